This is an optimization exercise on Yosys and OpenROAD, whose aim is small area, not a production implementation.
At most, simulation tests tie the RTL to the original design; equivalence was not proved.
Order is by start time. A run may have started before the one above it ended, and the first run may already hold edits.
The series may have gaps, and a smaller design here may also do less where the tests do not look.
For runs 1 to 6, only the layout was checked, not whether the RTL still works.
Power figures rest on the tool's default switching activity, not on a simulated workload.

--- flow/constraint.sdc ---
create_clock -name core_clock -period 10.0 [get_ports {clk}]
set_input_delay 2.0000 -clock core_clock [delete_from_list [all_inputs] [get_ports {clk}]]
set_output_delay 2.0000 -clock core_clock [all_outputs]
set_load 0.01 [all_outputs]
--- flow/run.sh ---
#!/bin/bash
# synth_recipe.tcl (not shown) runs the flow's synth.tcl, then flattens the netlist and writes it again
# the make line also repeats each setting of config.mk as NAME=value (left out here)
make -C /OpenROAD-flow-scripts/flow DESIGN_CONFIG=/design/flow/config.mk WORK_HOME=/design/flow/orfs CLKGATE_MAP_FILE= SYNTH_SCRIPT=/design/flow/synth_recipe.tcl finish
--- flow/config.mk ---
export PLATFORM = sky130hd
export DESIGN_NAME = labyrinth_car
export DESIGN_NICKNAME = labyrinth_car
export VERILOG_FILES = /design/flow/design.v
export SDC_FILE = /design/flow/constraint.sdc
export NUM_CORES = 4
export LEC_CHECK = 0
export CAP_MARGIN = 20
export CORE_MARGIN = 2
export CORE_UTILIZATION = 40
export SLEW_MARGIN = 20
--- flow/design.v ---
module UART_Tx
(
   input       i_Clock		,
   input       i_Reset		,	 
   input       i_TX_DV		,
   input [7:0] i_TX_Byte	,
   output reg  o_TX_Serial	,
   output      o_TX_Done
 );
  parameter CLKS_PER_BIT =       5;
  parameter IDLE         =  3'b000;
  parameter TX_START_BIT =  3'b001;
  parameter TX_DATA_BITS =  3'b010;
  parameter TX_STOP_BIT  =  3'b011;
  parameter CLEANUP      =  3'b100;
  reg [ 2:0] r_SM_Main     ;
  reg [12:0] r_Clock_Count ;
  reg [ 2:0] r_Bit_Index   ;
  reg [ 7:0] r_TX_Data     ;
  reg        r_TX_Done     ;
  reg        r_TX_Active   ;
  always @(posedge i_Clock)
  begin
    if (i_Reset)
    begin
      r_SM_Main     <= IDLE;
      r_Clock_Count <= 0;
      r_Bit_Index   <= 0;
      r_TX_Data     <= 0;
      r_TX_Done     <= 1'b0;
      r_TX_Active   <= 1'b0;
      o_TX_Serial   <= 1'b1;
    end
    else
    case (r_SM_Main)
      IDLE :
        begin
          o_TX_Serial   <= 1'b1;          
          r_TX_Done     <= 1'b0;
          r_Clock_Count <= 0;
          r_Bit_Index   <= 0;
          if (i_TX_DV)
          begin
            r_TX_Active <= 1'b1;
            r_TX_Data   <= i_TX_Byte;
            r_SM_Main   <= TX_START_BIT;
          end
          else
            r_SM_Main <= IDLE;
        end  
      TX_START_BIT :
        begin
          o_TX_Serial <= 1'b0;
          if (r_Clock_Count < CLKS_PER_BIT-1)
          begin
            r_Clock_Count <= r_Clock_Count + 1;
            r_SM_Main     <= TX_START_BIT;
          end
          else
          begin
            r_Clock_Count <= 0;
            r_SM_Main     <= TX_DATA_BITS;
          end
        end  
      TX_DATA_BITS :
        begin
          o_TX_Serial <= r_TX_Data[r_Bit_Index];
          if (r_Clock_Count < CLKS_PER_BIT-1)
          begin
            r_Clock_Count <= r_Clock_Count + 1;
            r_SM_Main     <= TX_DATA_BITS;
          end
          else
          begin
            r_Clock_Count <= 0;
            if (r_Bit_Index < 7)
            begin
              r_Bit_Index <= r_Bit_Index + 1;
              r_SM_Main   <= TX_DATA_BITS;
            end
            else
            begin
              r_Bit_Index <= 0;
              r_SM_Main   <= TX_STOP_BIT;
            end
          end
        end  
      TX_STOP_BIT :
        begin
          o_TX_Serial <= 1'b1;
          if (r_Clock_Count < CLKS_PER_BIT-1)
          begin
            r_Clock_Count <= r_Clock_Count + 1;
            r_SM_Main     <= TX_STOP_BIT;
          end
          else
          begin
            r_TX_Done     <= 1'b1;
            r_Clock_Count <= 0;
            r_SM_Main     <= CLEANUP;
            r_TX_Active   <= 1'b0;
          end
        end  
      CLEANUP :
        begin
          r_TX_Done <= 1'b1;
          r_SM_Main <= IDLE;
        end
      default :
        r_SM_Main <= IDLE;
    endcase
  end
  assign o_TX_Done   = r_TX_Done;
endmodule
module hcsr04
(
	input  					clk			,
	input  					rst			,	 
	input  					echoPin		,	 
	output reg 				trigPin		,	 
	output wire [11:0]	o_distance	, 	 
	output reg 				M_end				 
);
localparam [11:0] TRIG_LEN    = 12'd5;      
localparam [11:0] PERIOD      = 12'd3000;   
localparam [11:0] COUNTER_1CM = 12'd4;      
reg [11:0] 	counter			 ;  
reg [11:0]	echoHighCounter ;  
reg [11:0]  distance;
reg [11:0]  cnt_n;
reg [11:0]  dist_n;
reg         mend_n;
always@(posedge clk)
begin
	if (rst)
	begin
		counter         <= 0;
		echoHighCounter <= 0;
		distance        <= 0;
		M_end           <= 0;
		trigPin         <= 0;
	end
	else
	begin
		cnt_n  = counter + 1;
		dist_n = distance;
		mend_n = M_end;
		if(cnt_n <= TRIG_LEN)
			trigPin <= 1;
		else
			trigPin <= 0;
		if(echoPin)
			echoHighCounter <= echoHighCounter + 1;
		else
		begin
			if(echoHighCounter!=0)
			begin
				dist_n = echoHighCounter;
				echoHighCounter <= 0;
				if(dist_n >= 5*COUNTER_1CM && dist_n <= 180*COUNTER_1CM) mend_n = 1;
				else mend_n = 0;
			end
		end
		if(cnt_n == PERIOD)
		begin
			cnt_n  = 0;
			mend_n = 0;
		end
		counter  <= cnt_n;
		distance <= dist_n;
		M_end    <= mend_n;
	end
end
assign o_distance = distance;
endmodule
module PWM_generator
(
	input 					clk	,
	input 					rst	,	 
	input  		[27:0] 	duty	,	 
	output reg 	[ 3:0] 	IN			 
);
reg [12:0] counter;
reg [12:0] cnt_n;
always@(posedge clk)
begin
	if (rst)
	begin
		counter <= 0;
		IN      <= 4'b0000;
	end
	else
	begin
		cnt_n = counter + 1;
		if(cnt_n <= 62*duty[6:0])
			IN[0] <= 1;
		else
			IN[0] <= 0;
		if(cnt_n <= 62*duty[13:7])
			IN[1] <= 1;
		else
			IN[1] <= 0;
		if(cnt_n <= 62*duty[20:14])
			IN[2] <= 1;
		else
			IN[2] <= 0;
		if(cnt_n <= 62*duty[27:21])
			IN[3] <= 1;
		else
			IN[3] <= 0;
		if(cnt_n == 6200)
			counter <= 0;
		else
			counter <= cnt_n;
	end
end
endmodule
module algoritamKretanja
(
	input 				clk,
	input 				rst,		 
	input 		 [11:0] USR,		 
	input 		 [11:0]	USL,		 
	input 		 [11:0]	USM,		 
	input 				endR,		 
	input 				endL,		 
	input 				endM,		 
	output 	reg			TxEnable,	 
	output 	reg [ 7:0] 	TxData,		 
	output 	reg [27:0]	duty,		 
	output 	reg led,
	output 	reg buzzer
);
localparam [16:0] IDLE_WAIT     = 17'd50000;    
localparam [16:0] SENDINIT_WAIT = 17'd105;      
localparam [ 6:0] SENDINIT_MSG2 = 7'd100;       
localparam [ 6:0] SENDINIT_END  = 7'd101;
localparam [16:0] WAIT_LEFT     = 17'd3001;     
localparam [11:0] SEND_PERIOD   = 12'd3000;     
localparam [16:0] straight      = 17'd70500;    
localparam [16:0] turningTime   = 17'd55000;    
localparam [16:0] pause         = 17'd50000;    
localparam [16:0] turnTime      = 17'd80000;    
localparam [16:0] END_BLINK     = 17'd25000;    
localparam [ 5:0] numberOfMeasures = 6'd32;     
localparam        SHIFT         = 2;            
reg [16:0] 	statesCounter 	 ;	 
reg [11:0] 	counterSending 	 ;	 
reg [ 6:0] 	countSendingINIT ;	 
reg [16:0]  countSendingTurns;	 
reg [ 7:0] distanceL ;
reg [ 7:0] distanceD ;
reg [ 7:0] distanceS ;
reg [ 7:0]  initS	 ;		 
reg 		initEnd	 ;		 
reg [ 5:0]  NMeasures;		 
reg [13:0]	sum		 ;		 
reg [ 2:0] 	STATE;
parameter IDLE 				= 3'b000;
parameter INIT 				= 3'b001;
parameter sendingINIT 		= 3'b010;
parameter STRAIGHT 			= 3'b011;
parameter turningRIGHT 		= 3'b100;
parameter turningLEFT		= 3'b101;
parameter TURN 				= 3'b110;
parameter END 				= 3'b111;
parameter initialization 	= 3'd1;
parameter turnedRight 		= 3'd2;
parameter turnedLeft 		= 3'd3;
parameter turned 			= 3'd4;
reg [7:0] turns;	 
reg [7:0] turning;	 
reg [2:0] index;	 
wire rightBigger;
wire leftBigger;
wire centralSmaller9;
wire centralBigger43;
assign rightBigger = distanceD > 21;
assign leftBigger = distanceL > 21;
assign centralBigger43 = distanceS > 43;
assign centralSmaller9 = distanceS <= 9;
reg endR_q, endL_q, endM_q;
reg [ 5:0] nm_n;
reg [ 7:0] ds_n;
reg [13:0] sum_n;
always@(posedge clk)
begin
	if (rst)
	begin
		endR_q    <= 0;
		endL_q    <= 0;
		endM_q    <= 0;
		distanceD <= 0;
		distanceL <= 0;
		distanceS <= 0;
		NMeasures <= 0;
		sum       <= 0;
		initS     <= 0;
		initEnd   <= 0;
	end
	else
	begin
		endR_q <= endR;
		endL_q <= endL;
		endM_q <= endM;
		if (endR && !endR_q)
			distanceD <= USR >> SHIFT;
		if (endL && !endL_q)
			distanceL <= USL >> SHIFT;
		if (endM && !endM_q)
		begin
			if(STATE == INIT)
			begin
				nm_n  = NMeasures + 1;
				ds_n  = USM >> SHIFT;
				sum_n = sum + ds_n;
				NMeasures <= nm_n;
				distanceS <= ds_n;
				sum       <= sum_n;
				if(nm_n == numberOfMeasures)
				begin
					initS   <= sum_n >> 5;	 
					initEnd <= 1;
				end
			end
			else
			begin
				sum       <= 0;
				NMeasures <= 0;
				distanceS <= USM >> SHIFT;
				initEnd   <= 0;
			end
		end
	end
end
reg [16:0] sc_n;
reg [ 2:0] idx_n;
reg [ 7:0] turns_n;
reg [ 7:0] turning_n;
always@(posedge clk)
begin
	if (rst)
	begin
		STATE         <= IDLE;
		duty          <= 28'd0;
		statesCounter <= 0;
		index         <= 0;
		turns         <= 0;
		turning       <= 0;
		led           <= 0;
		buzzer        <= 0;
	end
	else
	begin
		sc_n      = statesCounter;
		idx_n     = index;
		turns_n   = turns;
		turning_n = turning;
		case(STATE)
			IDLE:
			begin
				sc_n = statesCounter + 1;
				duty <= {7'd0, 7'd0, 7'd0, 7'd0};
				if(sc_n == IDLE_WAIT)
				begin
					STATE <= INIT;
					sc_n  = 0;
				end
			end
			INIT:
			begin
				duty <= {7'd0, 7'd0, 7'd0, 7'd0};
				if(initEnd) STATE <= sendingINIT;
			end
			sendingINIT:
			begin
				duty <= {7'd0, 7'd0, 7'd0, 7'd0};
				sc_n = statesCounter + 1;
				if(statesCounter == SENDINIT_WAIT)
				begin
					STATE <= STRAIGHT;
					sc_n  = 0;
				end
			end
			STRAIGHT:
			begin
				if(turning[index]==0)
				begin
					if(!leftBigger && !rightBigger && !centralSmaller9) followLeft;
					else if(leftBigger && centralBigger43 && distanceD > 11 && !rightBigger) STATE <= END;
					else if(leftBigger || rightBigger)
					begin
						if(centralBigger43)		 
						begin
							idx_n = index + 1;
							turning_n[idx_n] = 0;
							turns_n[idx_n] = leftBigger ? 1'b0 : 1'b1;
						end
						STATE <= leftBigger ? turningLEFT : turningRIGHT;
					end
					else if(!leftBigger && !rightBigger && centralSmaller9)
						STATE <= TURN;
				end
				else	 
				begin
					case({rightBigger, leftBigger, centralBigger43})
						3'b110:
						begin
							idx_n = index - 1;
							if(turns[index] == 1)
								STATE <= turningRIGHT;
							else
								STATE <= turningLEFT;
						end
						3'b100: STATE <= turningRIGHT;
						3'b010:
						begin
							sc_n = statesCounter + 1;
							if(sc_n == WAIT_LEFT)
							begin
								STATE <= turningLEFT;
								sc_n  = 0;
							end
						end
						3'b000:
						begin
							if(centralSmaller9) STATE <= TURN;
						end
						3'b101, 3'b001: followLeft;
						3'b011: followRight;
						default: ;
					endcase
				end
			end
			turningLEFT:
			begin
				sc_n = statesCounter + 1;
				if(statesCounter <= straight)
					duty <= {7'd60, 7'd60, 7'd0, 7'd0};
				else if(statesCounter > straight && statesCounter < straight + turningTime)
					duty <= {7'd80, 7'd0, 7'd0, 7'd0};
				else if (statesCounter == straight + turningTime)
				begin
					sc_n  = 0;
					STATE <= IDLE;
					duty  <= {7'd0, 7'd0, 7'd0, 7'd0};
				end
			end
			turningRIGHT:
			begin
				sc_n = statesCounter + 1;
				if(statesCounter <= straight)
					duty <= {7'd60, 7'd60, 7'd0, 7'd0};
				else if(statesCounter > straight && statesCounter < straight + turningTime)
					duty <= {7'd0, 7'd80, 7'd0, 7'd0};
				else if (statesCounter == straight + turningTime)
				begin
					sc_n  = 0;
					STATE <= IDLE;
					duty  <= {7'd0, 7'd0, 7'd0, 7'd0};
				end
			end
			TURN:
			begin
				sc_n = statesCounter + 1;
				if(statesCounter <= pause)
					duty <= {7'd0, 7'd0, 7'd0, 7'd0};
				else if(statesCounter > pause && statesCounter < pause + turnTime)
					duty <= {7'd0, 7'd65, 7'd75, 7'd0};
				else if (statesCounter == pause + turnTime)
				begin
					sc_n  = 0;
					STATE <= IDLE;
					turning_n[index] = 1;
				end
			end
			END:
			begin
				duty <= {7'd0, 7'd0, 7'd0, 7'd0};
				sc_n = statesCounter + 1;
				if(statesCounter == END_BLINK)
				begin
					led    <= !led;
					buzzer <= !buzzer;
					sc_n   = 0;
				end
			end
			default:
				STATE <= IDLE;
		endcase
		statesCounter <= sc_n;
		index         <= idx_n;
		turns         <= turns_n;
		turning       <= turning_n;
	end
end
task followLeft;
	begin
		if(distanceL == 11)	  duty <= {7'd55, 7'd55, 7'd0, 7'd0};
		if(distanceL < 11) 	  duty <= {7'd55, 7'd65, 7'd0, 7'd0};
		else if(distanceL > 11) duty <= {7'd65, 7'd55, 7'd0, 7'd0};
	end
endtask
task followRight;
	begin
		if(distanceD == 11)	  duty <= {7'd55, 7'd55, 7'd0, 7'd0};
		if(distanceD < 11) 	  duty <= {7'd65, 7'd55, 7'd0, 7'd0};
		else if(distanceD > 11) duty <= {7'd55, 7'd65, 7'd0, 7'd0};
	end
endtask
reg [ 6:0] csi_n;
reg [16:0] cst_n;
always@(posedge clk)
begin
	if (rst)
	begin
		TxEnable          <= 0;
		TxData            <= 0;
		counterSending    <= 0;
		countSendingINIT  <= 0;
		countSendingTurns <= 0;
	end
	else
	case(STATE)
		sendingINIT:
		begin
			csi_n = countSendingINIT + 1;
			countSendingINIT <= csi_n;
			if(csi_n == 1)
			begin
				TxData 	<= initialization;
				TxEnable <= 1;
			end
			else if(csi_n == SENDINIT_MSG2)
			begin
				TxData 	<= initS;
				TxEnable <= 1;
			end
			else if(csi_n == SENDINIT_END)
			begin
				TxEnable 		 <= 0;
				counterSending	 <= 0;
			end
			else TxEnable <= 0;
		end
		STRAIGHT:
		begin
			countSendingTurns <= 0;
			if(counterSending == SEND_PERIOD)
			begin
				TxData 			 <= distanceS;
				TxEnable 		 <= 1;
				counterSending	 <= 0;
				countSendingINIT <= 0;
			end
			else
			begin
				counterSending <= counterSending + 1;
				TxEnable <= 0;
			end
		end
		turningLEFT, turningRIGHT:
		begin
			cst_n = countSendingTurns + 1;
			countSendingTurns <= cst_n;
			if(cst_n <= straight)	 
			begin
				if(counterSending == SEND_PERIOD)
				begin
					TxData 			<= distanceS;
					TxEnable 		<= 1;
					counterSending	<= 0;
				end
				else
				begin
					counterSending <= counterSending + 1;
					TxEnable <= 0;
				end
			end
			else
			begin
				if(TxData != ((STATE == turningLEFT) ? turnedLeft : turnedRight))	 
				begin
					TxData 	<= (STATE == turningLEFT) ? turnedLeft : turnedRight;
					TxEnable <= 1;
				end
				else TxEnable <= 0;
			end
		end
		TURN:
		begin
			if(TxData != turned)
			begin
				TxData 	<= turned;
				TxEnable <= 1;
			end
			else TxEnable <= 0;
		end
		default: ;
	endcase
end
endmodule
module labyrinth_car
(
	input  		 clk	,
	input  		 rst	,	 
	input  		 echoR,
	input  		 echoL,
	input  		 echoM,
	output 		 trigR,	 
	output 		 trigL,
	output 		 trigM,
	output 		 Tx	,
	output [3:0] motors_PWM,
	output 		 led,
	output 		 buzzer
);
wire [ 7:0] dataTransmit;
wire 			TxEnable 	;
wire [11:0] distanceR	;
wire [11:0] distanceL	;
wire [11:0] distanceM	;
wire 			endR 			;
wire 			endL			;
wire 			endM			;
wire [27:0]	duty			;
UART_Tx UART_Transmitter(
	.i_Clock(clk)        	,
	.i_Reset(rst)        	,
	.i_TX_DV(TxEnable)     	,
	.i_TX_Byte(dataTransmit),
	.o_TX_Serial(Tx) 		,
	.o_TX_Done()
);
algoritamKretanja AK
(
	.clk(clk)		,
	.rst(rst)		,
	.USR(distanceR),
	.USL(distanceL),
	.USM(distanceM),
	.endR(endR)		,
	.endL(endL)		,
	.endM(endM)		,
	.TxEnable(TxEnable)	,
	.TxData(dataTransmit),
	.duty(duty),
	.led(led),
	.buzzer(buzzer)
);
hcsr04 UltrasonicR
(
	.clk(clk)		,
	.rst(rst)		,
	.echoPin(echoR),
	.trigPin(trigR),
	.o_distance(distanceR),
	.M_end(endR)
);
hcsr04 UltrasonicL
(
	.clk(clk)		,
	.rst(rst)		,
	.echoPin(echoL),
	.trigPin(trigL),
	.o_distance(distanceL),
	.M_end(endL)
);
hcsr04 UltrasonicM
(
	.clk(clk)		,
	.rst(rst)		,
	.echoPin(echoM),
	.trigPin(trigM),
	.o_distance(distanceM),
	.M_end(endM)
);
PWM_generator PWM
(
	.clk(clk)	,
	.rst(rst)	,
	.duty(duty)	,
	.IN(motors_PWM)
);
endmodule
==> results of run 1 <==
layer usage:
layer | GRT usage, % | routed length (um)
met4 | 4.46 | 799
met3 | 2.65 | 1600
met2 | 29.2 | 21300
met1 | 22.9 | 21800
met5 | 0 | 0
cells in the final DEF, fill, tap and decap left out, types with 23 or more instances in the layout:
cell type / Yosys / final
nand2_1: 209 / 209
a31oi_1: 29 / 29
a21o_1: 28 / 28
xnor2_1: 74 / 74
ha_1: 168 / 168
nor3_1: 57 / 56
mux2i_1: 47 / 47
nand2b_1: 23 / 23
nor2b_1: 34 / 33
clkbuf_16: 0 / 39
fa_1: 57 / 57
nand3_1: 103 / 103
xor2_1: 60 / 60
a21oi_1: 191 / 191
and3_1: 50 / 50
inv_1: 164 / 163
o21a_1: 28 / 28
nor2_1: 276 / 276
or3_1: 27 / 27
o21ai_0: 107 / 104
nand4_1: 31 / 31
dfxtp_1: 316 / 316
cell families (layout without fill, tap and decap cells):
kind of cell | Yosys count | in the layout
AO/OA/AOI/OAI | 521 | 521
buffers and inverters | 284 | 258
flip-flops | 316 | 316
multiplexers | 64 | 64
adder cells (fa/ha/maj) | 225 | 225
XOR/XNOR | 134 | 134
AND/OR/NAND/NOR | 918 | 918
cell type report:
type	instances	area, um2	area share [%]
inverter	165	619	2.78
clock inverter	18	293	1.31
timing repair buffer	25	224	1.00
tap	672	841	3.77
clock buffer	50	1090	4.88
multi-input combinational	1862	12900	57.9
sequential	316	6330	28.4
power by group through the flow:
stage,logic (mW),clock network (mW),registers [mW]
floorplan,0.507,0,1.38
global placement,0.618,0,1.41
detailed placement,0.633,0,1.41
CTS,0.639,1.57,1.38
global route,0.729,1.62,1.39
finish,0.641,1.52,1.38
through the flow:
step                      std cells  area [um2]  setup slack (ns)  power, mW
final                          3108       22300              4.97       3.54
after global routing           3108       22300              4.66       3.74
after CTS                      3108       22300              4.96       3.59
after detailed placement       3040       20900              4.96       2.04
after global placement         3040       20900              5.14       2.03
after floorplan                2462       20300              5.35       1.88
critical path, cell delays in order (launching register included):
cell	delay [ns]
dfxtp_1	0.44
fa_1	0.51
fa_1	0.58
inv_1	0.08
fa_1	0.51
inv_1	0.04
ha_1	0.30
nor2b_1	0.14
o21ai_0	0.22
a21oi_1	0.11
o21ai_0	0.15
nand2b_1	0.11
a21o_1	0.18
a21oi_1	0.16
xor2_1	0.09
ha_1	0.30
and4_1	0.25
nand4_1	0.10
or3_1	0.33
nand2_1	0.08
a21oi_1	0.04
a211oi_1	0.21
final timing paths:
path                                       end
max                       PWM.IN[0]$_SDFF_PP0_
max reg2reg               PWM.IN[0]$_SDFF_PP0_
min          UltrasonicM.counter[0]$_SDFF_PP0_
min reg2reg  UltrasonicM.counter[0]$_SDFF_PP0_
registers in the layout (all words and copies together) (netlist names), 12 cells and up:
register	cells
AK.countSendingTurns	17
AK.counterSending	12
AK.duty	28
AK.statesCounter	17
AK.sum	13
PWM.counter	13
UART_Transmitter.r_Clock_Count	13
UltrasonicL.counter	12
UltrasonicL.echoHighCounter	12
UltrasonicM.counter	12
UltrasonicM.echoHighCounter	12
UltrasonicR.counter	12
UltrasonicR.echoHighCounter	12
==> impl_metrics.toml, run 1 <==
[outcome]
status = "complete, no violations"

[power]
p_sw_share_pct = 28.6
pwr-share-clk_pct = 42.8
power_frac_comb_pct = 18.1
p_per_area_mw_per_mm2 = 159
switchingPower_mw = 1.01
seq_power_share_pct = 39.1
peakVddDrop_mv = 0.100
p_leak_nw = 8.90
p_int_mw = 2.53

[synthesis]
synth_seq_cells = 316
avgSynthCellArea_um2 = 8.25
ys_types = 83
synth_adder_area_share_pct = 16.0
synth_top_family_by_area = "simple AND/OR/NAND/NOR gates"
syn_inst = 2462
synth_top_area_share_pct = 31.2
yosys.cell_count.top_type = "dfxtp_1"
synth_enable_flop_cells = 0
seq_area_frac_synth_pct = 31.2
synth_simple_gate_area_share_pct = 22.2
synth_compound_area_share_pct = 15.8
synth_area_leader_cell = "dfxtp_1"
synth_top_flop_cell = "dfxtp_1"
yosys_warnings = 4
synth_commonest_cells = "dfxtp_1, nor2_1, nand2_1"
async_reset_ff_share_pct = 0
syn_area_mm2 = 0.0203
muxShareOfSynthArea_pct = 3.65
syn-num-nets = 2692
synth_xor_area_share_pct = 5.78
synthTopCellsByArea = "dfxtp_1, ha_1, fa_1"

[floorplanning]
rows = 82
chipWidth_um = 229
start_util_pct = 40.5
die_h_um = 229
boundaryPins = 15
die_area_mm2 = 0.0526
coreArea_mm2 = 0.0502

[global_route]
grt_pass1_wl_um = 77600
grt_pass1_vias = 15900
overflow = 0
track_usage_pct = 17.3
grt_max_degree = 82
antenna_found_initial = 0

[worst_setup_path]
worstPathArrival_ns = 5.49
cp_max_fo = 5
cp-startpoint = "AK.duty[2]$_SDFFE_PP0P_"
r2r-start = "AK.duty[2]$_SDFFE_PP0P_"
critPathKind = "flop to flop"
required_ns = 10.46
end_kind = "flop"
critPathLaunchType = "flop"
r2r_setup_slack_ns = 4.97
reg2reg_depth = 21

[timing]
timing.setup.tns_ns = 0
tightest_slew_ns = 1.08
skew_ns = 0.0121
holdWs_ns = 0.456
slew_viol_final = 0
final_hold_viol_count = 0
timing.fmax_mhz = 199
finalSetupViolCount = 0
max_slew_margin_pct = 28.1
finalCritPeriodShare_pct = 50.3
rsz0062_at_grt = "no"
fin_crit_ns = 5.03

[finish]
area_growth_syn_to_layout_pct = 9.82
drive_above_1_share_pct = 4.64
final_nets = 2639
fill_cells = 4905
diodes = 0
finalCoreUtilization_pct = 44.4

[place]
finalWeightedCongestion = 0.833
hpwl_um = 32100
portBuffers = 14

[clock_network]
post_cts_resized = 0
cts_root_buf = "clkbuf_16"
clk_pin_slew_ns = 0.06
cts_sinks = 316
cts_setup_buffers = 0
ctsHoldBuffers = 0
htree_levels = 2
cts_tree = "done"
clk_latency_ns = 0.55
cts_buffers = 39
cts_max_path_buffers = 3

[detailed_routing]
post_drt_wl_per_cell_um = 14.6
via_per_inst = 5.37
drc_errors = 0
drtIter0Drc = 1159
drtPass1Iterations = 6
antenna_left = 0
routed_wl_um = 45500
num_vias = 16700

[hold_path]
hp-start = "UltrasonicM.counter[0]$_SDFF_PP0_"
whs_path_depth = 1
worst_hold_path_type = "flop to flop"

[flow_run]
maxCapViolations = 0
==> inputs of run 2 (changes only) <==
==> flow/design.v (replaced) <==
module UART_Tx
(
   input       i_Clock		,
   input       i_Reset		,	 
   input       i_TX_DV		,
   input [7:0] i_TX_Byte	,
   output reg  o_TX_Serial
 );
  reg [3:0] ph;
  reg [2:0] cc;
  reg [7:0] data;
  wire idle    = (ph == 4'd2);
  wire cleanup = (ph == 4'd1);
  wire cc4     = cc[2];			 
  always @(posedge i_Clock)
  begin
    if (i_Reset)
    begin
      ph          <= 4'd2;
      o_TX_Serial <= 1'b1;
    end
    else
    begin
      if (idle)
      begin
        if (i_TX_DV) ph <= 4'd7;
      end
      else if (cleanup)
        ph <= 4'd2;
      else if (cc4)
        ph <= ph + 1'b1;
      if (ph == 4'd7)
        o_TX_Serial <= 1'b0;
      else if (ph[3])
        o_TX_Serial <= data[ph[2:0]];
      else
        o_TX_Serial <= 1'b1;
    end
    if (idle || cc4)
      cc <= 0;
    else if (!cleanup)
      cc <= cc + 1'b1;
    if (idle && i_TX_DV)
      data <= i_TX_Byte;
  end
endmodule
module hcsr04
(
	input  				clk		,
	input  				rst		,	 
	input  				echoPin	,	 
	input  				perEnd	,	 
	output reg [11:0]	width	,	 
	output 				fall	,	 
	output reg 			M_end	,	 
	output 				rise		 
);
reg mend_q;
assign fall = !echoPin && (width != 0);
wire valid = (width >= 12'd20) && (width <= 12'd720);
always @(posedge clk)
begin
	if (rst)
	begin
		width <= 0;
		M_end <= 0;
	end
	else
	begin
		width <= echoPin ? width + 1'b1 : 12'd0;
		if (perEnd)    M_end <= 0;
		else if (fall) M_end <= valid;
	end
	mend_q <= M_end;
end
assign rise = M_end && !mend_q;
endmodule
module PWM_generator
(
	input 				clk		,
	input 				rst		,	 
	input 		[2:0]	duty	,	 
	output 				perEnd	,	 
	output 				trig	,	 
	output reg 	[3:0]	IN			 
);
reg [7:0] p;
reg [3:0] s;
reg [4:0] v;
wire p199 = p[7] & p[6] & p[2] & p[1] & p[0];	 
wire s14  = s[3] & s[2] & s[1];					 
wire v30  = v[4] & v[3] & v[2] & v[1];			 
assign perEnd = p199 & s14;
assign trig   = (s == 0) && (p[7:3] == 0) && (p[2:0] != 0) && !(p[2] & p[1]);
wire lt55 = (v < 17) || (v == 17 && p < 10);	 
wire lt60 = (v < 18) || (v == 18 && p < 120);	 
wire lt65 = (v < 20) || (v == 20 && p < 30);	 
wire lt75 = (v < 23) || (v == 23 && p < 50);	 
wire lt80 = (v < 24) || (v == 24 && p < 160);	 
reg in3, in2;
always @(*)
begin
	case (duty)
		3'd0: begin in3 = 0;    in2 = 0;    end	 
		3'd1: begin in3 = lt55; in2 = lt55; end	 
		3'd2: begin in3 = lt55; in2 = lt65; end	 
		3'd3: begin in3 = lt65; in2 = lt55; end	 
		3'd4: begin in3 = lt60; in2 = lt60; end	 
		3'd5: begin in3 = lt80; in2 = 0;    end	 
		3'd6: begin in3 = 0;    in2 = lt80; end	 
		default: begin in3 = 0; in2 = lt65; end	 
	endcase
end
always @(posedge clk)
begin
	if (rst)
	begin
		p  <= 0;
		s  <= 0;
		v  <= 0;
		IN <= 4'b0000;
	end
	else
	begin
		p <= p199 ? 8'd0 : p + 1'b1;
		if (p199)
		begin
			s <= s14 ? 4'd0 : s + 1'b1;
			v <= v30 ? 5'd0 : v + 1'b1;
		end
		IN <= {in3, in2, (duty == 3'd7) && lt75, 1'b0};
	end
end
endmodule
module algoritamKretanja
(
	input 				clk,
	input 				rst,		 
	input 		 [11:0] USR,		 
	input 		 [11:0]	USL,		 
	input 		 [11:0]	USM,		 
	input 				riseR,		 
	input 				riseL,		 
	input 				riseM,		 
	output 	reg			TxEnable,	 
	output 	reg [ 7:0] 	TxData,		 
	output 	reg [ 2:0]	duty,		 
	output 	reg 		led
);
localparam [2:0] D_0 = 3'd0, D_55 = 3'd1, D_L = 3'd2, D_R = 3'd3, D_60 = 3'd4, D_TL = 3'd5, D_TR = 3'd6, D_TT = 3'd7;
reg [16:0] 	statesCounter 	 ;
reg [11:0] 	counterSending 	 ;
reg [ 6:0] 	countSendingINIT ;
reg [16:0]  countSendingTurns;
reg [1:0] clsR, clsL;		 
reg [1:0] dR, dL;
reg [7:0] pdM;				 
reg [7:0] distanceS;
reg [ 7:0]  initS	 ;
reg 		initEnd	 ;
reg [ 5:0]  NMeasures;
reg [12:0]	sum		 ;
reg [ 2:0] 	STATE;
localparam IDLE 		= 3'b000;
localparam INIT 		= 3'b001;
localparam sendingINIT 	= 3'b010;
localparam STRAIGHT 	= 3'b011;
localparam turningRIGHT = 3'b100;
localparam turningLEFT	= 3'b101;
localparam TURN 		= 3'b110;
localparam END 			= 3'b111;
reg [7:0] turns;
reg [7:0] turning;
reg [2:0] index;
function [1:0] cls;
	input [11:0] w;
	begin
		cls[1] = w >= 12'd48;
		cls[0] = cls[1] ? (w >= 12'd88) : (w[11:2] == 10'd11);
	end
endfunction
wire rightBigger = dR == 2'b11;
wire leftBigger  = dL == 2'b11;
wire right11     = dR[1];			 
wire centralBigger43 = distanceS > 43;
wire centralSmaller9 = distanceS <= 9;
wire [12:0] sum_n = sum + pdM;
always @(posedge clk)
begin
	clsR <= cls(USR);
	clsL <= cls(USL);
	pdM  <= USM[9:2];
	if (rst)
	begin
		dR <= 0;
		dL <= 0;
		distanceS <= 0;
		NMeasures <= 0;
		sum       <= 0;
		initEnd   <= 0;
	end
	else
	begin
		if (riseR) dR <= clsR;
		if (riseL) dL <= clsL;
		if (riseM)
		begin
			distanceS <= pdM;
			if (STATE == INIT)
			begin
				NMeasures <= NMeasures + 1'b1;
				sum       <= sum_n;
				if (NMeasures == 6'd31)
				begin
					initS   <= sum_n[12:5];
					initEnd <= 1;
				end
			end
			else
			begin
				sum       <= 0;
				NMeasures <= 0;
				initEnd   <= 0;
			end
		end
	end
end
function [2:0] fl;
	input [1:0] d;
	fl = d[1] ? D_R : (d[0] ? D_55 : D_L);
endfunction
function [2:0] fr;
	input [1:0] d;
	fr = d[1] ? D_L : (d[0] ? D_55 : D_R);
endfunction
reg [16:0] sc_n;
reg [ 2:0] idx_n;
reg [ 7:0] turns_n;
reg [ 7:0] turning_n;
always @(posedge clk)
begin
	if (rst)
	begin
		STATE         <= IDLE;
		duty          <= D_0;
		statesCounter <= 0;
		index         <= 0;
		turns         <= 0;
		turning       <= 0;
		led           <= 0;
	end
	else
	begin
		sc_n      = statesCounter;
		idx_n     = index;
		turns_n   = turns;
		turning_n = turning;
		case(STATE)
			IDLE:
			begin
				sc_n = statesCounter + 1;
				duty <= D_0;
				if(statesCounter == 17'd49999)
				begin
					STATE <= INIT;
					sc_n  = 0;
				end
			end
			INIT:
			begin
				duty <= D_0;
				if(initEnd) STATE <= sendingINIT;
			end
			sendingINIT:
			begin
				duty <= D_0;
				sc_n = statesCounter + 1;
				if(statesCounter == 17'd105)
				begin
					STATE <= STRAIGHT;
					sc_n  = 0;
				end
			end
			STRAIGHT:
			begin
				if(turning[index]==0)
				begin
					if(!leftBigger && !rightBigger && !centralSmaller9) duty <= fl(dL);
					else if(leftBigger && centralBigger43 && right11 && !rightBigger) STATE <= END;
					else if(leftBigger || rightBigger)
					begin
						if(centralBigger43)
						begin
							idx_n = index + 1;
							turning_n[idx_n] = 0;
							turns_n[idx_n] = leftBigger ? 1'b0 : 1'b1;
						end
						STATE <= leftBigger ? turningLEFT : turningRIGHT;
					end
					else
						STATE <= TURN;
				end
				else
				begin
					case({rightBigger, leftBigger, centralBigger43})
						3'b110:
						begin
							idx_n = index - 1;
							if(turns[index] == 1)
								STATE <= turningRIGHT;
							else
								STATE <= turningLEFT;
						end
						3'b100: STATE <= turningRIGHT;
						3'b010:
						begin
							sc_n = statesCounter + 1;
							if(statesCounter == 17'd3000)
							begin
								STATE <= turningLEFT;
								sc_n  = 0;
							end
						end
						3'b000:
						begin
							if(centralSmaller9) STATE <= TURN;
						end
						3'b101, 3'b001: duty <= fl(dL);
						3'b011: duty <= fr(dR);
						default: ;
					endcase
				end
			end
			turningLEFT, turningRIGHT:
			begin
				sc_n = statesCounter + 1;
				if(statesCounter <= 17'd70500)
					duty <= D_60;
				else if (statesCounter == 17'd125500)
				begin
					sc_n  = 0;
					STATE <= IDLE;
					duty  <= D_0;
				end
				else
					duty <= STATE[0] ? D_TL : D_TR;
			end
			TURN:
			begin
				sc_n = statesCounter + 1;
				if(statesCounter <= 17'd50000)
					duty <= D_0;
				else if (statesCounter == 17'd130000)
				begin
					sc_n  = 0;
					STATE <= IDLE;
					turning_n[index] = 1;
				end
				else
					duty <= D_TT;
			end
			END:
			begin
				duty <= D_0;
				sc_n = statesCounter + 1;
				if(statesCounter == 17'd25000)
				begin
					led <= !led;
					sc_n   = 0;
				end
			end
		endcase
		statesCounter <= sc_n;
		index         <= idx_n;
		turns         <= turns_n;
		turning       <= turning_n;
	end
end
wire [7:0] msg = (STATE == TURN) ? 8'd4 : (STATE == turningLEFT) ? 8'd3 : 8'd2;
always @(posedge clk)
begin
	if (rst)
	begin
		TxEnable          <= 0;
		countSendingINIT  <= 0;
	end
	else
	case(STATE)
		sendingINIT:
		begin
			countSendingINIT <= countSendingINIT + 1'b1;
			if(countSendingINIT == 7'd0)
			begin
				TxData 	<= 8'd1;
				TxEnable <= 1;
			end
			else if(countSendingINIT == 7'd99)
			begin
				TxData 	<= initS;
				TxEnable <= 1;
			end
			else
			begin
				TxEnable <= 0;
				if(countSendingINIT == 7'd100)
					counterSending	 <= 0;
			end
		end
		STRAIGHT, turningLEFT, turningRIGHT:
		begin
			if (STATE == STRAIGHT)
				countSendingTurns <= 0;
			else
				countSendingTurns <= countSendingTurns + 1'b1;
			if(STATE == STRAIGHT || countSendingTurns < 17'd70500)
			begin
				if(counterSending == 12'd3000)
				begin
					TxData 			 <= distanceS;
					TxEnable 		 <= 1;
					counterSending	 <= 0;
					if (STATE == STRAIGHT)
						countSendingINIT <= 0;
				end
				else
				begin
					counterSending <= counterSending + 1'b1;
					TxEnable <= 0;
				end
			end
			else
			begin
				if(TxData != msg)
				begin
					TxData 	<= msg;
					TxEnable <= 1;
				end
				else TxEnable <= 0;
			end
		end
		TURN:
		begin
			if(TxData != msg)
			begin
				TxData 	<= msg;
				TxEnable <= 1;
			end
			else TxEnable <= 0;
		end
		default: ;
	endcase
end
endmodule
module labyrinth_car
(
	input  		 clk	,
	input  		 rst	,	 
	input  		 echoR,
	input  		 echoL,
	input  		 echoM,
	output 		 trigR,	 
	output 		 trigL,
	output 		 trigM,
	output 		 Tx	,
	output [3:0] motors_PWM,
	output 		 led,
	output 		 buzzer
);
wire [ 7:0] dataTransmit;
wire 		TxEnable;
wire [11:0] widthR, widthL, widthM;
wire 		riseR, riseL, riseM;
wire [ 2:0]	duty;
wire 		perEnd, trig;
wire [ 3:0] IN;
UART_Tx UART_Transmitter(
	.i_Clock(clk)        	,
	.i_Reset(rst)        	,
	.i_TX_DV(TxEnable)     	,
	.i_TX_Byte(dataTransmit),
	.o_TX_Serial(Tx)
);
algoritamKretanja AK
(
	.clk(clk)		,
	.rst(rst)		,
	.USR(widthR),
	.USL(widthL),
	.USM(widthM),
	.riseR(riseR)	,
	.riseL(riseL)	,
	.riseM(riseM)	,
	.TxEnable(TxEnable)	,
	.TxData(dataTransmit),
	.duty(duty),
	.led(led)
);
hcsr04 UltrasonicR (.clk(clk), .rst(rst), .echoPin(echoR), .perEnd(perEnd), .width(widthR), .fall(), .M_end(), .rise(riseR));
hcsr04 UltrasonicL (.clk(clk), .rst(rst), .echoPin(echoL), .perEnd(perEnd), .width(widthL), .fall(), .M_end(), .rise(riseL));
hcsr04 UltrasonicM (.clk(clk), .rst(rst), .echoPin(echoM), .perEnd(perEnd), .width(widthM), .fall(), .M_end(), .rise(riseM));
PWM_generator PWM
(
	.clk(clk)	,
	.rst(rst)	,
	.duty(duty)	,
	.perEnd(perEnd),
	.trig(trig),
	.IN(IN)
);
assign trigR = trig;
assign trigL = trig;
assign trigM = trig;
assign motors_PWM = {IN[3:1], 1'b0};
assign buzzer = led;	 
endmodule
==> run 2 against run 1 <==
Core utilization barely moved. Worst setup slack better by 0.91 ns. Count of clock-buffer cells in the layout fell by 19. Global-route usage fell by 0.25 points. Register-to-register slack better by 1.9 ns. Final area fell by 43%. Via count is 44% lower. Critical endpoint is now trigM. Largest cell class unchanged.
==> impl_metrics.toml, run 2 <==
[global_route]
track_usage_pct = 17.0
grt_pass1_vias = 8870
busiest_layer = "met2"
gr-usage-met2_pct = 27.4
grt_pass1_wl_um = 44400
grt_max_degree = 50
antenna_found_initial = 0
overflow = 0
gr-usage-met3_pct = 2.39
use_met1_pct = 23.9

[synthesis]
syn_area_mm2 = 0.0117
synth_top_area_share_pct = 28.2
synth_seq_cells = 218
synth_top_flop_cell = "dfxtp_1"
synth_area_leader_cell = "dfxtp_1"
synth_enable_flop_cells = 53
syn_inst = 1331
avgSynthCellArea_um2 = 8.81
async_reset_ff_share_pct = 0
yosys_warnings = 4
yosys.cell_count.top_type = "dfxtp_1"
seq_area_frac_synth_pct = 41.8
synth_commonest_cells = "dfxtp_1, nor2_1, nand2_1"
ys_types = 99
syn-num-nets = 1379
synthTopCellsByArea = "dfxtp_1, edfxtp_1, nor2_1"

[timing]
holdWs_ns = 0.362
rsz0062_at_grt = "no"
max_slew_margin_pct = 29.1
skew_ns = 0.0181
finalCritPeriodShare_pct = 41.1
final_hold_viol_count = 0
slew_viol_final = 0
timing.fmax_mhz = 243
finalSetupViolCount = 0
timing.setup.tns_ns = 0
tightest_slew_ns = 1.06
fin_crit_ns = 4.11

[clock_network]
cts_sinks = 218
cts_root_buf = "clkbuf_16"
ctsHoldBuffers = 0
htree_levels = 1
cts_setup_buffers = 0
clk_latency_ns = 0.53
clk_pin_slew_ns = 0.06
cts_max_path_buffers = 3
cts_tree = "done"
cts_buffers = 25
post_cts_resized = 0

[worst_setup_path]
worstPathArrival_ns = 2.11
required_ns = 8.00
worst-path-buf-inv = 2
worstSetupPathDepth = 5
r2r_setup_slack_ns = 6.87
crit_path_max_incr_delay_ns = 0.55
r2r_end = "AK.TxData[2]$_DFFE_PP_"
slowest_stage = "clkdlybuf4s50_1"
critPathKind = "flop to primary output"
critPathLaunchType = "flop"
critPathTopFamily = "buffers and inverters"
cp_max_fo = 5
r2r-start = "AK.STATE[0]$_SDFFE_PP0P_"
cp-endpoint = "trigM"
cp-startpoint = "PWM.s[1]$_SDFFE_PP0P_"
end_kind = "primary output"
reg2reg_depth = 5
path_cells = "inv_1 -> ha_1 -> nor4b_1 -> and3_1 -> clkdlybuf4s50_1"

[hold_path]
worst_hold_path_type = "flop to flop"
hp-start = "UltrasonicR.M_end$_SDFFE_PP0P_"

[flow_run]
maxCapViolations = 0

[power]
p_sw_share_pct = 23.1
peakVddDrop_mv = 0.145
switchingPower_uw = 427
p_per_area_mw_per_mm2 = 145
p_int_mw = 1.42
p_leak_nw = 4.43
pwr-share-clk_pct = 45.9
power_mw = 1.85
power_frac_comb_pct = 4.2
seq_power_share_pct = 50.0

[finish]
finalCoreUtilization_pct = 44.4
largest_registers = "AK.countSendingTurns (17), AK.statesCounter (17), AK.sum (13)"
fill_cells = 2811
final_nets = 1345
diodes = 0
drive_above_1_share_pct = 6.99
area_growth_syn_to_layout_pct = 9.10
layout_commonest_cell = "dfxtp_1"
final_cell_mix = "dfxtp_1, nor2_1, nand2_1"

[floorplanning]
coreArea_mm2 = 0.0288
boundaryPins = 15
die_area_mm2 = 0.0307
chipWidth_um = 175
start_util_pct = 40.7
rows = 62
die_h_um = 175

[detailed_routing]
drtIter0Drc = 540
antenna_left = 0
via_per_inst = 5.53
routed_wl_um = 26200
drc_errors = 0
post_drt_wl_per_cell_um = 15.4
num_vias = 9399
drtPass1Iterations = 5

[place]
portBuffers = 13
hpwl_um = 18000
finalWeightedCongestion = 0.830

[outcome]
status = "complete, no violations"
-- run 2: changes by cell type after synthesis, moves of 29 or more --
cell	change
and3_1	-31
clkbuf_1	-29
o21ai_0	-55
ha_1	-126
edfxtp_1	+53
xnor2_1	-42
dfxtp_1	-151
fa_1	-56
inv_1	-125
mux2i_1	-41
nor2_1	-122
nand2_1	-87
a21oi_1	-109
nand3_1	-32
-- run 2: how the worst min path moves through the flow --
stage                     slack (ns)                    endpoint  cells after the start
after floorplan                 0.34  UltrasonicL.mend_q$_DFF_P_                      0
after global placement          0.35  UltrasonicR.mend_q$_DFF_P_                      0
after detailed placement        0.36  UltrasonicR.mend_q$_DFF_P_                      0
after CTS                       0.37  UltrasonicR.mend_q$_DFF_P_                      0
after global routing            0.39  UltrasonicR.mend_q$_DFF_P_                      0
final                           0.36  UltrasonicR.mend_q$_DFF_P_                      0
-- run 2: kinds of logic after synthesis --
| kind of cell | Yosys count | share of synthesized area, % |
|---|---|---|
| flops | 218 | 41.8 |
| xor+xnor | 80 | 5.98 |
| buf+inv | 121 | 4.37 |
| fa+ha+maj | 43 | 4.65 |
| simple gates | 580 | 25.1 |
| compound gates | 273 | 16.1 |
| other cells | 1 | 0.0320 |
| mux | 15 | 2.05 |
-- run 2: routing by layer --
metal	wire, um	up-vias
met4	378	0
met3	1130	37
met1	12800	4449
met5	0	-
li1	-	4747
met2	11900	166
-- run 2: per-stage QoR --
stage / setup slack, ns / cells / area, um2
after floorplan: 6.31 / 1331 / 11700
after global placement: 6.24 / 1654 / 12000
after detailed placement: 6.24 / 1654 / 12000
after CTS: 5.86 / 1700 / 12800
after global routing: 5.73 / 1700 / 12800
final: 5.89 / 1700 / 12800
-- run 2: final cells by class --
cell class,instances,area (um2),area share (%)
clock buffers,31,678,5.30
clock inverters,15,86.3,0.675
flip-flops and latches,218,4890,38.3
multi-input cells,992,6320,49.4
repair buffers,20,180,1.41
well taps,384,480,3.76
inverters,40,150,1.17
-- run 2: power by group through the flow --
stage          combinational [mW]  clock (mW)  sequential, mW
2_1_floorplan              0.0656           0           0.935
3_5_place_dp               0.0771           0           0.943
3_3_place_gp               0.0763           0           0.943
4_1_cts                    0.0776       0.876           0.924
5_1_grt                    0.0885       0.912           0.926
6_report                   0.0769       0.848           0.924
-- run 2: worst reg2reg max path, cell delays in order, from the launching register on --
cell	delay (ns)
dfxtp_1	0.62
and3b_1	0.37
nor2_1	0.43
or2_2	0.39
inv_1	0.15
a21boi_0	0.80
==> inputs of run 3 (changes only) <==
--- a/flow/design.v
+++ b/flow/design.v
@@ -144,32 +144,39 @@
 	input 				riseM,		 
-	output 	reg			TxEnable,	 
-	output 	reg [ 7:0] 	TxData,		 
-	output 	reg [ 2:0]	duty,		 
-	output 	reg 		led
+	output 				TxEnable,	 
+	output 		[ 7:0] 	TxData,		 
+	output 		[ 2:0]	duty,		 
+	output 		 		led
+);
+wire [2:0] STATE;
+wire [1:0] dR, dL;
+wire [7:0] distanceS, initS;
+wire       initEnd, phase2;
+AK_sense SENSE (.clk(clk), .rst(rst), .USR(USR), .USL(USL), .USM(USM), .riseR(riseR), .riseL(riseL), .riseM(riseM),
+	.inINIT(STATE == 3'b001), .dR(dR), .dL(dL), .distanceS(distanceS), .initS(initS), .initEnd(initEnd));
+AK_fsm FSM (.clk(clk), .rst(rst), .dR(dR), .dL(dL), .distanceS(distanceS), .initEnd(initEnd),
+	.STATE(STATE), .duty(duty), .led(led), .phase2(phase2));
+AK_ser SER (.clk(clk), .rst(rst), .STATE(STATE), .phase2(phase2), .distanceS(distanceS), .initS(initS),
+	.TxEnable(TxEnable), .TxData(TxData));
+endmodule
+module AK_sense
+(
+	input 				clk,
+	input 				rst,
+	input 		 [11:0] USR,
+	input 		 [11:0]	USL,
+	input 		 [11:0]	USM,
+	input 				riseR,
+	input 				riseL,
+	input 				riseM,
+	input 				inINIT,
+	output reg	 [ 1:0]	dR,			 
+	output reg	 [ 1:0]	dL,			 
+	output reg	 [ 7:0]	distanceS,	 
+	output reg	 [ 7:0]	initS,		 
+	output reg			initEnd
 );
-localparam [2:0] D_0 = 3'd0, D_55 = 3'd1, D_L = 3'd2, D_R = 3'd3, D_60 = 3'd4, D_TL = 3'd5, D_TR = 3'd6, D_TT = 3'd7;
-reg [16:0] 	statesCounter 	 ;
-reg [11:0] 	counterSending 	 ;
-reg [ 6:0] 	countSendingINIT ;
-reg [16:0]  countSendingTurns;
 reg [1:0] clsR, clsL;		 
-reg [1:0] dR, dL;
 reg [7:0] pdM;				 
-reg [7:0] distanceS;
-reg [ 7:0]  initS	 ;
-reg 		initEnd	 ;
-reg [ 5:0]  NMeasures;
-reg [12:0]	sum		 ;
-reg [ 2:0] 	STATE;
-localparam IDLE 		= 3'b000;
-localparam INIT 		= 3'b001;
-localparam sendingINIT 	= 3'b010;
-localparam STRAIGHT 	= 3'b011;
-localparam turningRIGHT = 3'b100;
-localparam turningLEFT	= 3'b101;
-localparam TURN 		= 3'b110;
-localparam END 			= 3'b111;
-reg [7:0] turns;
-reg [7:0] turning;
-reg [2:0] index;
+reg [5:0] NMeasures;
+reg [12:0] sum;
 function [1:0] cls;
@@ -181,7 +188,2 @@
 endfunction
-wire rightBigger = dR == 2'b11;
-wire leftBigger  = dL == 2'b11;
-wire right11     = dR[1];			 
-wire centralBigger43 = distanceS > 43;
-wire centralSmaller9 = distanceS <= 9;
 wire [12:0] sum_n = sum + pdM;
@@ -208,3 +210,3 @@
 			distanceS <= pdM;
-			if (STATE == INIT)
+			if (inINIT)
 			begin
@@ -227,2 +229,37 @@
 end
+endmodule
+module AK_fsm
+(
+	input 				clk,
+	input 				rst,
+	input 		[1:0]	dR,
+	input 		[1:0]	dL,
+	input 		[7:0]	distanceS,
+	input 				initEnd,
+	output reg	[2:0]	STATE,
+	output reg	[2:0]	duty,		 
+	output reg			led,
+	output 				phase2		 
+);
+localparam [2:0] D_0 = 3'd0, D_55 = 3'd1, D_L = 3'd2, D_R = 3'd3, D_60 = 3'd4, D_TL = 3'd5, D_TR = 3'd6, D_TT = 3'd7;
+localparam IDLE 		= 3'b000;
+localparam INIT 		= 3'b001;
+localparam sendingINIT 	= 3'b010;
+localparam STRAIGHT 	= 3'b011;
+localparam turningRIGHT = 3'b100;
+localparam turningLEFT	= 3'b101;
+localparam TURN 		= 3'b110;
+localparam END 			= 3'b111;
+reg [16:0] 	statesCounter;
+reg [11:0]  K;				 
+reg [7:0] turns;
+reg [7:0] turning;
+reg [2:0] index;
+wire rightBigger = dR == 2'b11;
+wire leftBigger  = dL == 2'b11;
+wire right11     = dR[1];			 
+wire centralBigger43 = distanceS > 43;
+wire centralSmaller9 = distanceS <= 9;
+wire sc_ge70500 = statesCounter >= 17'd70500;
+assign phase2 = sc_ge70500 && (K == 0);
 function [2:0] fl;
@@ -262,3 +299,3 @@
 				duty <= D_0;
-				if(statesCounter == 17'd49999)
+				if(&{statesCounter[15:14], statesCounter[9:8], statesCounter[6], statesCounter[3:0]})	 
 				begin
@@ -277,3 +314,3 @@
 				sc_n = statesCounter + 1;
-				if(statesCounter == 17'd105)
+				if(&{statesCounter[6:5], statesCounter[3], statesCounter[0]})	 
 				begin
@@ -317,3 +354,3 @@
 							sc_n = statesCounter + 1;
-							if(statesCounter == 17'd3000)
+							if(&{statesCounter[11], statesCounter[9:7], statesCounter[5:3]})	 
 							begin
@@ -338,3 +375,3 @@
 					duty <= D_60;
-				else if (statesCounter == 17'd125500)
+				else if (&{statesCounter[16:13], statesCounter[11], statesCounter[9], statesCounter[5:2]})	 
 				begin
@@ -352,3 +389,3 @@
 					duty <= D_0;
-				else if (statesCounter == 17'd130000)
+				else if (&{statesCounter[16:11], statesCounter[9:6], statesCounter[4]})	 
 				begin
@@ -365,3 +402,3 @@
 				sc_n = statesCounter + 1;
-				if(statesCounter == 17'd25000)
+				if(&{statesCounter[14:13], statesCounter[8:7], statesCounter[5], statesCounter[3]})	 
 				begin
@@ -373,2 +410,6 @@
 		statesCounter <= sc_n;
+		if (STATE == STRAIGHT)
+			K <= sc_n[11:0];
+		else if (sc_ge70500 && K != 0)
+			K <= K - 1'b1;
 		index         <= idx_n;
@@ -378,2 +419,21 @@
 end
+endmodule
+module AK_ser
+(
+	input 				clk,
+	input 				rst,
+	input 		[2:0]	STATE,
+	input 				phase2,
+	input 		[7:0]	distanceS,
+	input 		[7:0]	initS,
+	output reg			TxEnable,
+	output reg	[7:0]	TxData
+);
+localparam sendingINIT 	= 3'b010;
+localparam STRAIGHT 	= 3'b011;
+localparam turningRIGHT = 3'b100;
+localparam turningLEFT	= 3'b101;
+localparam TURN 		= 3'b110;
+reg [11:0] 	counterSending 	 ;
+reg [ 6:0] 	countSendingINIT ;
 wire [7:0] msg = (STATE == TURN) ? 8'd4 : (STATE == turningLEFT) ? 8'd3 : 8'd2;
@@ -410,9 +470,5 @@
 		begin
-			if (STATE == STRAIGHT)
-				countSendingTurns <= 0;
-			else
-				countSendingTurns <= countSendingTurns + 1'b1;
-			if(STATE == STRAIGHT || countSendingTurns < 17'd70500)
+			if(STATE == STRAIGHT || !phase2)
 			begin
-				if(counterSending == 12'd3000)
+				if(&{counterSending[11], counterSending[9:7], counterSending[5:3]})	 
 				begin
--- a/flow/config.mk
+++ b/flow/config.mk
@@ -7,5 +7,6 @@
 export LEC_CHECK = 0
+export ABC_AREA = 1
 export CAP_MARGIN = 20
 export CORE_MARGIN = 2
-export CORE_UTILIZATION = 40
+export CORE_UTILIZATION = 60
 export SLEW_MARGIN = 20
==> run 3 against run 2 <==
Still clean on timing, DRC and antenna. Flip-flop and latch count shrank 5. Non-clock buffer count down 4. Synthesized cell count increased by 22%.
==> impl_metrics.toml, run 3 <==
[outcome]
status = "complete, no violations"

[synthesis]
yosys_warnings = 6
syn_inst = 1628
synth_area_leader_cell = "dfxtp_1"
yosys.cell_count.top_type = "nand2_1"
syn-num-nets = 1674
synth_seq_cells = 213
synth_commonest_cells = "nand2_1, nor2_1, inv_1"
synthTopCellsByArea = "dfxtp_1, edfxtp_1, nand2_1"
async_reset_ff_share_pct = 0
avgSynthCellArea_um2 = 7.19
synth_top_flop_cell = "dfxtp_1"
seq_area_frac_synth_pct = 40.6
ys_types = 60
synth_top_area_share_pct = 28.2
syn_area_mm2 = 0.0117
synth_enable_flop_cells = 48

[timing]
slew_viol_final = 0
tightest_slew_ns = 0.920
final_hold_viol_count = 0
skew_ns = 0.0159
finalSetupViolCount = 0
rsz0062_at_grt = "no"
max_slew_margin_pct = 38.6
fin_crit_ns = 4.15
timing.setup.tns_ns = 0
finalCritPeriodShare_pct = 41.5
timing.fmax_mhz = 241

[finish]
area_growth_syn_to_layout_pct = 8.66
diodes = 0
largest_reg_flops = 17
largest-register = "AK.FSM.statesCounter"
final_nets = 1674
layout_commonest_cell = "nand2_1"
post_layout_nonfiller_instances = 1909
finalCoreUtilization_pct = 66.0
drive_above_1_share_pct = 5.05
largest_registers = "AK.FSM.statesCounter (17), AK.SENSE.sum (13)"
postLayoutCellArea_mm2 = 0.0127
final_cell_mix = "nand2_1, nor2_1, inv_1"

[floorplanning]
coreArea_mm2 = 0.0193
start_util_pct = 60.7
die_area_mm2 = 0.0206
die_h_um = 144
boundaryPins = 15
chipWidth_um = 144
rows = 51

[worst_setup_path]
critPathLaunchType = "flop"
r2r_setup_slack_ns = 7.00
critPathKind = "flop to primary output"
path_cells = "inv_1 -> ha_1 -> nand2_1 -> nand4_1 -> nor3_1 -> clkdlybuf4s50_1"
cp-startpoint = "PWM.p[0]$_SDFF_PP0_"
reg2reg_depth = 7
slowest_stage = "clkdlybuf4s50_1"
worstPathArrival_ns = 2.15
r2r-start = "UltrasonicM.M_end$_SDFFE_PP0P_"
crit_path_max_incr_delay_ns = 0.60
required_ns = 8.00
cp_max_fo = 3
r2r_end = "AK.SENSE.initS[5]$_DFFE_PP_"
cp-endpoint = "trigR"
end_kind = "primary output"

[clock_network]
cts_buffers = 25
cts_root_buf = "clkbuf_16"
ctsHoldBuffers = 0
cts_setup_buffers = 0
clk_pin_slew_ns = 0.06
cts_max_path_buffers = 3
clk_latency_ns = 0.53
cts_sinks = 213
htree_levels = 1
post_cts_resized = 0
cts_tree = "done"

[place]
portBuffers = 13
dp.cells = 1866
finalWeightedCongestion = 0.931
placed_area_mm2 = 0.0120
hpwl_um = 18800

[detailed_routing]
drtPass1Iterations = 7
num_vias = 10300
via_per_inst = 5.38
drc_errors = 0
routed_wl_um = 26100
drtIter0Drc = 677
post_drt_wl_per_cell_um = 13.7
antenna_left = 0

[power]
peakVddDrop_mv = 0.130
p_per_area_mw_per_mm2 = 144
p_leak_nw = 5.12

[global_route]
antenna_found_initial = 0
grt_pass1_vias = 9496
overflow = 0
grt_pass1_wl_um = 43500
grt_max_degree = 51
track_usage_pct = 25.3

[flow_run]
maxCapViolations = 0

[hold_path]
worst_hold_path_type = "flop to flop"
-- run 3: changes by cell type after synthesis, moves of 18 or more --
cell	delta
inv_1	+163
clkbuf_1	-45
xnor2_1	-24
nand2_1	+208
o21ai_0	+58
xor2_1	-23
nand3_1	+42
nor2_1	+54
or3_1	-18
a21oi_1	+40
and3_1	-18
-- run 3: cell type report --
type | count | area (um2)
Fill cell | 1756 | 6560
Inverter | 215 | 810
Timing Repair Buffer | 16 | 148
Multi-Input combinational cell | 1157 | 5930
Clock inverter | 7 | 72.6
Clock buffer | 36 | 677
Tap cell | 265 | 332
Sequential cell | 213 | 4740
-- run 3: worst min path at each step --
stage                                               start                    endpoint  slack [ns]  cells past startpoint
after CTS                  UltrasonicM.M_end$_SDFFE_PP0P_  UltrasonicM.mend_q$_DFF_P_        0.37                      0
after floorplan            UltrasonicM.M_end$_SDFFE_PP0P_  UltrasonicM.mend_q$_DFF_P_        0.35                      0
after detailed placement   UltrasonicM.M_end$_SDFFE_PP0P_  UltrasonicM.mend_q$_DFF_P_        0.37                      0
after global placement     UltrasonicL.M_end$_SDFFE_PP0P_  UltrasonicL.mend_q$_DFF_P_        0.36                      0
after global routing      UltrasonicM.width[8]$_SDFF_PP0_     AK.SENSE.pdM[6]$_DFF_P_        0.38                      0
final                      UltrasonicM.M_end$_SDFFE_PP0P_  UltrasonicM.mend_q$_DFF_P_        0.37                      0
-- run 3: cells by family after synthesis --
group	share of synthesized area (%)
xor gates and xnor gates	2.47
DFF	40.6
buffers and inverters	8.83
adders and majority gates	4.45
other	0.0321
and+or+nand+nor	29.6
AOI/OAI and AO/OA	14.1
-- run 3: power breakdown --
group / internal (mW) / switching, mW
combinational: 0.0311 / 0.0553
clock: 0.495 / 0.348
sequential: 0.887 / 0.0125
-- run 3: critical path, delay by kind of cell (launching register included) --
| family | cells | cell delay [ns] |
|---|---|---|
| adder cells (fa/ha/maj) | 1 | 0.19 |
| buffers and inverters | 2 | 0.68 |
| flip-flops | 1 | 0.36 |
| AND/OR/NAND/NOR | 3 | 0.39 |
-- run 3: per-stage QoR --
stage	setup slack (ns)	hold WS [ns]	total power, mW
6_report	5.85	0.370	1.83
4_1_cts	5.82	0.373	1.84
3_3_place_gp	6.23	0.358	1.00
5_1_grt	5.71	0.385	1.89
3_5_place_dp	6.09	0.365	1.00
2_1_floorplan	6.21	0.345	0.980
-- run 3: per-layer routing --
metal / share of wire (%) / global-route usage (%)
met5: 0 / 0
met4: 2.1 / 6.09
met3: 3.6 / 3.00
met2: 48 / 44.9
met1: 46 / 33.1
==> inputs of run 4 (changes only) <==
--- a/flow/config.mk
+++ b/flow/config.mk
@@ -11,2 +11,5 @@
 export CORE_UTILIZATION = 60
+export CTS_BUF_LIST = sky130_fd_sc_hd__clkbuf_8
+export CTS_CLUSTER_DIAMETER = 50
+export CTS_CLUSTER_SIZE = 20
 export SLEW_MARGIN = 20
==> run 4 against run 3 <==
Still clean on timing, DRC and antenna. Hold slack worse by 0.0096 ns. Combinational power is essentially flat. Synthesized cell count unchanged. Core utilization down 0.53 points. Flip-flop and latch count stayed put. Final area down 0.80%. Power decreased by 6.1%. Die area is the same. Sequential power about the same. Critical path type unchanged. Largest cell class unchanged.
==> impl_metrics.toml, run 4 <==
[place]
finalWeightedCongestion = 0.931
hpwl_um = 18800
dp.cells = 1866
portBuffers = 13
placed_area_mm2 = 0.0120
post-place-ws_ns = 6.09

[worst_setup_path]
critPathLaunchType = "flop"
cp_max_fo = 4
critPathKind = "flop to primary output"
end_kind = "primary output"
worstPathArrival_ns = 2.22
required_ns = 8.00

[timing]
finalCritPeriodShare_pct = 42.2
rsz0062_at_grt = "no"
max_slew_margin_pct = 38.6
finalSetupViolCount = 0
final_hold_viol_count = 0
holdWs_ns = 0.360
fin_crit_ns = 4.22
slew_viol_final = 0
timing.setup.tns_ns = 0
tightest_slew_ns = 0.919
skew_ns = 0.0405
fin_ws_ns = 5.78
timing.fmax_mhz = 237

[synthesis]
async_reset_ff_share_pct = 0
synthTopCellsByArea = "dfxtp_1, edfxtp_1, nand2_1"
yosys.cell_count.top_type = "nand2_1"
seq_area_frac_synth_pct = 40.6
syn_inst = 1628
ys_types = 60
syn_area_mm2 = 0.0117
synth_commonest_cells = "nand2_1, nor2_1, inv_1"
syn-num-nets = 1674
synth_top_flop_cell = "dfxtp_1"
synth_enable_flop_cells = 48
synth_seq_cells = 213
synth_top_area_share_pct = 28.2
synth_area_leader_cell = "dfxtp_1"
avgSynthCellArea_um2 = 7.19
yosys_warnings = 6

[finish]
fill_cells = 1756
final_cell_mix = "nand2_1, nor2_1, inv_1"
largest_reg_flops = 17
postLayoutCellArea_mm2 = 0.0126
finalCoreUtilization_pct = 65.4
final_nets = 1677
post_layout_nonfiller_instances = 1918
diodes = 0
drive_above_1_share_pct = 6.23
layout_commonest_cell = "nand2_1"
largest_registers = "AK.FSM.statesCounter (17), AK.SENSE.sum (13)"
regArea_mm2 = 0.00474
area_growth_syn_to_layout_pct = 7.80
multi_input_area_mm2 = 0.00593
largest-register = "AK.FSM.statesCounter"

[power]
switchingPower_uw = 475
p_sw_share_pct = 27.7
peakVddDrop_mv = 0.105
p_leak_nw = 5.07
power_frac_comb_pct = 5.0
pwr-share-clk_pct = 42.7
p_per_area_mw_per_mm2 = 136
p_int_mw = 1.24
seq_power_share_pct = 52.3
power_mw = 1.72

[clock_network]
htree_levels = 1
cts_sinks = 213
cts_tree = "done"
cts_setup_buffers = 0
post_cts_resized = 0
clk_pin_slew_ns = 0.08
ctsHoldBuffers = 0
cts_buffers = 28
clk_latency_ns = 0.61
cts_root_buf = "clkbuf_8"
cts_max_path_buffers = 3

[detailed_routing]
via_per_inst = 5.36
antenna_left = 0
drtIter0Drc = 617
post_drt_wl_per_cell_um = 13.7
drc_errors = 0
num_vias = 10300
routed_wl_um = 26200
drtPass1Iterations = 5

[floorplanning]
rows = 51
coreArea_mm2 = 0.0193
boundaryPins = 15
chipWidth_um = 144
die_h_um = 144
start_util_pct = 60.7
die_area_mm2 = 0.0206

[hold_path]
worst_hold_path_type = "flop to flop"

[global_route]
grt_pass1_wl_um = 43500
overflow = 0
grt_max_degree = 51
antenna_found_initial = 0
grt_pass1_vias = 9533
track_usage_pct = 25.4

[flow_run]
maxCapViolations = 0

[outcome]
status = "complete, no violations"
## run 4: critical path: stages, from the launching register on
cell	delay, ns
dfxtp_1	0.37
inv_1	0.08
ha_1	0.18
nand2_1	0.06
nand4_1	0.07
nor3_1	0.25
clkdlybuf4s50_1	0.60
## run 4: path summary, 6_finish.rpt
kind,from,to,slack (ns),cells after the start
worst min register to register,UltrasonicM.M_end$_SDFFE_PP0P_,UltrasonicM.mend_q$_DFF_P_,0.36,0
worst max-delay path,PWM.p[1]$_SDFF_PP0_,trigR,5.78,6
worst min-delay path,UltrasonicM.M_end$_SDFFE_PP0P_,UltrasonicM.mend_q$_DFF_P_,0.36,0
worst max register to register,UltrasonicM.M_end$_SDFFE_PP0P_,AK.SENSE.initS[5]$_DFFE_PP_,6.96,7
## run 4: layout make-up
type                    instances  area share (%)
inverters                     215            6.42
multi-input cells            1157            47.0
flip-flops and latches        213            37.6
well taps                     265            2.63
clock buffers                  28            3.06
repair buffers                 16            1.17
clock inverters                24            2.08
## run 4: cell families (layout without fill, tap and decap cells)
family                   after synthesis  count (layout)  synth area share, %
AND/OR/NAND/NOR                      786             786                 29.6
AO/OA/AOI/OAI                        296             296                 14.1
buffers and inverters                258             283                 8.83
flip-flops                           213             213                 40.6
adder cells (fa/ha/maj)               41              41                 4.45
XOR/XNOR                              33              33                 2.47
other                                  1               1               0.0321
## run 4: per-layer routing
layer,part of all wire [%],vias up,global-route usage [%]
met3,3.9,55,3.20
met5,0,-,0
met1,46,4637,33.1
met2,47,219,44.4
li1,-,5372,-
met4,2.6,0,7.17
## run 4: power by group through the flow
stage | logic, mW | clock network [mW] | registers (mW)
after floorplan | 0.0669 | 0 | 0.913
after global placement | 0.0835 | 0 | 0.917
after detailed placement | 0.0848 | 0 | 0.917
after CTS | 0.0856 | 0.750 | 0.897
after global routing | 0.0981 | 0.783 | 0.899
final | 0.0861 | 0.733 | 0.897
==> inputs of run 5 (changes only) <==
--- a/flow/config.mk
+++ b/flow/config.mk
@@ -11,5 +11,5 @@
 export CORE_UTILIZATION = 60
-export CTS_BUF_LIST = sky130_fd_sc_hd__clkbuf_8
-export CTS_CLUSTER_DIAMETER = 50
-export CTS_CLUSTER_SIZE = 20
+export CTS_BUF_LIST = sky130_fd_sc_hd__clkbuf_4
+export CTS_CLUSTER_DIAMETER = 40
+export CTS_CLUSTER_SIZE = 12
 export SLEW_MARGIN = 20
==> run 5 against run 4 <==
Clock power decreased by 3.3%. Sequential share of layout area increased by 0.20 points. Clock skew decreased by 0.0095 ns. Final area decreased by 0.54%.
==> impl_metrics.toml, run 5 <==
[outcome]
status = "complete, no violations"

[worst_setup_path]
end_kind = "primary output"
path_cells = "inv_1 -> ha_1 -> nand2_1 -> nand4_1 -> nor3_1 -> clkdlybuf4s50_1"
crit_path_max_incr_delay_ns = 0.60
worstPathArrival_ns = 2.23
slowest_stage = "clkdlybuf4s50_1"
required_ns = 8.00
worst-path-buf-inv = 2
critPathLaunchType = "flop"
cp_max_fo = 3
critPathTopFamily = "buffers and inverters"
critPathKind = "flop to primary output"

[timing]
slew_viol_final = 0
timing.setup.tns_ns = 0
skew_ns = 0.0310
timing.fmax_mhz = 236
final_hold_viol_count = 0
finalCritPeriodShare_pct = 42.3
rsz0062_at_grt = "no"
fin_crit_ns = 4.23
tightest_slew_ns = 0.918
finalSetupViolCount = 0
max_slew_margin_pct = 38.4

[synthesis]
synth_commonest_cells = "nand2_1, nor2_1, inv_1"
synth_xor_area_share_pct = 2.47
yosys_warnings = 6
synth_enable_flop_cells = 48
synth_adder_area_share_pct = 4.45
ys_types = 60
async_reset_ff_share_pct = 0
avgSynthCellArea_um2 = 7.19
syn-num-nets = 1674
syn_area_mm2 = 0.0117
seq_area_frac_synth_pct = 40.6
synth_simple_gate_area_share_pct = 29.6
synth_top_flop_cell = "dfxtp_1"
syn_inst = 1628
yosys.cell_count.top_type = "nand2_1"
synth_seq_cells = 213
muxShareOfSynthArea_pct = 0
synth_top_area_share_pct = 28.2
synth_top_family_by_area = "simple AND/OR/NAND/NOR gates"
synth_area_leader_cell = "dfxtp_1"
synth_compound_area_share_pct = 14.1
synthTopCellsByArea = "dfxtp_1, edfxtp_1, nand2_1"

[clock_network]
clk_pin_slew_ns = 0.11
cts_buffers = 35
cts_tree = "done"
cts_setup_buffers = 0
clk_latency_ns = 0.65
ctsHoldBuffers = 0
htree_levels = 2
cts_max_path_buffers = 3
post_cts_resized = 0
cts_sinks = 213
cts_root_buf = "clkbuf_4"

[detailed_routing]
num_vias = 10300
drtIter0Drc = 656
drc_errors = 0
drtPass1Iterations = 7
routed_wl_um = 26000
antenna_left = 0
via_per_inst = 5.36
post_drt_wl_per_cell_um = 13.5

[finish]
largest_registers = "AK.FSM.statesCounter (17), AK.SENSE.sum (13)"
drive_above_1_share_pct = 6.50
area_growth_syn_to_layout_pct = 7.22
layout_commonest_cell = "nand2_1"
final_nets = 1684
final_cell_mix = "nand2_1, nor2_1, inv_1"
largest-register = "AK.FSM.statesCounter"
largest_reg_flops = 17
post_layout_nonfiller_instances = 1928
fill_cells = 1781

[flow_run]
maxCapViolations = 0

[floorplanning]
chipWidth_um = 144
die_area_mm2 = 0.0206
rows = 51
coreArea_mm2 = 0.0193
die_h_um = 144
start_util_pct = 60.7
boundaryPins = 15

[hold_path]
worst_hold_path_type = "flop to flop"

[place]
finalWeightedCongestion = 0.931
portBuffers = 13
dp.cells = 1866
hpwl_um = 18800

[global_route]
gr-usage-met2_pct = 44.1
busiest_layer = "met2"
grt_pass1_vias = 9551
antenna_found_initial = 1
grt_max_degree = 51
gr-usage-met3_pct = 3.90
use_met1_pct = 32.6
track_usage_pct = 25.5
overflow = 0
grt_pass1_wl_um = 43400

[power]
peakVddDrop_mv = 0.113
p_per_area_mw_per_mm2 = 135
p_leak_nw = 5.05
==> run 5: cell counts after synthesis <==
Identical to the previous run, type by type.
==> run 5: worst register-to-register path, stage by stage, from the launching register on <==
cell and delay (ns):
dfxtp_1 0.36, inv_1 0.04, nor2_1 0.15, clkinv_1 0.75, nor2_2 0.92, inv_1 0.17, nor4_1 0.20, buf_4 0.22
==> run 5: path summary, 6_finish.rpt <==
path,cells past startpoint,end,from,slack (ns)
setup / recovery,6,trigR,PWM.p[0]$_SDFF_PP0_,5.77
hold / removal,0,UltrasonicM.mend_q$_DFF_P_,UltrasonicM.M_end$_SDFFE_PP0P_,0.36
setup reg to reg,7,AK.SENSE.initS[1]$_DFFE_PP_,UltrasonicM.M_end$_SDFFE_PP0P_,6.93
hold reg to reg,0,UltrasonicM.mend_q$_DFF_P_,UltrasonicM.M_end$_SDFFE_PP0P_,0.36
==> run 5: cell families after synthesis <==
kind of cell / after synthesis
AND/OR/NAND/NOR: 786
AO/OA/AOI/OAI: 296
buffers and inverters: 258
flip-flops: 213
adder cells (fa/ha/maj): 41
XOR/XNOR: 33
other: 1
==> run 5: through the flow <==
step | hold WS [ns] | setup WS (ns) | utilization (%) | instance area, um2 | power (mW)
2_1_floorplan | 0.345 | 6.21 | - | 11700 | 0.980
3_3_place_gp | 0.358 | 6.23 | 62.1 | 12000 | 1.00
3_5_place_dp | 0.365 | 6.09 | 62.1 | 12000 | 1.00
4_1_cts | 0.366 | 5.69 | 65.1 | 12500 | 1.71
5_1_grt | 0.386 | 5.58 | 65.1 | 12500 | 1.76
6_report | 0.362 | 5.77 | 65.1 | 12500 | 1.69
==> run 5: per-layer routing <==
metal  vias to the layer above  wire (um)
met5                         -          0
met4                         0        640
met3                        60       1080
met2                       232      12200
met1                      4630      12100
li1                       5406          -
==> run 5: area by class of cell <==
cell class | instances | area, um2 | share of cell area (%)
multi-input combinational | 1157 | 5930 | 47.3
sequential | 213 | 4740 | 37.8
inverter | 215 | 810 | 6.45
tap | 265 | 332 | 2.64
clock buffer | 39 | 293 | 2.33
clock inverter | 21 | 283 | 2.25
timing repair buffer | 16 | 148 | 1.18
antenna | 2 | 5.00 | 0.0399
==> run 5: power breakdown <==
part	total, mW	internal (mW)	switching (mW)	leakage, nW
registers	0.898	0.885	0.0125	1.77
logic	0.0857	0.0311	0.0547	2.98
clock network	0.709	0.358	0.350	0.305
total	1.69	1.27	0.417	5.05
==> inputs of run 6 (changes only) <==
==> flow/flow/run.sh (new file) <==
#!/bin/bash
# Layout flow: the standard synthesis, then the combinational logic between the
# registers mapped again by ABC for area (the registers, their names and cell types are
# kept as the standard synthesis made them), then the rest of the standard flow.
# Each tool's output goes to a log of its own in this folder.
set -euo pipefail
R=orfs/results/$FLOW_PLATFORM/labyrinth_car/base
PLAT=$FLOW_HOME/platforms/$FLOW_PLATFORM
LIB=$PLAT/lib/sky130_fd_sc_hd__tt_025C_1v80.lib
YOSYS=$(command -v yosys || echo /OpenROAD-flow-scripts/tools/install/yosys/bin/yosys)

bash standard.sh synth > 1_standard_synth.log 2>&1
cp $R/1_2_yosys.v 1_standard_netlist.v

# the platform's don't-use cells
DU=$(sed -n '/DONT_USE_CELLS += /,/^#/p' $PLAT/config.mk | grep -o 'sky130_fd_sc_hd__[a-z0-9_]*' | sed 's/^/-dont_use /' | tr '\n' ' ')

# read each combinational cell as its function and each register cell as a black box,
# flatten the combinational cells into logic and map that logic again
$YOSYS -p "read_liberty -ignore_miss_func $LIB; \
  blackbox sky130_fd_sc_hd__df* sky130_fd_sc_hd__edf* sky130_fd_sc_hd__sdf* sky130_fd_sc_hd__sedf* sky130_fd_sc_hd__dl*; \
  read_verilog 1_standard_netlist.v; hierarchy -top $FLOW_TOP; flatten; opt_clean -purge; \
  techmap; opt -fast; \
  abc -script flow/area.abc -liberty $LIB $DU; opt_clean -purge; \
  hilomap -singleton -hicell sky130_fd_sc_hd__conb_1 HI -locell sky130_fd_sc_hd__conb_1 LO; \
  splitnets; opt_clean -purge; stat -liberty $LIB; \
  write_verilog -noattr -nohex -nodec 1_remapped_netlist.v" > 1_remap.log 2>&1

cp 1_remapped_netlist.v $R/1_2_yosys.v
bash standard.sh finish > 2_standard_finish.log 2>&1
==> flow/flow/area.abc (new file) <==
strash
&get -n
&deepsyn -T 30
&put
dch -f
amap
==> flow/standard.sh (new file) <==
#!/bin/bash
# synth_recipe.tcl (not shown) runs the flow's synth.tcl, then flattens the netlist and writes it again
# the make line also repeats each setting of config.mk as NAME=value (left out here)
make -C /OpenROAD-flow-scripts/flow DESIGN_CONFIG=/design/flow/config.mk WORK_HOME=/design/flow/orfs CLKGATE_MAP_FILE= SYNTH_SCRIPT=/design/flow/synth_recipe.tcl "${@:-finish}"
removed: flow/run.sh
==> run 6 against run 5 <==
Combinational power rose to 2.8 times the previous value. Critical endpoint is now trigM. Still clean. First-iteration DRC count down 22%. Global-route usage down 2.3 points.
==> impl_metrics.toml, run 6 <==
[outcome]
status = "complete, no violations"

[finish]
layout_commonest_cell = "nor2_1"
largest_registers = "AK.FSM.statesCounter (17), AK.SENSE.sum (13)"
fill_cells = 1264
area_growth_syn_to_layout_pct = 10.2
multi_input_area_mm2 = 0.00377
final_cell_mix = "nor2_1, dfxtp_1, clkinv_1"
drive_above_1_share_pct = 4.63
final_nets = 1129
largest_reg_flops = 17
largest-register = "AK.FSM.statesCounter"
postLayoutCellArea_mm2 = 0.00996
regArea_mm2 = 0.00474

[clock_network]
cts_buffers = 28
htree_levels = 1
cts_setup_buffers = 0
cts_tree = "done"
cts_max_path_buffers = 3
ctsHoldBuffers = 0
cts_root_buf = "clkbuf_4"
clk_pin_slew_ns = 0.11
cts_sinks = 213
clk_latency_ns = 0.66
post_cts_resized = 0

[place]
finalWeightedCongestion = 0.911
hpwl_um = 13500
placed_area_mm2 = 0.00943
portBuffers = 13

[worst_setup_path]
r2r-start = "AK.FSM.index[0]$_SDFFE_PP0P_"
r2r_end = "AK.FSM.statesCounter[15]$_SDFFE_PP0P_"
critPathKind = "flop to primary output"
cp_max_fo = 5
required_ns = 8.00
reg2reg_depth = 16
end_kind = "primary output"
worstPathArrival_ns = 2.31
cp-startpoint = "PWM.p[1]$_SDFF_PP0_"
critPathLaunchType = "flop"
crit_path_max_incr_delay_ns = 0.61
path_cells = "a211oi_1 -> o2111ai_1 -> nor3_1 -> clkdlybuf4s50_1"
r2r_setup_slack_ns = 5.90
cp-endpoint = "trigM"
slowest_stage = "clkdlybuf4s50_1"

[floorplanning]
die_area_mm2 = 0.0161
start_util_pct = 61.7
rows = 44
chipWidth_um = 127
coreArea_mm2 = 0.0146
die_h_um = 127
boundaryPins = 15

[timing]
tightest_slew_ns = 1.09
finalCritPeriodShare_pct = 43.1
slew_viol_final = 0
max_slew_margin_pct = 26.9
rsz0062_at_grt = "no"
fin_crit_ns = 4.31
skew_ns = 0.0285
finalSetupViolCount = 0
final_hold_viol_count = 0
timing.setup.tns_ns = 0
timing.fmax_mhz = 232

[synthesis]
syn-num-nets = 1082
syn_inst = 1077
yosys_warnings = 6
avgSynthCellArea_um2 = 8.39
syn_area_mm2 = 0.00904

[global_route]
grt_pass1_vias = 6821
overflow = 0
track_usage_pct = 23.2
grt_pass1_wl_um = 31500
antenna_found_initial = 1
grt_max_degree = 36

[detailed_routing]
num_vias = 7448
drtIter0Drc = 511
antenna_left = 0
drc_errors = 0
drtPass1Iterations = 4
post_drt_wl_per_cell_um = 13.8
via_per_inst = 5.60
routed_wl_um = 18400

[hold_path]
worst_hold_path_type = "flop to flop"

[power]
p_per_area_mw_per_mm2 = 188
p_leak_nw = 3.24
peakVddDrop_mv = 0.112

[flow_run]
maxCapViolations = 0
[run 6: worst max-delay path, delay by kind of cell, from the launching register on]
kind                   cells  cell delay [ns]
AO/OA/AOI/OAI              2             0.37
AND/OR/NAND/NOR            1             0.32
flip-flops                 1             0.36
buffers and inverters      1             0.61
[run 6: how the worst min path moves through the flow]
stage | startpoint | endpoint | cells after the start
2_1_floorplan | UltrasonicM.width[9]$_SDFF_PP0_ | AK.SENSE.pdM[7]$_DFF_P_ | 0
3_5_place_dp | UltrasonicM.M_end$_SDFFE_PP0P_ | UltrasonicM.mend_q$_DFF_P_ | 0
6_report | UltrasonicM.M_end$_SDFFE_PP0P_ | UltrasonicM.mend_q$_DFF_P_ | 0
3_3_place_gp | UltrasonicM.M_end$_SDFFE_PP0P_ | UltrasonicM.mend_q$_DFF_P_ | 0
5_1_grt | UltrasonicR.M_end$_SDFFE_PP0P_ | UltrasonicR.mend_q$_DFF_P_ | 0
4_1_cts | UltrasonicR.M_end$_SDFFE_PP0P_ | UltrasonicR.mend_q$_DFF_P_ | 0
[run 6: through the flow]
step	cells	setup WS, ns	utilization (%)	hold WS [ns]	power [mW]
6_report	1330	5.69	68.0	0.362	1.87
5_1_grt	1330	5.32	68.0	0.368	1.95
4_1_cts	1329	5.63	68.0	0.368	1.88
3_5_place_dp	1278	5.60	64.4	0.348	1.23
3_3_place_gp	1278	5.69	64.4	0.340	1.22
2_1_floorplan	1077	6.37	-	0.338	1.15
[run 6: layout make-up]
class | count | share of cell area [%]
Antenna cell | 1 | 0.0251
Clock buffer | 30 | 2.26
Clock inverter | 21 | 3.05
Inverter | 140 | 5.28
Multi-Input combinational cell | 724 | 37.8
Sequential cell | 213 | 47.6
Tap cell | 184 | 2.31
Timing Repair Buffer | 17 | 1.61
[run 6: routing by layer]
layer | up-vias | part of all wire [%] | track usage [%] | routed length, um
li1 | 3962 | - | - | -
met1 | 3316 | 49 | 31.8 | 9040
met2 | 143 | 45 | 38.9 | 8320
met3 | 27 | 4.3 | 3.16 | 799
met4 | 0 | 1.4 | 6.27 | 259
met5 | - | 0 | 0 | 0
[run 6: where the power goes]
group | internal (mW) | switching, mW
Clock | 0.339 | 0.316
Combinational | 0.0692 | 0.167
Sequential | 0.941 | 0.0358
Total | 1.35 | 0.519
==> inputs of run 7 (changes only) <==
--- a/flow/design.v
+++ b/flow/design.v
@@ -253,3 +253,3 @@
 reg [16:0] 	statesCounter;
-reg [11:0]  K;				 
+reg [16:0]  cst;			 
 reg [7:0] turns;
@@ -263,3 +263,5 @@
 wire sc_ge70500 = statesCounter >= 17'd70500;
-assign phase2 = sc_ge70500 && (K == 0);
+assign phase2 = cst >= 17'd70500;
+always @(posedge clk)
+	cst <= (STATE == STRAIGHT) ? 17'd0 : cst + 1'b1;
 function [2:0] fl;
@@ -410,6 +412,2 @@
 		statesCounter <= sc_n;
-		if (STATE == STRAIGHT)
-			K <= sc_n[11:0];
-		else if (sc_ge70500 && K != 0)
-			K <= K - 1'b1;
 		index         <= idx_n;
@@ -436,3 +434,3 @@
 localparam TURN 		= 3'b110;
-reg [11:0] 	counterSending 	 ;
+reg [11:0] 	counterSending 	 ;	 
 reg [ 6:0] 	countSendingINIT ;
@@ -465,3 +463,3 @@
 				if(countSendingINIT == 7'd100)
-					counterSending	 <= 0;
+					counterSending	 <= 12'd1;
 			end
@@ -472,3 +470,3 @@
 			begin
-				if(&{counterSending[11], counterSending[9:7], counterSending[5:3]})	 
+				if(counterSending == 12'b101100110101)	 
 				begin
@@ -476,3 +474,3 @@
 					TxEnable 		 <= 1;
-					counterSending	 <= 0;
+					counterSending	 <= 12'd1;
 					if (STATE == STRAIGHT)
@@ -482,3 +480,3 @@
 				begin
-					counterSending <= counterSending + 1'b1;
+					counterSending <= {counterSending[10:0], counterSending[11] ^ counterSending[10] ^ counterSending[9] ^ counterSending[3]};
 					TxEnable <= 0;
==> run 7 against run 6 <==
Hold slack lost 0.0039 ns. Clock power decreased by 4.0%. Worst setup slack got worse by 0.33 ns. Maximum frequency shrank 7.2%. Critical path type unchanged. Critical path depth unchanged. Register-to-register slack worse by 0.20 ns.
==> impl_metrics.toml, run 7 <==
[detailed_routing]
num_vias = 7314
antenna_left = 0
via_per_inst = 5.49
drtIter0Drc = 439
post_drt_wl_per_cell_um = 13.1
routed-wl-met2_um = 7730
routed_wl_um = 17400
drc_errors = 0
wirelength_met1_um = 8590
drtPass1Iterations = 7
dr_wl_met3_um = 827
highest_layer = "met4"

[clock_network]
cts_setup_buffers = 0
htree_levels = 2
cts_sinks = 218
ctsHoldBuffers = 0
cts_max_path_buffers = 3
post_cts_resized = 0
clk_latency_ns = 0.62
clk_pin_slew_ns = 0.10
cts_root_buf = "clkbuf_4"
cts_tree = "done"
cts_buffers = 34

[floorplanning]
boundaryPins = 15
coreArea_mm2 = 0.0145
die_area_mm2 = 0.0158
rows = 44
start_util_pct = 61.2
die_h_um = 126
chipWidth_um = 126

[power]
p_sw_share_pct = 24.3
seq_power_share_pct = 56.8
p_leak_nw = 3.33
p_int_mw = 1.24
peakVddDrop_mv = 0.186
p_per_area_mw_per_mm2 = 167
power_mw = 1.64
pwr-share-clk_pct = 38.3
power_frac_comb_pct = 4.9
switchingPower_uw = 400

[worst_setup_path]
path_cells = "nor3_1 -> nand2b_1 -> a2111oi_0 -> clkdlybuf4s50_1"
worstPathArrival_ns = 2.64
required_ns = 8.00
critPathKind = "flop to primary output"
cp_max_fo = 5
critPathLaunchType = "flop"
worst-path-buf-inv = 1
end_kind = "primary output"
slowest_stage = "clkdlybuf4s50_1"
worstSetupPathDepth = 4
critPathTopFamily = "buffers and inverters"
crit_path_max_incr_delay_ns = 0.67
reg2reg_depth = 19

[finish]
regArea_mm2 = 0.00472
multi_input_area_mm2 = 0.00366
fill_cells = 1226
largest_registers = "AK.FSM.cst (17), AK.FSM.statesCounter (17), AK.SENSE.sum (13)"
final_nets = 1129
drive_above_1_share_pct = 5.66
postLayoutCellArea_mm2 = 0.00983
layout_commonest_cell = "nor2_1"
area_growth_syn_to_layout_pct = 10.5
final_cell_mix = "nor2_1, dfxtp_1, clkinv_1"
post_layout_nonfiller_instances = 1333

[place]
finalWeightedCongestion = 0.852
placed_area_mm2 = 0.00931
hpwl_um = 12500
dp.cells = 1272
portBuffers = 13

[timing]
finalCritPeriodShare_pct = 46.4
slew_viol_final = 0
skew_ns = 0.0501
timing.setup.tns_ns = 0
tightest_slew_ns = 1.01
final_hold_viol_count = 0
timing.fmax_mhz = 216
holdWs_ns = 0.358
finalSetupViolCount = 0
fin_crit_ns = 4.64
rsz0062_at_grt = "no"
max_slew_margin_pct = 32.5

[global_route]
track_usage_pct = 22.8
antenna_found_initial = 1
overflow = 0
grt_pass1_wl_um = 30600
grt_pass1_vias = 6744
grt_max_degree = 30

[synthesis]
syn-num-nets = 1074
syn_area_mm2 = 0.00890
syn_inst = 1069
yosys_warnings = 6
avgSynthCellArea_um2 = 8.32

[flow_run]
maxCapViolations = 0

[hold_path]
worst_hold_path_type = "flop to flop"
whs_path_depth = 0

[outcome]
status = "complete, no violations"
-- run 7: power groups by stage --
stage               Sequential, mW  Clock [mW]  Combinational [mW]
floorplan                    0.950           0              0.0590
global placement             0.954           0              0.0790
detailed placement           0.954           0              0.0813
CTS                          0.934       0.645              0.0813
global route                 0.939       0.686              0.0941
finish                       0.934       0.629              0.0806
-- run 7: layer usage --
layer / vias up / track usage [%]
met2: 130 / 35.2
met1: 3267 / 32.5
met5: - / 0
met4: 0 / 7.24
li1: 3893 / -
met3: 24 / 4.42
-- run 7: final cells by class --
cell class,instances,area share [%]
tap,184,2.34
antenna,1,0.0255
sequential,218,48.1
multi-input combinational,711,37.2
timing repair buffer,19,1.78
inverter,140,5.35
clock buffer,43,3.28
clock inverter,17,1.91
-- run 7: through the flow --
stage	utilization, %	setup slack (ns)
floorplan	-	5.58
global placement	64.1	4.75
detailed placement	64.1	4.59
CTS	67.6	5.21
global route	67.6	5.12
finish	67.6	5.36
-- run 7: final timing paths --
kind,slack (ns),end,startpoint
setup / recovery,5.36,trigR,PWM.p[6]$_SDFF_PP0_
hold / removal,0.36,UltrasonicR.mend_q$_DFF_P_,UltrasonicR.M_end$_SDFFE_PP0P_
setup reg to reg,5.70,AK.FSM.statesCounter[15]$_SDFFE_PP0P_,AK.FSM.index[1]$_SDFFE_PP0P_
hold reg to reg,0.36,UltrasonicR.mend_q$_DFF_P_,UltrasonicR.M_end$_SDFFE_PP0P_
==> inputs of run 8 (changes only) <==
--- a/flow/design.v
+++ b/flow/design.v
@@ -90,6 +90,6 @@
 wire p199 = p[7] & p[6] & p[2] & p[1] & p[0];	 
-wire s14  = s[3] & s[2] & s[1];					 
+wire s14  = (s == 4'b1000);
 wire v30  = v[4] & v[3] & v[2] & v[1];			 
 assign perEnd = p199 & s14;
-assign trig   = (s == 0) && (p[7:3] == 0) && (p[2:0] != 0) && !(p[2] & p[1]);
+assign trig   = (s == 4'd1) && (p[7:3] == 0) && (p[2:0] != 0) && !(p[2] & p[1]);
 wire lt55 = (v < 17) || (v == 17 && p < 10);	 
@@ -118,3 +118,3 @@
 		p  <= 0;
-		s  <= 0;
+		s  <= 4'd1;
 		v  <= 0;
@@ -127,3 +127,3 @@
 		begin
-			s <= s14 ? 4'd0 : s + 1'b1;
+			s <= {s[2:0], s[3] ^ s[2]};
 			v <= v30 ? 5'd0 : v + 1'b1;
@@ -254,5 +254,4 @@
 reg [16:0]  cst;			 
-reg [7:0] turns;
-reg [7:0] turning;
-reg [2:0] index;
+reg [7:0] turns;	 
+reg [7:0] turning;	 
 wire rightBigger = dR == 2'b11;
@@ -263,5 +262,18 @@
 wire sc_ge70500 = statesCounter >= 17'd70500;
-assign phase2 = cst >= 17'd70500;
+reg ph2;
+wire cst70500 = (cst == 17'b10100000100000011);
+assign phase2 = ph2 | cst70500;
 always @(posedge clk)
-	cst <= (STATE == STRAIGHT) ? 17'd0 : cst + 1'b1;
+begin
+	if (STATE == STRAIGHT)
+	begin
+		cst <= 17'd1;
+		ph2 <= 0;
+	end
+	else
+	begin
+		cst <= {cst[15:0], cst[16] ^ cst[13]};
+		if (cst70500) ph2 <= 1;
+	end
+end
 function [2:0] fl;
@@ -275,3 +287,2 @@
 reg [16:0] sc_n;
-reg [ 2:0] idx_n;
 reg [ 7:0] turns_n;
@@ -285,3 +296,2 @@
 		statesCounter <= 0;
-		index         <= 0;
 		turns         <= 0;
@@ -293,3 +303,2 @@
 		sc_n      = statesCounter;
-		idx_n     = index;
 		turns_n   = turns;
@@ -324,3 +333,3 @@
 			begin
-				if(turning[index]==0)
+				if(turning[0]==0)
 				begin
@@ -332,5 +341,4 @@
 						begin
-							idx_n = index + 1;
-							turning_n[idx_n] = 0;
-							turns_n[idx_n] = leftBigger ? 1'b0 : 1'b1;
+							turning_n = {turning[0], turning[7:2], 1'b0};
+							turns_n   = {turns[0], turns[7:2], !leftBigger};
 						end
@@ -346,4 +354,5 @@
 						begin
-							idx_n = index - 1;
-							if(turns[index] == 1)
+							turning_n = {turning[6:0], turning[7]};
+							turns_n   = {turns[6:0], turns[7]};
+							if(turns[0] == 1)
 								STATE <= turningRIGHT;
@@ -395,3 +404,3 @@
 					STATE <= IDLE;
-					turning_n[index] = 1;
+					turning_n[0] = 1;
 				end
@@ -412,3 +421,2 @@
 		statesCounter <= sc_n;
-		index         <= idx_n;
 		turns         <= turns_n;
--- a/flow/flow/run.sh
+++ b/flow/flow/run.sh
@@ -29,2 +29,2 @@
 cp 1_remapped_netlist.v $R/1_2_yosys.v
-bash standard.sh finish > 2_standard_finish.log 2>&1
+bash standard.sh finish BUFFER_PORTS_ARGS="-buffer_cell sky130_fd_sc_hd__buf_1" CTS_ARGS="-sink_clustering_enable -repair_clock_nets -sink_clustering_size 20 -sink_clustering_max_diameter 50 -buf_list sky130_fd_sc_hd__clkbuf_8 -dont_use_dummy_load" > 2_standard_finish.log 2>&1
==> run 8 against run 7 <==
Area after synthesis down 3.8%. Sequential power down 3.1%. Core utilization down 1.9 points.
==> impl_metrics.toml, run 8 <==
[global_route]
grt_max_degree = 25
track_usage_pct = 22.2
use_met1_pct = 31.8
gr-usage-met3_pct = 3.55
grt_pass1_vias = 6087
overflow = 0
grt_pass1_wl_um = 27700
antenna_found_initial = 0
busiest_layer = "met2"
gr-usage-met2_pct = 35.3

[timing]
final_hold_viol_count = 0
tightest_slew_ns = 0.862
timing.fmax_mhz = 240
rsz0062_at_grt = "no"
finalCritPeriodShare_pct = 41.7
slew_viol_final = 0
finalSetupViolCount = 0
fin_crit_ns = 4.17
timing.setup.tns_ns = 0
skew_ns = 0.0528
max_slew_margin_pct = 41.8

[worst_setup_path]
cp_max_fo = 4
reg2reg_depth = 20
critPathLaunchType = "flop"
end_kind = "primary output"
worstPathArrival_ns = 2.17
critPathKind = "flop to primary output"
required_ns = 8.00

[place]
finalWeightedCongestion = 0.823
portBuffers = 13
hpwl_um = 12000

[finish]
largest_registers = "AK.FSM.cst (17), AK.FSM.statesCounter (17), AK.SENSE.sum (13)"
fill_cells = 1214
drive_above_1_share_pct = 2.69
layout_commonest_cell = "nor2_1"
final_cell_mix = "nor2_1, dfxtp_1, clkinv_1"
finalCoreUtilization_pct = 65.7
final_nets = 1046
diodes = 0
area_growth_syn_to_layout_pct = 6.99

[power]
p_per_area_mw_per_mm2 = 151
p_leak_nw = 3.04
peakVddDrop_mv = 0.108

[clock_network]
cts_tree = "done"
clk_pin_slew_ns = 0.08
cts_setup_buffers = 0
clk_latency_ns = 0.52
cts_max_path_buffers = 3
post_cts_resized = 0
cts_root_buf = "clkbuf_8"
ctsHoldBuffers = 0
htree_levels = 1
cts_sinks = 216
cts_buffers = 20

[flow_run]
maxCapViolations = 0

[floorplanning]
start_util_pct = 61.4
die_h_um = 123
coreArea_mm2 = 0.0139
chipWidth_um = 123
boundaryPins = 15
rows = 43
die_area_mm2 = 0.0152

[synthesis]
avgSynthCellArea_um2 = 8.54
syn_inst = 1002
syn_area_mm2 = 0.00856
syn-num-nets = 1007
yosys_warnings = 6

[detailed_routing]
post_drt_wl_per_cell_um = 13.6
routed_wl_um = 16600
antenna_left = 0
drtIter0Drc = 499
num_vias = 6796
drtPass1Iterations = 5
drc_errors = 0
via_per_inst = 5.58

[hold_path]
worst_hold_path_type = "flop to flop"
whs_path_depth = 0

[outcome]
status = "complete, no violations"
## run 8: layout make-up
type,instances,area (um2),area share (%)
Clock buffer,20,275,3.01
Inverter,142,533,5.82
Multi-Input combinational cell,644,3360,36.7
Sequential cell,216,4680,51.1
Tap cell,180,225,2.46
Timing Repair Buffer,17,78.8,0.861
## run 8: metrics by stage
step                      cells  worst slack, ns  hold WS [ns]  instance area (um2)  total power, mW
after floorplan            1002             5.45         0.344                 8560            0.949
after global placement     1199             5.51         0.357                 8860            0.962
after detailed placement   1199             5.37         0.364                 8870            0.964
after CTS                  1219             5.81         0.350                 9150             1.40
after global routing       1219             5.64         0.364                 9160             1.44
final                      1219             5.83         0.350                 9160             1.39
## run 8: report_power, final
group,total (mW),internal [mW],switching (mW),leakage [nW]
combinational,0.0381,0.0127,0.0254,1.10
clock,0.443,0.179,0.263,0.144
sequential,0.905,0.897,0.00816,1.79
total,1.39,1.09,0.297,3.04
## run 8: metal layers
layer	vias to the layer above	routed length, um
met5	-	0
met4	0	345
met3	30	487
met2	76	7410
met1	3106	8350
li1	3584	-
## run 8: critical path, cell delays in order (launching register included)
cell and delay (ns):
dfxtp_1 0.33, nor2b_1 0.15, nor3_1 0.13, nand4_1 0.11, a2111oi_0 0.73, buf_1 0.22
## run 8: worst paths after layout
| path | slack, ns | endpoint | start |
|---|---|---|---|
| max | 5.83 | trigR | PWM.p[1]$_SDFF_PP0_ |
| min | 0.35 | UltrasonicR.mend_q$_DFF_P_ | UltrasonicR.M_end$_SDFFE_PP0P_ |
| max reg2reg | 6.16 | AK.FSM.statesCounter[16]$_SDFFE_PP0P_ | AK.SENSE.dL[1]$_SDFFE_PP0P_ |
| min reg2reg | 0.35 | UltrasonicR.mend_q$_DFF_P_ | UltrasonicR.M_end$_SDFFE_PP0P_ |
==> inputs of run 9 (changes only) <==
--- a/flow/flow/run.sh
+++ b/flow/flow/run.sh
@@ -29,2 +29,2 @@
 cp 1_remapped_netlist.v $R/1_2_yosys.v
-bash standard.sh finish BUFFER_PORTS_ARGS="-buffer_cell sky130_fd_sc_hd__buf_1" CTS_ARGS="-sink_clustering_enable -repair_clock_nets -sink_clustering_size 20 -sink_clustering_max_diameter 50 -buf_list sky130_fd_sc_hd__clkbuf_8 -dont_use_dummy_load" > 2_standard_finish.log 2>&1
+bash standard.sh finish BUFFER_PORTS_ARGS="-buffer_cell sky130_fd_sc_hd__buf_1" CTS_ARGS="-sink_clustering_enable -repair_clock_nets -sink_clustering_size 12 -sink_clustering_max_diameter 40 -buf_list sky130_fd_sc_hd__clkbuf_4 -dont_use_dummy_load" > 2_standard_finish.log 2>&1
==> run 9 against run 8 <==
Register-to-register slack is essentially flat. Final area shrank 1.5%. Sequential power grew 3.1%. Count of clock-buffer cells in the layout grew 8. Area after synthesis shrank 0.75%. Core utilization shrank 0.71 points. Critical endpoint unchanged. Highest routed layer unchanged.
==> impl_metrics.toml, run 9 <==
[floorplanning]
start_util_pct = 61.2
chipWidth_um = 123
die_h_um = 123
boundaryPins = 15
rows = 43
die_area_mm2 = 0.0151
coreArea_mm2 = 0.0139

[clock_network]
clk_pin_slew_ns = 0.11
ctsHoldBuffers = 0
htree_levels = 1
cts_root_buf = "clkbuf_4"
post_cts_resized = 0
cts_sinks = 216
cts_buffers = 28
cts_setup_buffers = 0
clk_latency_ns = 0.65
cts_max_path_buffers = 3
cts_tree = "done"

[finish]
post_layout_nonfiller_instances = 1199
final_nets = 1026
largest_registers = "AK.FSM.cst (17), AK.FSM.statesCounter (17), AK.SENSE.sum (13)"
finalCoreUtilization_pct = 65.0
drive_above_1_share_pct = 3.43
diodes = 0
final_cell_mix = "dfxtp_1, nor2_1, clkinv_1"
area_growth_syn_to_layout_pct = 6.21

[worst_setup_path]
critPathKind = "flop to primary output"
worstPathArrival_ns = 2.30
path_cells = "nor2b_1 -> nor3_1 -> nand4_1 -> a2111oi_0 -> buf_1"
crit_path_max_incr_delay_ns = 0.68
end_kind = "primary output"
r2r_end = "AK.FSM.statesCounter[15]$_SDFFE_PP0P_"
critPathLaunchType = "flop"
reg2reg_depth = 21
critPathTopFamily = "compound AO/OA/AOI/OAI gates"
r2r-start = "AK.SENSE.dL[1]$_SDFFE_PP0P_"
slowest_stage = "a2111oi_0"
worst-path-buf-inv = 1
r2r_setup_slack_ns = 6.15
required_ns = 8.00
cp_max_fo = 4

[hold_path]
whs_path_depth = 0
hp-start = "UltrasonicM.width[4]$_SDFF_PP0_"
worst_hold_path_type = "flop to flop"
hold_end = "AK.SENSE.pdM[2]$_DFF_P_"

[timing]
max_slew_margin_pct = 32.5
finalSetupViolCount = 0
tightest_slew_ns = 1.00
timing.fmax_mhz = 232
slew_viol_final = 0
finalCritPeriodShare_pct = 43.0
fin_ws_ns = 5.70
skew_ns = 0.0483
fin_crit_ns = 4.30
final_hold_viol_count = 0
timing.setup.tns_ns = 0
rsz0062_at_grt = "no"

[detailed_routing]
highest_layer = "met4"
drtPass1Iterations = 6
via_per_inst = 5.88
routed_wl_um = 17200
drtIter0Drc = 417
wirelength_met1_um = 7770
num_vias = 7045
dr_wl_met3_um = 816
post_drt_wl_per_cell_um = 14.4
routed-wl-met2_um = 8110
drc_errors = 0
antenna_left = 0

[power]
power_frac_comb_pct = 6.2
pwr-share-clk_pct = 27.5
peakVddDrop_mv = 0.104
switchingPower_uw = 334
p_sw_share_pct = 23.7
p_int_mw = 1.07
power_mw = 1.41
p_per_area_mw_per_mm2 = 156
seq_power_share_pct = 66.3
p_leak_nw = 3.01

[synthesis]
yosys_warnings = 6
avgSynthCellArea_um2 = 8.72
syn_inst = 974
syn_area_mm2 = 0.00850
syn-num-nets = 979

[place]
finalWeightedCongestion = 0.938
dp.cells = 1171
hpwl_um = 12400
portBuffers = 13
post-place-ws_ns = 5.17

[global_route]
grt_pass1_wl_um = 28800
overflow = 0
track_usage_pct = 23.0
grt_pass1_vias = 6607
grt_max_degree = 27
antenna_found_initial = 0

[flow_run]
maxCapViolations = 0

[outcome]
status = "complete, no violations"
[run 9: cell types whose count changed in the layout (fill, tap and decap cells not counted), moves of 5 or more]
cell and change:
o21ai_0 +5, clkbuf_4 +28, clkbuf_8 -20, nand4_1 +5, a22oi_1 -5, nor2_1 -5, a22o_1 +5, o22ai_1 -10
a222oi_1 +13, o221ai_1 -10, clkinv_1 -22
[run 9: routing by layer]
metal	vias up	track usage (%)
met3	48	3.74
met2	184	39.2
li1	3542	-
met4	0	8.59
met5	-	0
met1	3271	29.4
[run 9: how the worst max path moves through the flow]
stage / startpoint / endpoint / cells after the start
after floorplan: rst / AK.SENSE.initS[0]$_DFFE_PP_ / 5
after global placement: rst / AK.SENSE.initS[0]$_DFFE_PP_ / 9
after detailed placement: rst / AK.SENSE.initS[1]$_DFFE_PP_ / 9
after CTS: PWM.p[1]$_SDFF_PP0_ / trigL / 5
after global routing: PWM.p[1]$_SDFF_PP0_ / trigM / 5
final: PWM.p[1]$_SDFF_PP0_ / trigR / 5
[run 9: layout make-up]
type,instances,area (um2)
fillers,1165,4860
flip-flops and latches,216,4680
multi-input cells,638,3380
inverters,120,450
well taps,180,225
clock buffers,28,210
repair buffers,17,78.8
[run 9: power groups by stage]
stage	Combinational (mW)	Sequential, mW	Clock [mW]
after floorplan	0.0651	0.948	0
after global placement	0.0828	0.951	0
after detailed placement	0.0864	0.953	0
after CTS	0.0870	0.933	0.401
after global routing	0.0990	0.938	0.432
final	0.0872	0.933	0.387
[run 9: metrics by stage]
stage,area (um2),hold slack [ns]
after detailed placement,8800,0.349
after global routing,9020,0.372
after CTS,9010,0.365
after floorplan,8500,0.338
after global placement,8800,0.343
final,9020,0.362
==> inputs of run 10 (changes only) <==
--- a/flow/flow/run.sh
+++ b/flow/flow/run.sh
@@ -29,2 +29,2 @@
 cp 1_remapped_netlist.v $R/1_2_yosys.v
-bash standard.sh finish BUFFER_PORTS_ARGS="-buffer_cell sky130_fd_sc_hd__buf_1" CTS_ARGS="-sink_clustering_enable -repair_clock_nets -sink_clustering_size 12 -sink_clustering_max_diameter 40 -buf_list sky130_fd_sc_hd__clkbuf_4 -dont_use_dummy_load" > 2_standard_finish.log 2>&1
+bash standard.sh finish BUFFER_PORTS_ARGS="-buffer_cell sky130_fd_sc_hd__buf_1" CTS_ARGS="-sink_clustering_enable -repair_clock_nets -sink_clustering_size 11 -sink_clustering_max_diameter 50 -buf_list sky130_fd_sc_hd__clkbuf_4 -dont_use_dummy_load" > 2_standard_finish.log 2>&1
--- a/flow/config.mk
+++ b/flow/config.mk
@@ -10,6 +10,3 @@
 export CORE_MARGIN = 2
-export CORE_UTILIZATION = 60
-export CTS_BUF_LIST = sky130_fd_sc_hd__clkbuf_4
-export CTS_CLUSTER_DIAMETER = 40
-export CTS_CLUSTER_SIZE = 12
+export CORE_UTILIZATION = 70
 export SLEW_MARGIN = 20
==> run 10 against run 9 <==
Critical path type unchanged. Power shrank 2.0%. Critical endpoint unchanged. Synthesized cell count is the same. Sequential power is essentially flat. Die area shrank 14%. First-iteration DRC count grew 21%. Still clean on timing, DRC and antenna. Maximum frequency grew 0.81%. Critical path depth is the same.
==> impl_metrics.toml, run 10 <==
[worst_setup_path]
worstPathArrival_ns = 2.27
required_ns = 8.00
critPathKind = "flop to primary output"
path_cells = "nor2b_1 -> nor3_1 -> nand4_1 -> a2111oi_0 -> buf_1"
slowest_stage = "a2111oi_0"
end_kind = "primary output"
worst-path-buf-inv = 1
critPathTopFamily = "compound AO/OA/AOI/OAI gates"
critPathLaunchType = "flop"
crit_path_max_incr_delay_ns = 0.69
cp_max_fo = 4

[detailed_routing]
antenna_left = 0
via_per_inst = 5.98
post_drt_wl_per_cell_um = 14.2
num_vias = 6937
drtIter0Drc = 506
drtPass1Iterations = 6
routed_wl_um = 16500
drc_errors = 0

[flow_run]
maxCapViolations = 0

[timing]
final_hold_viol_count = 0
finalSetupViolCount = 0
skew_ns = 0.0586
tightest_slew_ns = 1.02
fin_crit_ns = 4.27
timing.setup.tns_ns = 0
slew_viol_final = 0
rsz0062_at_grt = "no"
max_slew_margin_pct = 31.2
timing.fmax_mhz = 234
finalCritPeriodShare_pct = 42.7

[floorplanning]
boundaryPins = 15
die_h_um = 114
start_util_pct = 71.3
coreArea_mm2 = 0.0119
rows = 40
die_area_mm2 = 0.0130
chipWidth_um = 114

[finish]
area_growth_syn_to_layout_pct = 5.29
drive_above_1_share_pct = 2.96
fill_cells = 888
final_cell_mix = "dfxtp_1, nor2_1, clkinv_1"
final_nets = 1021
largest_registers = "AK.FSM.cst (17), AK.FSM.statesCounter (17), AK.SENSE.sum (13)"
diodes = 0
multi_input_area_mm2 = 0.00338
postLayoutCellArea_mm2 = 0.00895
regArea_mm2 = 0.00468

[global_route]
antenna_found_initial = 0
track_usage_pct = 26.0
grt_pass1_wl_um = 28400
overflow = 0
grt_max_degree = 27
grt_pass1_vias = 6340

[clock_network]
htree_levels = 1
cts_root_buf = "clkbuf_4"
clk_pin_slew_ns = 0.11
cts_sinks = 216
cts_max_path_buffers = 3
ctsHoldBuffers = 0
cts_setup_buffers = 0
cts_tree = "done"
cts_buffers = 23
post_cts_resized = 0
clk_latency_ns = 0.62

[power]
power_mw = 1.38
p_per_area_mw_per_mm2 = 154
p_leak_nw = 2.99
peakVddDrop_mv = 0.114

[synthesis]
syn_area_mm2 = 0.00850
syn_inst = 974
avgSynthCellArea_um2 = 8.72
syn-num-nets = 979
yosys_warnings = 6

[place]
portBuffers = 13
placed_area_mm2 = 0.00876
hpwl_um = 12000
finalWeightedCongestion = 0.891

[outcome]
status = "complete, no violations"

[hold_path]
worst_hold_path_type = "flop to flop"
[run 10: changes by cell type in the layout (fill, tap and decap cells not counted), sizes merged]
cell    before  now
clkbuf      28   23
[run 10: through the flow]
step / cells / util [%] / setup WS, ns / hold WS, ns
2_1_floorplan: 974 / - / 5.42 / 0.338
3_3_place_gp: 1138 / 73.5 / 5.33 / 0.343
3_5_place_dp: 1138 / 73.5 / 5.20 / 0.343
4_1_cts: 1161 / 75.0 / 5.68 / 0.360
6_report: 1161 / 75.1 / 5.73 / 0.359
5_1_grt: 1161 / 75.1 / 5.51 / 0.369
[run 10: area by class of cell]
| cell class | count | share of cell area, % |
|---|---|---|
| flip-flops and latches | 216 | 52.4 |
| multi-input cells | 638 | 37.7 |
| inverters | 120 | 5.03 |
| well taps | 147 | 2.06 |
| clock buffers | 23 | 1.93 |
| repair buffers | 17 | 0.881 |
[run 10: where the power goes]
group,internal [mW],switching [mW],leakage [nW]
Combinational,0.0293,0.0577,1.08
Sequential,0.915,0.0180,1.80
Clock,0.106,0.252,0.106
[run 10: layer usage]
layer  wire [um]  track usage [%]  vias up  part of all wire (%)
met3         681             3.39       40                   4.1
met2        7850             44.4      171                    48
li1            -                -     3547                     -
met5           0                0        -                     0
met1        7560             35.2     3179                    46
met4         413             7.32        0                   2.5
[run 10: path summary, 6_finish.rpt]
| kind | startpoint | to | slack (ns) | cells past startpoint |
|---|---|---|---|---|
| worst min-delay path | UltrasonicM.width[4]$_SDFF_PP0_ | AK.SENSE.pdM[2]$_DFF_P_ | 0.36 | 0 |
| worst max-delay path | PWM.p[1]$_SDFF_PP0_ | trigR | 5.73 | 5 |
| worst min register to register | UltrasonicM.width[4]$_SDFF_PP0_ | AK.SENSE.pdM[2]$_DFF_P_ | 0.36 | 0 |
| worst max register to register | AK.SENSE.dL[1]$_SDFFE_PP0P_ | AK.FSM.statesCounter[15]$_SDFFE_PP0P_ | 6.19 | 21 |

[static timing again, ports no longer ideal]
In the flow no input, the clock included, has a driving cell. The finished layouts below were timed again as built, in two steps.
Step 1: set_driving_cell puts a clkbuf_16 on clk and a buf_2 on each other input, an assumption about the parent block.
Step 2 times the ports against the registers' clock, not the clock port: input delays grow and output delays shrink by t, the midpoint of the rising clock arrivals with the driver on.
a / b / c = no drivers / after step 1 / after step 2; a / b = the first two.
| run | t (ns) | setup slack, ns | worst register clock-pin slew, ns | pins driven straight from the clock port |
|---|---|---|---|---|
| run 1 | 0.609 | 4.974 / 4.974 / 4.974 | 0.06 / 0.06 | 1 |
| run 2 | 0.572 | 5.889 / 5.839 / 6.213 | 0.06 / 0.06 | 1 |
| run 3 | 0.571 | 5.853 / 5.804 / 6.103 | 0.06 / 0.06 | 1 |
| run 4 | 0.631 | 5.784 / 5.740 / 6.090 | 0.10 / 0.10 | 1 |
| run 5 | 0.669 | 5.771 / 5.732 / 6.074 | 0.12 / 0.12 | 1 |
| run 6 | 0.685 | 5.695 / 5.659 / 5.715 | 0.12 / 0.12 | 1 |
| run 7 | 0.629 | 5.362 / 5.323 / 4.919 | 0.12 / 0.12 | 1 |
| run 8 | 0.539 | 5.827 / 5.788 / 5.694 | 0.11 / 0.11 | 1 |
| run 9 | 0.657 | 5.697 / 5.660 / 5.436 | 0.12 / 0.12 | 1 |
| run 10 | 0.625 | 5.731 / 5.698 / 5.469 | 0.12 / 0.12 | 1 |
After both steps every run listed still meets setup and hold. For run 7, which loses most, drivers alone change the setup slack by -0.039 ns; drivers and shift together by -0.443 ns.
